From an optimization exercise on the open Yosys and OpenROAD flow, aimed at small area; shortcuts taken in it are not production practice.
Where RTL was checked, it was by simulation tests only, not by an equivalence proof against the original.
The runs stand in the order in which they began. Some may have run side by side, so a run need not build on the results above it, and the first need not be the original design.
Some runs may be left out. An edit can pass the tests and still lose a function that they never use.
Function not checked in run 9: the RTL went through the layout flow alone.
No activity file was given, so power comes from the tool's default toggle rates.

--- flow/config.mk ---
export PLATFORM = sky130hd
export DESIGN_NAME = Game_trinity
export DESIGN_NICKNAME = Game_trinity
export VERILOG_FILES = /design/flow/design.v
export SDC_FILE = /design/flow/constraint.sdc
export NUM_CORES = 4
export LEC_CHECK = 0
export CAP_MARGIN = 20
export CORE_MARGIN = 2
export CORE_UTILIZATION = 40
export PLACE_DENSITY = 0.6
export SLEW_MARGIN = 20
--- flow/design.v ---
module Game_trinity (SW, B1, B2, CLK, RST, LED, HEX0, HEX1, HEX2, HEX3, HEX4, HEX5);
input [9:0] SW;
input B1, CLK, B2, RST;
output [0:6] HEX0, HEX1, HEX2, HEX3, HEX4, HEX5;
output [9:0] LED;
wire [17:0] V;
wire [3:0] count, set_count, d;
wire W, R_PS, reset;
randomV vector (RST, R_PS, d, CLK, V);
timer t (RST, set_count, CLK, count, LED);													 
GM1 G (RST, reset, SW[5:0], count, CLK, V, W);
controller CC (RST, V, B1, B2, W, CLK, count, SW[9:0], set_count, R_PS, reset, d, HEX0, HEX1, HEX2, HEX3, HEX4, HEX5);
endmodule
module controller(RST, V, B1, B2, W, CLK, count, SW, set_count, R_PS, reset, d, HEX0, HEX1, HEX2, HEX3, HEX4, HEX5);
input RST;
input [17:0] V;
input [9:0] SW;
input [3:0] count;
input B1, B2, W, CLK;
output reg R_PS, reset;
output reg [3:0] set_count, d;
output reg [0:6] HEX0, HEX1, HEX2, HEX3, HEX4, HEX5;
parameter [2:0] S0 = 3'd0, S1 = 3'd1, S2 = 3'd2, S3 = 3'd3;
reg cp, off_c, sp, off_s, sp_q, S, T;
reg [3:0] Hscore_1, Hscore_2, Hscore_3, Hscore_4, read, x, score;
reg [1:0] PS, NS;
integer count_c;
integer count_s;
wire ON_c = ~off_c;
wire ON_s = ~off_s;
always @ (posedge CLK)
if (RST) begin x <= 4'd2; d <= 4'd1; end
else if (score == 4'd0 & PS == S0)
begin
	if(SW[7] == 0 & SW[6] == 0) begin x <= 4'd2; d <= 4'd1; end 		 
	else if(SW[7] == 0 & SW[6] == 1) begin x <= 4'd4; d <= 4'd2; end	 
	else if(SW[7] == 1 & SW[6] == 0) begin x <= 4'd6; d <= 4'd3; end  
	else if(SW[7] == 1 & SW[6] == 1) begin x <= 4'd8; d <= 4'd4; end  
end
always @ (posedge CLK)
if (RST) begin off_c <= 0; count_c <= 0; cp <= 0; end
else if (count != 0)  off_c <= 0;				 
else
begin
	if ((ON_c == 1) &&  (count_c <5))
	begin
	 count_c <= count_c +1;
	 cp <= 1;
	end
	 else if ( (count_c == 5) && (ON_c == 1))
	 begin
	  count_c <= 0;
	  cp <= 0;
	  off_c <= 1;
	 end
end
always @ (posedge CLK)
if (RST) begin off_s <= 0; count_s <= 0; sp <= 0; end
else if (S == 0)  off_s <= 0;				 
else
begin
	if ((ON_s == 1) &&  (count_s <5))
	begin
	 count_s <= count_s +1;
	 sp <= 1;
	end
	 else if ( (count_s == 5) && (ON_s == 1))
	 begin
	  count_s <= 0;
	  sp <= 0;
	  off_s <= 1;
	 end
end
always @ (posedge CLK)		 
if (RST) begin
	sp_q <= 0; score <= 4'd0;
	Hscore_1 <= 4'd0; Hscore_2 <= 4'd0; Hscore_3 <= 4'd0; Hscore_4 <= 4'd0;
end
else
begin
	sp_q <= sp;
	if (sp & !sp_q)		 
	begin
		if(T & d == 1 & Hscore_1 <= score) Hscore_1 <= score;
		else if(T & d == 2 & Hscore_2 <= score) Hscore_2 <= score;
		else if(T & d == 3 & Hscore_3 <= score) Hscore_3 <= score;
		else if(T & d == 4 & Hscore_4 <= score) Hscore_4 <= score;
		else if(!T) score <= score + 4'd1;
		if(T) score <= 4'd0;
	end
end
always @ (SW[9], SW[8], Hscore_1, Hscore_2, Hscore_3, Hscore_4)			 
begin
	if(SW[9] == 0 & SW[8] == 0) read = Hscore_1;
	else if(SW[9] == 0 & SW[8] == 1) read = Hscore_2;
	else if(SW[9] == 1 & SW[8] == 0) read = Hscore_3;
	else read = Hscore_4;
end
always @ (V, PS, cp, SW[9:0], B1, W, score, B2, read, x, count)
begin
	NS = PS;
	case(PS)
	S0: begin																	 
			set_count = 0;
			R_PS = 0;
			reset = 1;
			S = 0;
			T = 0;
			if(B2)
			begin
				HEX0 = 7'h7E; HEX1 = 7'h7E; HEX2 = 7'h7E; HEX3 = 7'h7E; HEX4 = 7'h7E;
				case (score)  
				0: HEX5 = 7'h01;
				1: HEX5 = 7'h4F;
				2: HEX5 = 7'h12;
				3: HEX5 = 7'h06;
				4: HEX5 = 7'h4C;
				5: HEX5 = 7'h24;
				6: HEX5 = 7'h20;
				7: HEX5 = 7'h0F;
				8: HEX5 = 7'h00;
				9: HEX5 = 7'h04;
				default: HEX5 = 7'h7F;
				endcase
			end
			else begin
				HEX5 = 7'h42; HEX4 = 7'h7E; HEX2 = 7'h7E; HEX1 = 7'h7E; HEX0 = 7'h7E;
				case (read)  
				0: HEX3 = 7'h01;
				1: HEX3 = 7'h4F;
				2: HEX3 = 7'h12;
				3: HEX3 = 7'h06;
				4: HEX3 = 7'h4C;
				5: HEX3 = 7'h24;
				6: HEX3 = 7'h20;
				7: HEX3 = 7'h0F;
				8: HEX3 = 7'h00;
				9: HEX3 = 7'h04;
				default: HEX3 = 7'h7F;
				endcase
			end
			if(!B1 & !W) NS = S1; else NS = S0;
		 end
	S1: begin															 
			set_count = x;  
			R_PS = 1;
			reset = 0;
			case (V[2:0])  
			0: HEX0 = 7'h01;
			1: HEX0 = 7'h4F;
			2: HEX0 = 7'h12;
			3: HEX0 = 7'h06;
			4: HEX0 = 7'h4C;
			5: HEX0 = 7'h24;
			6: HEX0 = 7'h20;
			7: HEX0 = 7'h0F;
			default: HEX0 = 7'h7F;
			endcase
			case (V[5:3])	 
			0: HEX1 = 7'h01;
			1: HEX1 = 7'h4F;
			2: HEX1 = 7'h12;
			3: HEX1 = 7'h06;
			4: HEX1 = 7'h4C;
			5: HEX1 = 7'h24;
			6: HEX1 = 7'h20;
			7: HEX1 = 7'h0F;
			default: HEX1 = 7'h7F;
			endcase
			case (V[8:6])	 
			0: HEX2 = 7'h01;
			1: HEX2 = 7'h4F;
			2: HEX2 = 7'h12;
			3: HEX2 = 7'h06;
			4: HEX2 = 7'h4C;
			5: HEX2 = 7'h24;
			6: HEX2 = 7'h20;
			7: HEX2 = 7'h0F;
			default: HEX2 = 7'h7F;
			endcase
			case (V[11:9])	 
			0: HEX3 = 7'h01;
			1: HEX3 = 7'h4F;
			2: HEX3 = 7'h12;
			3: HEX3 = 7'h06;
			4: HEX3 = 7'h4C;
			5: HEX3 = 7'h24;
			6: HEX3 = 7'h20;
			7: HEX3 = 7'h0F;
			default: HEX3 = 7'h7F;
			endcase
			case (V[14:12])	 
			0: HEX4 = 7'h01;
			1: HEX4 = 7'h4F;
			2: HEX4 = 7'h12;
			3: HEX4 = 7'h06;
			4: HEX4 = 7'h4C;
			5: HEX4 = 7'h24;
			6: HEX4 = 7'h20;
			7: HEX4 = 7'h0F;
			default: HEX4 = 7'h7F;
			endcase
			case (V[17:15])	 
			0: HEX5 = 7'h01;
			1: HEX5 = 7'h4F;
			2: HEX5 = 7'h12;
			3: HEX5 = 7'h06;
			4: HEX5 = 7'h4C;
			5: HEX5 = 7'h24;
			6: HEX5 = 7'h20;
			7: HEX5 = 7'h0F;
			default: HEX5 = 7'h7F;
			endcase
			S = 0;
			T = 0;
			if(W) NS = S2;
			if(cp) NS = S3;
		 end
	S2: begin											 
			set_count = 0;
			R_PS = 0;
			reset = 0;
			HEX0 = 7'h3F; HEX1 = 7'h3F; HEX2 = 7'h3F; HEX3 = 7'h3F; HEX4 = 7'h3F; HEX5 = 7'h3F;
			S = 1;
			T = 0;
			if(SW[5:0] == 5'd0 & count == 0) NS = S0;
		 end
	default: begin									 
			set_count = 0;
			R_PS = 0;
			reset = 0;
			HEX0 = 7'h77; HEX1 = 7'h77; HEX2 = 7'h77; HEX3 = 7'h77; HEX4 = 7'h77; HEX5 = 7'h77;
			S = 1;
			T = 1;
			if(SW[5:0] == 5'd0 & count == 0) NS = S0;
		 end
	endcase
end
always @ (posedge CLK)			 
begin
	if (RST) PS <= S0;
	else PS <= NS;
end
endmodule
module randomV (RST, R_PS, d, CLK, V);
input RST, R_PS, CLK;
input [3:0] d;
output reg [17:0] V;
parameter DIV = 2500;			 
reg [3:0] H;
reg [3:0] H0;
reg [3:0] H_n, H0_n;
reg sclk;
reg [4:0] A;
reg [3:0] B;
integer count;
wire S;
wire tick;
assign S = R_PS;
assign tick = (count >= DIV) & ~sclk;			 
always @ (posedge CLK)							 
if (RST) begin count <= 0; sclk <= 0; end
else if (count < DIV) count <= count +1;
else begin
	count <= 0;
	sclk <= ~sclk;
end
always @ (posedge CLK) 						 
if (RST) begin A <= 5'b10000; B <= 4'd0; H0 <= 4'd0; H <= 4'd0; V <= 18'o000123; end
else if (tick)
begin
	H0_n = H0;
	A <= {A[2]^A[0],A[4:1]};
	if (A[4:1] > 4'b1001) B <= A[4:1] - 10;
	else
	begin
		B <= A[4:1];
		case (B)
		0: H0_n = 4'd0;
		1: H0_n = 4'd1;
		2: H0_n = 4'd2;
		3: H0_n = 4'd3;
		4: H0_n = 4'd4;
		5: H0_n = 4'd5;
		6: H0_n = 4'd6;
		7: H0_n = 4'd7;
		8: H0_n = 4'd8;
		9: H0_n = 4'd9;
		default: H0_n = 4'd0;
		endcase
	end
	H0 <= H0_n;
	H_n = H;
	if(!S) H_n = H0_n; 	 
	H <= H_n;
	if (d == 4'd1)  
	begin
		case(H_n)
		0: V <= 18'o000123;
		1: V <= 18'o000132;
		2: V <= 18'o000213;
		3: V <= 18'o000231;
		4: V <= 18'o000321;
		5: V <= 18'o000312;
		6: V <= 18'o000312;
		7: V <= 18'o000132;
		8: V <= 18'o000213;
		9: V <= 18'o000231;
		default: V <= 18'o000123;
		endcase
	end
	else if (d == 4'd2)   
	begin
		case(H_n)
		0: V <= 18'o003421;
		1: V <= 18'o001234;
		2: V <= 18'o001342;
		3: V <= 18'o001432;
		4: V <= 18'o002413;
		5: V <= 18'o002143;
		6: V <= 18'o003124;
		7: V <= 18'o003214;
		8: V <= 18'o004321;
		9: V <= 18'o004213;
		default: V <= 18'o001234;
		endcase
	end
	else if (d == 4'd3)  
	begin
		case(H_n)
		0: V <= 18'o012345;
		1: V <= 18'o014532;
		2: V <= 18'o025143;
		3: V <= 18'o021354;
		4: V <= 18'o032145;
		5: V <= 18'o035241;
		6: V <= 18'o042513;
		7: V <= 18'o043125;
		8: V <= 18'o054312;
		9: V <= 18'o051243;
		default: V <= 18'o012345;
		endcase
	end
	else if (d == 4'd4)  
	begin
		case(H_n)
		0: V <= 18'o124365;
		1: V <= 18'o231546;
		2: V <= 18'o254631;
		3: V <= 18'o342156;
		4: V <= 18'o364521;
		5: V <= 18'o465312;
		6: V <= 18'o412536;
		7: V <= 18'o541236;
		8: V <= 18'o654321;
		9: V <= 18'o621345;
		default: V <= 18'o621345;
		endcase
	end
end
endmodule
module timer(RST, set_count, CLK, count, LED);
input RST;
input [3:0] set_count;
input CLK;
output reg [9:0] LED;
output reg [3:0] count;
parameter DIV = 1250;			 
integer J;
reg SCLK;
wire tick;
assign tick = (J >= DIV) & ~SCLK;			 
always @ (posedge CLK) 				 
if (RST) begin J <= 0; SCLK <= 0; end
else if(J < DIV) J <= J+1;
else
begin
	J <= 0;
	SCLK <= ~SCLK;
end
always @ (posedge CLK)				 
if (RST) count <= 4'd0;
else if (tick)
begin
	count <= set_count;
	if(count != 0) count <= count - 4'd1;
end
always @ (count)				 
begin
	case(count)
	10: LED = 10'h3FF;
	9: LED = 10'h1FF;
	8: LED = 10'h0FF;
	7: LED = 10'h07F;
	6: LED = 10'h03F;
	5: LED = 10'h01F;
	4: LED = 10'h00F;
	3: LED = 10'h007;
	2: LED = 10'h003;
	1: LED = 10'h001;
	0: LED = 10'h000;
	default: LED = 10'h111;
	endcase
end
endmodule
module GM1 (RST, reset, SW, count, CLK, V, W);
input [5:0] SW;
input [17:0] V;
input [3:0] count;
input CLK, reset, RST;
output reg W;
parameter DIV = 140;			 
reg ap, bp, cp, dp, ep, fp, sp;
reg ap_q, bp_q, cp_q, dp_q, ep_q, fp_q, sp_q;
reg [2:0] Y;
reg [2:0] A, B, C, D, E, F;
wire [17:0] SET;
wire S;
reg slow_clk;
integer j;
wire tick;
integer count_a, count_b, count_c, count_d, count_e, count_f, count_s;
reg off_a, off_b, off_c, off_d, off_e, off_f, off_s;
wire ON_a = ~off_a, ON_b = ~off_b, ON_c = ~off_c, ON_d = ~off_d, ON_e = ~off_e, ON_f = ~off_f, ON_s = ~off_s;	 
assign tick = (j >= DIV) & ~slow_clk;		 
always @ (posedge CLK)						 
if (RST) begin j <= 0; slow_clk <= 0; end
else if (j < DIV) j <= j+1;
else begin
j <= 0;
slow_clk <= ~ slow_clk;
end
always @ (posedge CLK)				 
if (RST) begin off_a <= 0; count_a <= 0; ap <= 0; end
else if (tick)
begin
if (SW[0] == 0)  off_a <= 0;
else
begin
	if ((ON_a == 1) &&  (count_a <5))
	begin
	 count_a <= count_a +1;
	 ap <= 1;
	end
	 else if ( (count_a == 5) && (ON_a == 1))
	 begin
	  count_a <= 0;
	  ap <= 0;
	  off_a <= 1;
	 end
end
end
always @ (posedge CLK)				 
if (RST) begin off_b <= 0; count_b <= 0; bp <= 0; end
else if (tick)
begin
if (SW[1] == 0)  off_b <= 0;
else
begin
	if ((ON_b == 1) &&  (count_b <5))
	begin
	 count_b <= count_b +1;
	 bp <= 1;
	end
	 else if ( (count_b == 5) && (ON_b == 1))
	 begin
	  count_b <= 0;
	  bp <= 0;
	  off_b <= 1;
	 end
end
end
always @ (posedge CLK)				 
if (RST) begin off_c <= 0; count_c <= 0; cp <= 0; end
else if (tick)
begin
if (SW[2] == 0)  off_c <= 0;
else
begin
	if ((ON_c == 1) &&  (count_c <5))
	begin
	 count_c <= count_c +1;
	 cp <= 1;
	end
	 else if ( (count_c == 5) && (ON_c == 1))
	 begin
	  count_c <= 0;
	  cp <= 0;
	  off_c <= 1;
	 end
end
end
always @ (posedge CLK)				 
if (RST) begin off_d <= 0; count_d <= 0; dp <= 0; end
else if (tick)
begin
if (SW[3] == 0)  off_d <= 0;
else
begin
	if ((ON_d == 1) &&  (count_d <5))
	begin
	 count_d <= count_d +1;
	 dp <= 1;
	end
	 else if ( (count_d == 5) && (ON_d == 1))
	 begin
	  count_d <= 0;
	  dp <= 0;
	  off_d <= 1;
	 end
end
end
always @ (posedge CLK)				 
if (RST) begin off_e <= 0; count_e <= 0; ep <= 0; end
else if (tick)
begin
if (SW[4] == 0)  off_e <= 0;
else
begin
	if ((ON_e == 1) &&  (count_e <5))
	begin
	 count_e <= count_e +1;
	 ep <= 1;
	end
	 else if ( (count_e == 5) && (ON_e == 1))
	 begin
	  count_e <= 0;
	  ep <= 0;
	  off_e <= 1;
	 end
end
end
always @ (posedge CLK)				 
if (RST) begin off_f <= 0; count_f <= 0; fp <= 0; end
else if (tick)
begin
if (SW[5] == 0)  off_f <= 0;
else
begin
	if ((ON_f == 1) &&  (count_f <5))
	begin
	 count_f <= count_f +1;
	 fp <= 1;
	end
	 else if ( (count_f == 5) && (ON_f == 1))
	 begin
	  count_f <= 0;
	  fp <= 0;
	  off_f <= 1;
	 end
end
end
always @ (A, B, C, D, E, F)
begin
	if(A < F & B < F & C < F & D < F & E < F) Y = F;
	else if(A < E & B < E & C < E & D < E & F < E) Y = E;
	else if(A < D & B < D & C < D & E < D & F < D) Y = D;
	else if(A < C & B < C & E < C & D < C & F < C) Y = C;		 
	else if(A < B & E < B & C < B & D < B & F < B) Y = B;
	else if(E < A & B < A & C < A & D < A & F < A) Y = A;
	else Y = A;
end
always @ (posedge CLK)						 
if (RST) begin ap_q <= 0; bp_q <= 0; cp_q <= 0; dp_q <= 0; ep_q <= 0; fp_q <= 0; sp_q <= 0; end
else begin ap_q <= ap; bp_q <= bp; cp_q <= cp; dp_q <= dp; ep_q <= ep; fp_q <= fp; sp_q <= sp; end
always @ (posedge CLK)
begin
	if(RST | reset) A <= 0; else if (ap & !ap_q) A <= Y + 3'b001;		 
end
always @ (posedge CLK)
begin
	if(RST | reset) B <= 0; else if (bp & !bp_q) B <= Y + 3'b001;		 
end
always @ (posedge CLK)
begin
	if(RST | reset) C <= 0; else if (cp & !cp_q) C <= Y + 3'b001;		 
end
always @ (posedge CLK)
begin
	if(RST | reset) D <= 0; else if (dp & !dp_q) D <= Y + 3'b001;		 
end
always @ (posedge CLK)
begin
	if(RST | reset) E <= 0; else if (ep & !ep_q) E <= Y + 3'b001;		 
end
always @ (posedge CLK)
begin
	if(RST | reset) F <= 0; else if (fp & !fp_q) F <= Y + 3'b001;		 
end
assign SET = {F,E,D,C,B,A};
assign S = (SET[17:0] == V[17:0]);					 
always @ ( posedge CLK)
if (RST) begin off_s <= 0; count_s <= 0; sp <= 0; end
else if (S == 0)  off_s <= 0;								 
else														 
begin
	if ((ON_s == 1) &&  (count_s <5))
	begin
	 count_s <= count_s +1;
	 sp <= 1;
	end
	 else if ( (count_s == 5) && (ON_s == 1))
	 begin
	  count_s <= 0;
	  sp <= 0;
	  off_s <= 1;
	 end
	end
always @ (posedge CLK)
begin
	if(RST | reset) W <= 0;
	else if(sp & !sp_q & count != 0) W <= 1; 			 
end												 
endmodule
--- flow/constraint.sdc ---
create_clock -name core_clock -period 10.0 [get_ports {CLK}]
set_input_delay 2.0000 -clock core_clock [delete_from_list [all_inputs] [get_ports {CLK}]]
set_output_delay 2.0000 -clock core_clock [all_outputs]
set_load 0.01 [all_outputs]
--- flow/run.sh ---
#!/bin/bash
# synth_recipe.tcl (not shown) runs the flow's synth.tcl, then flattens the netlist and writes it again
# the make line also repeats each setting of config.mk as NAME=value (left out here)
make -C /OpenROAD-flow-scripts/flow DESIGN_CONFIG=/design/flow/config.mk WORK_HOME=/design/flow/orfs CLKGATE_MAP_FILE= SYNTH_SCRIPT=/design/flow/synth_recipe.tcl finish
==> results of run 1 <==
sequential cells by signal, indices dropped and copies added, names as in the netlist, 4 cells and up, named ones only:
signal	cells
CC.Hscore_2	4
vector.H0	4
G.count_a	32
G.count_e	32
CC.count_c	32
G.count_c	32
vector.A	4
G.count_f	32
vector.H	4
t.count	4
G.count_d	32
LED	10
t.J	32
vector.V	18
G.count_s	32
CC.Hscore_1	4
CC.score	4
G.j	32
CC.count_s	32
vector.B	4
CC.Hscore_4	4
G.count_b	32
CC.Hscore_3	4
vector.count	32
synth_stat cells (38+ instances only):
| library cell | number | area (um^2) |
|---|---|---|
| nand4_1 | 101 | 632 |
| nor3_1 | 103 | 515 |
| dfxtp_1 | 558 | 11200 |
| clkbuf_1 | 119 | 447 |
| nand3_1 | 181 | 906 |
| a31oi_1 | 38 | 238 |
| nor2b_1 | 44 | 275 |
| ha_1 | 151 | 1890 |
| nor4_1 | 95 | 594 |
| mux2i_1 | 59 | 591 |
| o21ai_0 | 165 | 826 |
| nor2_1 | 527 | 1980 |
| nand2b_1 | 53 | 332 |
| a311oi_1 | 52 | 455 |
| xor2_1 | 142 | 1240 |
| inv_1 | 160 | 601 |
| xnor2_1 | 91 | 797 |
| and3_1 | 87 | 544 |
| nand2_1 | 260 | 976 |
| a21oi_1 | 188 | 941 |
worst register-to-register path: stages (launching register included):
cell       delay (ns)
dfxtp_1          0.50
buf_4            0.36
nand2b_1         0.38
buf_4            0.33
nor2_1           0.07
a31oi_1          0.15
buf_4            0.25
inv_1            0.16
ha_1             0.35
nand2b_1         0.21
nor2_1           0.24
a21oi_1          0.09
o32ai_1          0.36
a2111oi_2        0.08
nor3_1           0.53
inv_1            0.18
ha_1             0.36
mux2_2           0.27
per-layer routing:
metal	vias up	wire, um	global-route usage [%]
li1	12900	-	-
met1	11800	35500	25.5
met2	465	31300	29.0
met3	140	3270	3.38
met4	2	1980	6.09
met5	-	13	0
final timing paths:
kind              cells after the start                 to  slack [ns]             startpoint
setup / recovery                     12            HEX3[4]        3.47                  SW[8]
hold / removal                        2  G.fp_q$_SDFF_PP0_        0.46      G.fp$_SDFFE_PP0P_
setup reg to reg                     17               flop        5.02  CC.PS[1]$_SDFFE_PP0P_
hold reg to reg                       2  G.fp_q$_SDFF_PP0_        0.46      G.fp$_SDFFE_PP0P_
cell families (layout without fill, tap and decap cells):
kind of cell    Yosys count  in the layout
xor+xnor                233            233
mux                      76             76
buf+inv                 312            372
compound gates          670            670
fa+ha+maj               151            151
flops                   558            558
simple gates           1623           1623
cell usage in the layout (no fill, tap or decap), drive strengths merged, types with 103 or more instances in the layout:
| cell type | count |
|---|---|
| nor2 | 536 |
| nand2 | 262 |
| o21ai | 170 |
| xor2 | 142 |
| a21oi | 188 |
| nor3 | 103 |
| ha | 151 |
| dfxtp | 558 |
| inv | 164 |
| nand3 | 181 |
final cells by class:
| cell class | instances | area (um^2) | share of cell area, % |
|---|---|---|---|
| multi-input combinational | 2753 | 17200 | 51.8 |
| sequential | 558 | 11200 | 33.6 |
| clock buffer | 100 | 2030 | 6.11 |
| tap | 959 | 1200 | 3.61 |
| timing repair buffer | 93 | 866 | 2.60 |
| inverter | 162 | 608 | 1.83 |
| clock inverter | 17 | 148 | 0.444 |
metrics by stage:
step	hold WS, ns	worst slack, ns
after floorplan	0.428	4.68
after global routing	0.493	3.27
after global placement	0.445	3.44
after detailed placement	0.455	3.45
final	0.457	3.47
after CTS	0.463	3.45
power breakdown:
group          total, uW  switching [uW]  internal (uW)
logic                368             239            130
clock network       2410             975           1440
registers           2250            16.6           2230
==> flow_metrics.tcl, run 1 <==
set metrics [dict create \
    cp_slowest_cell "mux4_2" \
    final.setup.tns_ns 0 \
    cp-start-kind "primary input" \
    cts_resized 0 \
    synth_compound_area_share_pct 15.0 \
    dpl.cell_count 4525 \
    ys_types 96 \
    syn_area_per_cell_um2 8.17 \
    drv_slew 0 \
    clockBufferDepth 3 \
    critical_path_buf_inv_count 4 \
    min_period_ns 6.53 \
    post-cts-setup-buffers 0 \
    powerDensity_nw_per_um2 151 \
    grt_max_degree 74 \
    synth-edff-count 0 \
    wire_per_inst_um 15.5 \
    start_util_pct 40.5 \
    p_leak_uw 0.0122 \
    root_buffer "clkbuf_16" \
    cts_sinks 558 \
    cts_max_level 3 \
    synthCells 3623 \
    rsz0062_at_grt "false" \
    area_delta_synth_final_pct 12.4 \
    post-route-util_pct 45.5 \
    timing.slew.headroom_pct 28.4 \
    coreArea_um2 73100 \
    grt-ovfl-total 0 \
    finalNonFillerCells 4642 \
    ys_ff_latch 558 \
    setup_violations 0 \
    via_count 25400 \
    arrival_ns 4.53 \
    max_stage_delay_ns 0.63 \
    post_synth_instance_area_um2 29600 \
    antenna_cells 0 \
    die_x_um 276 \
    clk_latency_ns 0.61 \
    ys_async_sr_fraction_pct 0 \
    synthAdderAreaFrac_pct 6.38 \
    path_cells "clkdlybuf4s50_1 > mux4_2 > inv_1 > ha_1 > inv_1 > nand2_1 > o21ai_0 > o22ai_1 > nand2_1 > o21ai_0 > nand2_1 > clkdlybuf4s50_1" \
    ant_nets 0 \
    irDropWorstVdd_mv 0.101 \
    fill_cells 7253 \
    dieArea_um2 76200 \
    viasPerCell 5.47 \
    fin_crit_sh_pct 65.3 \
    drive_above_1_share_pct 5.70 \
    hold_path_class "reg -> reg" \
    antenna_found_initial 1 \
    endpoint_kind "output pin" \
    power_uw 5030 \
    clock_skew_ns 0.0246 \
    path_common_cell "nand2_1" \
    hpwl_um 48700 \
    synth_top_family_by_area "simple AND/OR/NAND/NOR gates" \
    drt_pass1_iterations 16 \
    critPathKind "in -> out" \
    io_buffers 65 \
    hold_viol 0 \
    grt_pass1_vias 23800 \
    hold_buffers 0 \
    yosysWarnings 4 \
    tritoncts "yes" \
    path_max_fanout 7 \
    synth-main-ff-cell "dfxtp_1" \
    die_h_um 276 \
    ys_seq_area_share_pct 37.7 \
    rows 99 \
    max-cap-violations 0 \
    ios 66 \
    final_nets 3800 \
    design_area_um2 33300 \
    cp.required_ns 8.00 \
    cpLargestDelayFamily "buffers and inverters" \
    status "complete, no violations" \
    synthXorXnorAreaFrac_pct 6.89 \
    drc 0 \
    cts_made_buffers 67 \
    tightest_slew_ns 1.06 \
    clk_pin_slew_ns 0.05 \
    synth_mux_area_share_pct 2.83 \
    place_area_um2 31100 \
    fmax_mhz 153 \
    gp_congestion 0.929 \
    drt_wl_total_um 72000 \
    track_usage_pct 18.5 \
    grt_pass1_wl_um 121000 \
    dr.first_iter.drc_count 1552 \
    yosys.area_share.simple_pct 27.1 \
]
==> run 2: changes to the inputs <==
==> flow/design.v (replaced) <==
module Game_trinity (SW, B1, B2, CLK, RST, LED, HEX0, HEX1, HEX2, HEX3, HEX4, HEX5);
input [9:0] SW;
input B1, CLK, B2, RST;
output reg [0:6] HEX0, HEX1, HEX2, HEX3, HEX4, HEX5;
output reg [9:0] LED;
localparam [12:0] R_R = 13'd2365, R_L = 13'd2353, R_T = 13'd3929, R_M = 13'd7037;
localparam [11:0] T_R = 12'd1125, T_L = 12'd1639, T_T = 12'd2921, T_M = 12'd2554;
localparam [8:0]  G_R = 9'd447, G_L = 9'd171, G_T = 9'd197, G_M = 9'd302;
reg [12:0] rdiv;
reg [11:0] tdiv;
reg [8:0]  gdiv;
wire rtick = ((rdiv ^ R_T) & R_M) == 13'd0;
wire ttick = ((tdiv ^ T_T) & T_M) == 12'd0;
wire gtick = ((gdiv ^ G_T) & G_M) == 9'd0;
always @(posedge CLK)
	if (RST) rdiv <= R_R;
	else if (rtick) rdiv <= R_L;
	else rdiv <= {rdiv[11:0], rdiv[12] ^ rdiv[9]};
always @(posedge CLK)
	if (RST) tdiv <= T_R;
	else if (ttick) tdiv <= T_L;
	else tdiv <= {tdiv[10:0], tdiv[11] ^ tdiv[10]};
always @(posedge CLK)
	if (RST) gdiv <= G_R;
	else if (gtick) gdiv <= G_L;
	else gdiv <= {gdiv[7:0], gdiv[8] ^ gdiv[1]};
localparam [1:0] S0 = 2'd0, S1 = 2'd1, S2 = 2'd2, S3 = 2'd3;
reg [1:0] PS, NS;
reg [1:0] diff;			 
reg [3:0] score, Hs1, Hs2, Hs3, Hs4;
reg [3:0] count;		 
reg [4:0] A;			 
reg [3:0] H;			 
reg [1:0] dV;			 
reg [2:0] XA, XB, XC, XD, XE, XF;	 
reg W;
wire idle = (PS == S0);
wire play = (PS == S1);
localparam [2:0] P_I = 3'd0, P_F = 3'd1, P_1 = 3'd2, P_2 = 3'd3, P_3 = 3'd4, P_4 = 3'd5, P_5 = 3'd6, P_O = 3'd7;
function [2:0] pulse_c;
	input [2:0] s;
	input x;
	case (s)
	P_I: pulse_c = x ? P_F : P_I;
	P_F: pulse_c = x ? P_2 : P_1;
	P_1: pulse_c = x ? P_2 : P_1;
	P_2: pulse_c = x ? P_3 : P_2;
	P_3: pulse_c = x ? P_4 : P_3;
	P_4: pulse_c = x ? P_5 : P_4;
	P_5: pulse_c = x ? P_O : P_5;
	default: pulse_c = x ? P_O : P_I;
	endcase
endfunction
function [2:0] pulse_t;
	input [2:0] s;
	input x, t;
	case (s)
	P_I: pulse_t = (t & x) ? P_F : P_I;
	P_F: pulse_t = P_1;
	P_1: pulse_t = (t & x) ? P_2 : P_1;
	P_2: pulse_t = (t & x) ? P_3 : P_2;
	P_3: pulse_t = (t & x) ? P_4 : P_3;
	P_4: pulse_t = (t & x) ? P_5 : P_4;
	P_5: pulse_t = (t & x) ? P_O : P_5;
	default: pulse_t = (t & ~x) ? P_I : P_O;
	endcase
endfunction
reg [2:0] cst;			 
reg [2:0] sst;			 
reg [2:0] mst;			 
reg [2:0] wa, wb, wc, wd, we, wf;	 
wire cp = (cst != P_I) & (cst != P_O);
wire srise = (sst == P_F);
wire mrise = (mst == P_F);
reg [3:0] H0n;
always @(*)
	case (A)
	5'd1: H0n = 4'd1;  5'd2: H0n = 4'd2;  5'd3: H0n = 4'd3;  5'd4: H0n = 4'd4;
	5'd5: H0n = 4'd5;  5'd6: H0n = 4'd6;  5'd7: H0n = 4'd7;  5'd8: H0n = 4'd8;
	5'd9: H0n = 4'd9;  5'd10: H0n = 4'd0; 5'd11: H0n = 4'd1; 5'd12: H0n = 4'd2;
	5'd13: H0n = 4'd3; 5'd14: H0n = 4'd4; 5'd15: H0n = 4'd5; 5'd16: H0n = 4'd0;
	5'd17: H0n = 4'd1; 5'd18: H0n = 4'd2; 5'd19: H0n = 4'd3; 5'd20: H0n = 4'd9;
	5'd21: H0n = 4'd1; 5'd22: H0n = 4'd2; 5'd23: H0n = 4'd4; 5'd24: H0n = 4'd1;
	5'd25: H0n = 4'd3; 5'd26: H0n = 4'd9; 5'd27: H0n = 4'd2; 5'd28: H0n = 4'd3;
	5'd29: H0n = 4'd2; 5'd30: H0n = 4'd3; 5'd31: H0n = 4'd3;
	default: H0n = 4'd0;
	endcase
always @(posedge CLK)
	if (RST) begin A <= 5'b10000; H <= 4'd0; dV <= 2'd0; end
	else if (rtick) begin
		A <= {A[2] ^ A[0], A[4:1]};
		if (!play) H <= H0n;
		dV <= diff;
	end
reg [17:0] V;
always @(*)
	case (dV)
	2'd0:
		case (H)
		0: V = 18'o000123; 1: V = 18'o000132; 2: V = 18'o000213; 3: V = 18'o000231;
		4: V = 18'o000321; 5: V = 18'o000312; 6: V = 18'o000312; 7: V = 18'o000132;
		8: V = 18'o000213; 9: V = 18'o000231; default: V = 18'o000123;
		endcase
	2'd1:
		case (H)
		0: V = 18'o003421; 1: V = 18'o001234; 2: V = 18'o001342; 3: V = 18'o001432;
		4: V = 18'o002413; 5: V = 18'o002143; 6: V = 18'o003124; 7: V = 18'o003214;
		8: V = 18'o004321; 9: V = 18'o004213; default: V = 18'o001234;
		endcase
	2'd2:
		case (H)
		0: V = 18'o012345; 1: V = 18'o014532; 2: V = 18'o025143; 3: V = 18'o021354;
		4: V = 18'o032145; 5: V = 18'o035241; 6: V = 18'o042513; 7: V = 18'o043125;
		8: V = 18'o054312; 9: V = 18'o051243; default: V = 18'o012345;
		endcase
	default:
		case (H)
		0: V = 18'o124365; 1: V = 18'o231546; 2: V = 18'o254631; 3: V = 18'o342156;
		4: V = 18'o364521; 5: V = 18'o465312; 6: V = 18'o412536; 7: V = 18'o541236;
		8: V = 18'o654321; 9: V = 18'o621345; default: V = 18'o621345;
		endcase
	endcase
always @(posedge CLK)
	if (RST) count <= 4'd0;
	else if (ttick) begin
		if (count != 4'd0) count <= count - 4'd1;
		else if (play) count <= {{1'b0, diff} + 3'd1, 1'b0};
		else count <= 4'd0;
	end
integer i;
always @(*)
	for (i = 0; i < 10; i = i + 1) LED[i] = (count > i);
always @(posedge CLK)
	if (RST) begin wa <= P_I; wb <= P_I; wc <= P_I; wd <= P_I; we <= P_I; wf <= P_I; end
	else begin
		wa <= pulse_t(wa, SW[0], gtick);
		wb <= pulse_t(wb, SW[1], gtick);
		wc <= pulse_t(wc, SW[2], gtick);
		wd <= pulse_t(wd, SW[3], gtick);
		we <= pulse_t(we, SW[4], gtick);
		wf <= pulse_t(wf, SW[5], gtick);
	end
reg [2:0] Y;
always @(*)
begin
	if(XA < XF & XB < XF & XC < XF & XD < XF & XE < XF) Y = XF;
	else if(XA < XE & XB < XE & XC < XE & XD < XE & XF < XE) Y = XE;
	else if(XA < XD & XB < XD & XC < XD & XE < XD & XF < XD) Y = XD;
	else if(XA < XC & XB < XC & XE < XC & XD < XC & XF < XC) Y = XC;
	else if(XA < XB & XE < XB & XC < XB & XD < XB & XF < XB) Y = XB;
	else Y = XA;
end
wire [2:0] Y1 = Y + 3'd1;
always @(posedge CLK)
	if (RST | idle) begin XA <= 0; XB <= 0; XC <= 0; XD <= 0; XE <= 0; XF <= 0; end
	else begin
		if (wa == P_F) XA <= Y1;
		if (wb == P_F) XB <= Y1;
		if (wc == P_F) XC <= Y1;
		if (wd == P_F) XD <= Y1;
		if (we == P_F) XE <= Y1;
		if (wf == P_F) XF <= Y1;
	end
wire match = ({XF, XE, XD, XC, XB, XA} == V);
always @(posedge CLK)
	if (RST) begin cst <= P_I; sst <= P_I; mst <= P_I; end
	else begin
		cst <= pulse_c(cst, count == 4'd0);
		sst <= pulse_c(sst, PS[1]);
		mst <= pulse_c(mst, match);
	end
always @(posedge CLK)
	if (RST | idle) W <= 1'b0;
	else if (mrise & (count != 4'd0)) W <= 1'b1;
always @(posedge CLK)
	if (RST) diff <= 2'd0;
	else if (score == 4'd0 & idle) diff <= SW[7:6];
always @(posedge CLK)
	if (RST) begin score <= 4'd0; Hs1 <= 4'd0; Hs2 <= 4'd0; Hs3 <= 4'd0; Hs4 <= 4'd0; end
	else if (srise) begin
		if (PS == S3) begin
			case (diff)
			2'd0: if (Hs1 <= score) Hs1 <= score;
			2'd1: if (Hs2 <= score) Hs2 <= score;
			2'd2: if (Hs3 <= score) Hs3 <= score;
			default: if (Hs4 <= score) Hs4 <= score;
			endcase
			score <= 4'd0;
		end
		else score <= score + 4'd1;
	end
always @(*)
	case (PS)
	S0: NS = (!B1 & !W) ? S1 : S0;
	S1: NS = cp ? S3 : (W ? S2 : S1);
	default: NS = (SW[5:0] == 6'd0 & count == 4'd0) ? S0 : PS;
	endcase
always @(posedge CLK)
	if (RST) PS <= S0;
	else PS <= NS;
function [0:6] seg;
	input [3:0] v;
	case (v)
	0: seg = 7'h01; 1: seg = 7'h4F; 2: seg = 7'h12; 3: seg = 7'h06;
	4: seg = 7'h4C; 5: seg = 7'h24; 6: seg = 7'h20; 7: seg = 7'h0F;
	8: seg = 7'h00; 9: seg = 7'h04; default: seg = 7'h7F;
	endcase
endfunction
reg [3:0] read;
always @(*)
	case (SW[9:8])
	2'd0: read = Hs1;
	2'd1: read = Hs2;
	2'd2: read = Hs3;
	default: read = Hs4;
	endcase
always @(*)
	case (PS)
	S0: begin
		HEX0 = 7'h7E; HEX1 = 7'h7E; HEX2 = 7'h7E; HEX4 = 7'h7E;
		if (B2) begin HEX3 = 7'h7E; HEX5 = seg(score); end
		else begin HEX3 = seg(read); HEX5 = 7'h42; end
	end
	S1: begin
		HEX0 = seg({1'b0, V[2:0]});
		HEX1 = seg({1'b0, V[5:3]});
		HEX2 = seg({1'b0, V[8:6]});
		HEX3 = seg({1'b0, V[11:9]});
		HEX4 = seg({1'b0, V[14:12]});
		HEX5 = seg({1'b0, V[17:15]});
	end
	S2: begin
		HEX0 = 7'h3F; HEX1 = 7'h3F; HEX2 = 7'h3F; HEX3 = 7'h3F; HEX4 = 7'h3F; HEX5 = 7'h3F;
	end
	default: begin
		HEX0 = 7'h77; HEX1 = 7'h77; HEX2 = 7'h77; HEX3 = 7'h77; HEX4 = 7'h77; HEX5 = 7'h77;
	end
	endcase
endmodule
==> run 2 against run 1 <==
- clock skew fell by 0.017 ns
- synthesized cell count is 66% lower
- area after synthesis down 66%
- global-route usage grew 1.1 points
- sequential share of layout area shrank 12 points
- flip-flop and latch count down 432
- design area decreased by 66%
- total power decreased by 74%
- clock-buffer cell count decreased by 80
- critical endpoint is now HEX3[0]
- largest cell class unchanged
==> flow_metrics.tcl, run 2 <==
set metrics [dict create \
    status "complete, no violations" \
    synth-main-ff-cell "dfxtp_1" \
    drt_pass1_iterations 5 \
    dr.first_iter.drc_count 521 \
    hold_buffers 0 \
    grt-ovfl-total 0 \
    drc 0 \
    start_util_pct 40.8 \
    synth_largest_area_cell "dfxtp_1" \
    syn_area_per_cell_um2 8.04 \
    setup_violations 0 \
    synthCells 1237 \
    synth-edff-count 0 \
    synth_top_cell_area_share_pct 25.4 \
    min_period_ns 6.79 \
    io_buffers 65 \
    powerDensity_nw_per_um2 115 \
    post-cts-setup-buffers 0 \
    hold_viol 0 \
    tritoncts "yes" \
    final.setup.tns_ns 0 \
    track_usage_pct 19.6 \
    tightest_slew_ns 1.03 \
    rsz0062_at_grt "false" \
    clockBufferDepth 2 \
    seq_power_share_pct 39.9 \
    grt_pass1_wl_um 42300 \
    dieArea_um2 26100 \
    switching_share_pct 24.1 \
    coreArea_um2 24400 \
    grt_pass1_vias 8210 \
    area_delta_synth_final_pct 15.0 \
    power_switching_uw 318 \
    ys_seq_area_share_pct 25.4 \
    antenna_found_initial 0 \
    die_h_um 162 \
    viasPerCell 5.57 \
    clock_skew_ns 0.00757 \
    ys_top_cells_by_count "dfxtp_1, ha_1, nor2_1" \
    antenna_cells 0 \
    grt_max_degree 83 \
    regMostFlops "rdiv" \
    p_clk_share_pct 48.8 \
    critPathKind "in -> out" \
    p_int_uw 1000 \
    timing.slew.headroom_pct 31.2 \
    cts_made_buffers 17 \
    hold_path_class "reg -> reg" \
    final_nets 1406 \
    pwr-share-comb_pct 11.3 \
    path_max_fanout 5 \
    dpl.cell_count 1571 \
    reg.largest.list "rdiv (13), tdiv (12), gdiv (9)" \
    largest_register_ffs 13 \
    drt_wl_total_um 25700 \
    cp.required_ns 8.00 \
    endpoint_kind "output pin" \
    root_buffer "clkbuf_16" \
    ios 66 \
    cp-start-kind "primary input" \
    fmax_mhz 147 \
    arrival_ns 4.79 \
    via_count 8925 \
    yosysWarnings 1 \
    power_uw 1320 \
    ys_types 85 \
    rows 57 \
    max-cap-violations 0 \
    synth_area_leaders "dfxtp_1, ha_1, mux2i_1, a21oi_1, nor2_1" \
    drive_above_1_share_pct 6.88 \
    irDropWorstVdd_mv 0.114 \
    drv_slew 0 \
    setup_ws_ns 3.21 \
    cts_sinks 126 \
    clk_pin_slew_ns 0.05 \
    wire_per_inst_um 16.0 \
    die_x_um 162 \
    finalNonFillerCells 1603 \
    final_cell_mix "dfxtp_1, ha_1, nor2_1" \
    fin_crit_sh_pct 67.9 \
    ys_async_sr_fraction_pct 0 \
    gp_congestion 0.895 \
    cts_max_level 4 \
    cts_resized 0 \
    ant_nets 0 \
    post_synth_instance_area_um2 9940 \
    dp_slack_ns 3.21 \
    clk_latency_ns 0.42 \
    ys_ff_latch 126 \
    hpwl_um 18700 \
    p_leak_uw 0.00456 \
]
==> run 2: cell families after synthesis <==
kind of cell               after synthesis  share of synthesized area, %
and+or+nand+nor                        447                          22.8
muxes                                   73                          8.19
buffers and inverters                  138                          5.60
DFF                                    126                          25.4
xor gates and xnor gates                18                          1.59
adders and majority gates              131                          16.4
AOI/OAI and AO/OA                      304                          20.1
==> run 2: area by class of cell <==
cell class                 instances  area (um^2)
clock buffer                      20          467
clock inverter                    12          159
fill                            2410        13000
inverter                          72          270
multi-input combinational        973         6890
sequential                       126         2520
tap                              324          405
timing repair buffer              76          728
==> run 2: worst paths after layout <==
check / startpoint / endpoint / slack (ns) / cells past startpoint
setup / recovery: SW[8] / HEX3[0] / 3.21 / 11
hold / removal: rdiv[7]$_SDFF_PP0_ / rdiv[8]$_SDFF_PP1_ / 0.41 / 1
setup reg to reg: XD[2]$_SDFFE_PP0P_ / XF[2]$_SDFFE_PP0P_ / 5.74 / 16
hold reg to reg: rdiv[7]$_SDFF_PP0_ / rdiv[8]$_SDFF_PP1_ / 0.41 / 1
==> run 2: worst max-delay path: stages <==
cell and delay (ns):
clkdlybuf4s50_1 0.61, mux4_2 0.61, inv_1 0.16, ha_1 0.18, nor2_1 0.05, a21oi_1 0.13
o22ai_1 0.13, a21oi_1 0.17, nor2_1 0.06, a31oi_1 0.14, clkdlybuf4s50_1 0.55
==> run 2: power groups by stage <==
stage | registers, uW | clock network (uW) | logic, uW
2_1_floorplan | 534 | 0 | 81.8
3_3_place_gp | 537 | 0 | 151
3_5_place_dp | 537 | 0 | 151
4_1_cts | 527 | 656 | 152
5_1_grt | 529 | 678 | 163
6_report | 527 | 645 | 150
==> run 2: stage by stage <==
stage | hold slack (ns) | cell area [um^2] | utilization [%]
2_1_floorplan | 0.390 | 9940 | -
3_3_place_gp | 0.394 | 10800 | 44.3
3_5_place_dp | 0.400 | 10800 | 44.3
4_1_cts | 0.411 | 11400 | 46.9
5_1_grt | 0.427 | 11400 | 46.9
6_report | 0.406 | 11400 | 46.9
==> run 2: per-layer routing <==
metal	part of all wire (%)	up-vias	GRT usage (%)
li1	-	4491	-
met1	48	4168	27.1
met2	45	216	31.3
met3	4.3	50	2.91
met4	2.4	0	6.88
met5	0	-	0
==> run 3: changes to the inputs <==
--- a/flow/design.v
+++ b/flow/design.v
@@ -74,15 +74,35 @@
 wire mrise = (mst == P_F);
-reg [3:0] H0n;
-always @(*)
-	case (A)
-	5'd1: H0n = 4'd1;  5'd2: H0n = 4'd2;  5'd3: H0n = 4'd3;  5'd4: H0n = 4'd4;
-	5'd5: H0n = 4'd5;  5'd6: H0n = 4'd6;  5'd7: H0n = 4'd7;  5'd8: H0n = 4'd8;
-	5'd9: H0n = 4'd9;  5'd10: H0n = 4'd0; 5'd11: H0n = 4'd1; 5'd12: H0n = 4'd2;
-	5'd13: H0n = 4'd3; 5'd14: H0n = 4'd4; 5'd15: H0n = 4'd5; 5'd16: H0n = 4'd0;
-	5'd17: H0n = 4'd1; 5'd18: H0n = 4'd2; 5'd19: H0n = 4'd3; 5'd20: H0n = 4'd9;
-	5'd21: H0n = 4'd1; 5'd22: H0n = 4'd2; 5'd23: H0n = 4'd4; 5'd24: H0n = 4'd1;
-	5'd25: H0n = 4'd3; 5'd26: H0n = 4'd9; 5'd27: H0n = 4'd2; 5'd28: H0n = 4'd3;
-	5'd29: H0n = 4'd2; 5'd30: H0n = 4'd3; 5'd31: H0n = 4'd3;
-	default: H0n = 4'd0;
-	endcase
+wire [3:0] H0n =
+	(A == 5'd1) ? 4'd1 :
+	(A == 5'd2) ? 4'd2 :
+	(A == 5'd3) ? 4'd3 :
+	(A == 5'd4) ? 4'd4 :
+	(A == 5'd5) ? 4'd5 :
+	(A == 5'd6) ? 4'd6 :
+	(A == 5'd7) ? 4'd7 :
+	(A == 5'd8) ? 4'd8 :
+	(A == 5'd9) ? 4'd9 :
+	(A == 5'd10) ? 4'd0 :
+	(A == 5'd11) ? 4'd1 :
+	(A == 5'd12) ? 4'd2 :
+	(A == 5'd13) ? 4'd3 :
+	(A == 5'd14) ? 4'd4 :
+	(A == 5'd15) ? 4'd5 :
+	(A == 5'd16) ? 4'd0 :
+	(A == 5'd17) ? 4'd1 :
+	(A == 5'd18) ? 4'd2 :
+	(A == 5'd19) ? 4'd3 :
+	(A == 5'd20) ? 4'd9 :
+	(A == 5'd21) ? 4'd1 :
+	(A == 5'd22) ? 4'd2 :
+	(A == 5'd23) ? 4'd4 :
+	(A == 5'd24) ? 4'd1 :
+	(A == 5'd25) ? 4'd3 :
+	(A == 5'd26) ? 4'd9 :
+	(A == 5'd27) ? 4'd2 :
+	(A == 5'd28) ? 4'd3 :
+	(A == 5'd29) ? 4'd2 :
+	(A == 5'd30) ? 4'd3 :
+	(A == 5'd31) ? 4'd3 :
+	4'd0;
 always @(posedge CLK)
@@ -94,30 +114,44 @@
 	end
-reg [17:0] V;
-always @(*)
-	case (dV)
-	2'd0:
-		case (H)
-		0: V = 18'o000123; 1: V = 18'o000132; 2: V = 18'o000213; 3: V = 18'o000231;
-		4: V = 18'o000321; 5: V = 18'o000312; 6: V = 18'o000312; 7: V = 18'o000132;
-		8: V = 18'o000213; 9: V = 18'o000231; default: V = 18'o000123;
-		endcase
-	2'd1:
-		case (H)
-		0: V = 18'o003421; 1: V = 18'o001234; 2: V = 18'o001342; 3: V = 18'o001432;
-		4: V = 18'o002413; 5: V = 18'o002143; 6: V = 18'o003124; 7: V = 18'o003214;
-		8: V = 18'o004321; 9: V = 18'o004213; default: V = 18'o001234;
-		endcase
-	2'd2:
-		case (H)
-		0: V = 18'o012345; 1: V = 18'o014532; 2: V = 18'o025143; 3: V = 18'o021354;
-		4: V = 18'o032145; 5: V = 18'o035241; 6: V = 18'o042513; 7: V = 18'o043125;
-		8: V = 18'o054312; 9: V = 18'o051243; default: V = 18'o012345;
-		endcase
-	default:
-		case (H)
-		0: V = 18'o124365; 1: V = 18'o231546; 2: V = 18'o254631; 3: V = 18'o342156;
-		4: V = 18'o364521; 5: V = 18'o465312; 6: V = 18'o412536; 7: V = 18'o541236;
-		8: V = 18'o654321; 9: V = 18'o621345; default: V = 18'o621345;
-		endcase
-	endcase
+wire [17:0] V =
+	({dV, H} == 6'd0) ? 18'o000123 :
+	({dV, H} == 6'd1) ? 18'o000132 :
+	({dV, H} == 6'd2) ? 18'o000213 :
+	({dV, H} == 6'd3) ? 18'o000231 :
+	({dV, H} == 6'd4) ? 18'o000321 :
+	({dV, H} == 6'd5) ? 18'o000312 :
+	({dV, H} == 6'd6) ? 18'o000312 :
+	({dV, H} == 6'd7) ? 18'o000132 :
+	({dV, H} == 6'd8) ? 18'o000213 :
+	({dV, H} == 6'd9) ? 18'o000231 :
+	({dV, H} == 6'd16) ? 18'o003421 :
+	({dV, H} == 6'd17) ? 18'o001234 :
+	({dV, H} == 6'd18) ? 18'o001342 :
+	({dV, H} == 6'd19) ? 18'o001432 :
+	({dV, H} == 6'd20) ? 18'o002413 :
+	({dV, H} == 6'd21) ? 18'o002143 :
+	({dV, H} == 6'd22) ? 18'o003124 :
+	({dV, H} == 6'd23) ? 18'o003214 :
+	({dV, H} == 6'd24) ? 18'o004321 :
+	({dV, H} == 6'd25) ? 18'o004213 :
+	({dV, H} == 6'd32) ? 18'o012345 :
+	({dV, H} == 6'd33) ? 18'o014532 :
+	({dV, H} == 6'd34) ? 18'o025143 :
+	({dV, H} == 6'd35) ? 18'o021354 :
+	({dV, H} == 6'd36) ? 18'o032145 :
+	({dV, H} == 6'd37) ? 18'o035241 :
+	({dV, H} == 6'd38) ? 18'o042513 :
+	({dV, H} == 6'd39) ? 18'o043125 :
+	({dV, H} == 6'd40) ? 18'o054312 :
+	({dV, H} == 6'd41) ? 18'o051243 :
+	({dV, H} == 6'd48) ? 18'o124365 :
+	({dV, H} == 6'd49) ? 18'o231546 :
+	({dV, H} == 6'd50) ? 18'o254631 :
+	({dV, H} == 6'd51) ? 18'o342156 :
+	({dV, H} == 6'd52) ? 18'o364521 :
+	({dV, H} == 6'd53) ? 18'o465312 :
+	({dV, H} == 6'd54) ? 18'o412536 :
+	({dV, H} == 6'd55) ? 18'o541236 :
+	({dV, H} == 6'd56) ? 18'o654321 :
+	({dV, H} == 6'd57) ? 18'o621345 :
+	18'o000123;
 always @(posedge CLK)
@@ -125,9 +159,26 @@
 	else if (ttick) begin
-		if (count != 4'd0) count <= count - 4'd1;
-		else if (play) count <= {{1'b0, diff} + 3'd1, 1'b0};
-		else count <= 4'd0;
-	end
-integer i;
-always @(*)
-	for (i = 0; i < 10; i = i + 1) LED[i] = (count > i);
+		case (count)
+		4'd0: count <= play ? {diff[1] & diff[0], diff[1] ^ diff[0], ~diff[0], 1'b0} : 4'd0;
+		4'd1: count <= 4'd0;
+		4'd2: count <= 4'd1;
+		4'd3: count <= 4'd2;
+		4'd4: count <= 4'd3;
+		4'd5: count <= 4'd4;
+		4'd6: count <= 4'd5;
+		4'd7: count <= 4'd6;
+		default: count <= 4'd7;
+		endcase
+	end
+always @(*) begin
+	LED[0] = |count;
+	LED[1] = count[3] | count[2] | count[1];
+	LED[2] = count[3] | count[2] | (count[1] & count[0]);
+	LED[3] = count[3] | count[2];
+	LED[4] = count[3] | (count[2] & (count[1] | count[0]));
+	LED[5] = count[3] | (count[2] & count[1]);
+	LED[6] = count[3] | (count[2] & count[1] & count[0]);
+	LED[7] = count[3];
+	LED[8] = 1'b0;
+	LED[9] = 1'b0;
+end
 always @(posedge CLK)
@@ -142,13 +193,16 @@
 	end
-reg [2:0] Y;
-always @(*)
-begin
-	if(XA < XF & XB < XF & XC < XF & XD < XF & XE < XF) Y = XF;
-	else if(XA < XE & XB < XE & XC < XE & XD < XE & XF < XE) Y = XE;
-	else if(XA < XD & XB < XD & XC < XD & XE < XD & XF < XD) Y = XD;
-	else if(XA < XC & XB < XC & XE < XC & XD < XC & XF < XC) Y = XC;
-	else if(XA < XB & XE < XB & XC < XB & XD < XB & XF < XB) Y = XB;
-	else Y = XA;
-end
-wire [2:0] Y1 = Y + 3'd1;
+wire [5:0] b2 = {XF[2], XE[2], XD[2], XC[2], XB[2], XA[2]};
+wire [5:0] b1 = {XF[1], XE[1], XD[1], XC[1], XB[1], XA[1]};
+wire [5:0] b0 = {XF[0], XE[0], XD[0], XC[0], XB[0], XA[0]};
+wire m2 = |b2;
+wire [5:0] c2 = m2 ? b2 : 6'h3F;
+wire [5:0] t1 = c2 & b1;
+wire m1 = |t1;
+wire [5:0] c1 = m1 ? t1 : c2;
+wire [5:0] t0 = c1 & b0;
+wire m0 = |t0;
+wire [5:0] c0 = m0 ? t0 : c1;
+wire multi = (c0[0] & (|c0[5:1])) | (c0[1] & (|c0[5:2])) | (c0[2] & (|c0[5:3])) | (c0[3] & (|c0[5:4])) | (c0[4] & c0[5]);
+wire [2:0] Y = multi ? XA : {m2, m1, m0};
+wire [2:0] Y1 = {Y[2] ^ (Y[1] & Y[0]), Y[1] ^ Y[0], ~Y[0]};
 always @(posedge CLK)
@@ -177,15 +231,25 @@
 	else if (score == 4'd0 & idle) diff <= SW[7:6];
+reg [3:0] best;
+always @(*)
+	case (diff)
+	2'd0: best = Hs1;
+	2'd1: best = Hs2;
+	2'd2: best = Hs3;
+	default: best = Hs4;
+	endcase
+wire best_gt = (best[3] & ~score[3]) |
+	(~(best[3] ^ score[3]) & ((best[2] & ~score[2]) |
+	(~(best[2] ^ score[2]) & ((best[1] & ~score[1]) |
+	(~(best[1] ^ score[1]) & best[0] & ~score[0])))));
+wire lose = PS[1] & PS[0];
+wire hs_we = srise & lose & ~best_gt;
+wire [3:0] score_inc = {score[3] ^ (score[2] & score[1] & score[0]), score[2] ^ (score[1] & score[0]), score[1] ^ score[0], ~score[0]};
 always @(posedge CLK)
 	if (RST) begin score <= 4'd0; Hs1 <= 4'd0; Hs2 <= 4'd0; Hs3 <= 4'd0; Hs4 <= 4'd0; end
-	else if (srise) begin
-		if (PS == S3) begin
-			case (diff)
-			2'd0: if (Hs1 <= score) Hs1 <= score;
-			2'd1: if (Hs2 <= score) Hs2 <= score;
-			2'd2: if (Hs3 <= score) Hs3 <= score;
-			default: if (Hs4 <= score) Hs4 <= score;
-			endcase
-			score <= 4'd0;
-		end
-		else score <= score + 4'd1;
+	else begin
+		if (srise) score <= lose ? 4'd0 : score_inc;
+		if (hs_we & (diff == 2'd0)) Hs1 <= score;
+		if (hs_we & (diff == 2'd1)) Hs2 <= score;
+		if (hs_we & (diff == 2'd2)) Hs3 <= score;
+		if (hs_we & (diff == 2'd3)) Hs4 <= score;
 	end
@@ -202,7 +266,14 @@
 	input [3:0] v;
-	case (v)
-	0: seg = 7'h01; 1: seg = 7'h4F; 2: seg = 7'h12; 3: seg = 7'h06;
-	4: seg = 7'h4C; 5: seg = 7'h24; 6: seg = 7'h20; 7: seg = 7'h0F;
-	8: seg = 7'h00; 9: seg = 7'h04; default: seg = 7'h7F;
-	endcase
+	seg =
+		(v == 4'd0) ? 7'h01 :
+		(v == 4'd1) ? 7'h4F :
+		(v == 4'd2) ? 7'h12 :
+		(v == 4'd3) ? 7'h06 :
+		(v == 4'd4) ? 7'h4C :
+		(v == 4'd5) ? 7'h24 :
+		(v == 4'd6) ? 7'h20 :
+		(v == 4'd7) ? 7'h0F :
+		(v == 4'd8) ? 7'h00 :
+		(v == 4'd9) ? 7'h04 :
+		7'h7F;
 endfunction
--- a/flow/config.mk
+++ b/flow/config.mk
@@ -7,2 +7,3 @@
 export LEC_CHECK = 0
+export ABC_AREA = 1
 export CAP_MARGIN = 20
==> run 3 against run 2 <==
- worst hold slack improved by 0.0042 ns
- synthesized cell count is 4.5% higher
- sequential power decreased by 5.3%
- non-clock buffer count is 9 lower
- area after synthesis decreased by 19%
- utilization up 1.3 points
- worst setup slack worse by 0.031 ns
- die area fell by 19%
- register-to-register slack improved by 1.1 ns
- sequential share of layout area up 3.2 points
- combinational power up 23%
- clock skew about the same
==> flow_metrics.tcl, run 3 <==
set metrics [dict create \
    syn_area_per_cell_um2 6.20 \
    grt-ovfl-total 0 \
    fin_crit_sh_pct 68.2 \
    final_cell_mix "nand2_1, inv_1, nor2_1" \
    pwr-share-comb_pct 14.9 \
    p_clk_share_pct 44.6 \
    hold_buffers 0 \
    cp.required_ns 8.00 \
    regMostFlops "rdiv" \
    synth_top_cell_area_share_pct 29.7 \
    place_area_um2 8910 \
    design_area_um2 9450 \
    reg2reg_slack_ns 6.82 \
    largest_register_ffs 13 \
    critPathKind "in -> out" \
    setup_violations 0 \
    p_leak_uw 0.00432 \
    rsz0062_at_grt "false" \
    multi_input_area_um2 4710 \
    critPathLaunch "SW[8]" \
    synthCells 1293 \
    drc 0 \
    synth-edff-count 0 \
    cts_made_buffers 17 \
    final.setup.tns_ns 0 \
    drt_wl_total_um 23200 \
    crit_path_end "HEX3[6]" \
    start_util_pct 40.9 \
    endpoint_kind "output pin" \
    drive_above_1_share_pct 8.79 \
    clk_pin_slew_ns 0.05 \
    arrival_ns 4.82 \
    ys_seq_area_share_pct 29.7 \
    max-cap-violations 0 \
    seq_power_share_pct 40.5 \
    grt_pass1_wl_um 37400 \
    clk_latency_ns 0.42 \
    cts_max_level 4 \
    ios 66 \
    synth_area_leaders "dfxtp_1, nand2_1, inv_1, nor2_1, a21oi_1" \
    viasPerCell 5.18 \
    final_nets 1381 \
    antenna_cells 0 \
    tritoncts "yes" \
    clockBufferDepth 2 \
    status "complete, no violations" \
    drt_pass1_iterations 5 \
    drv_slew 0 \
    ant_nets 0 \
    path_max_fanout 8 \
    switching_share_pct 26.2 \
    root_buffer "clkbuf_16" \
    yosysWarnings 1 \
    cts_resized 0 \
    dieArea_um2 21200 \
    post-cts-setup-buffers 0 \
    regArea_um2 2380 \
    gp_congestion 0.983 \
    wire_per_inst_um 14.2 \
    area_delta_synth_final_pct 17.8 \
    reg.largest.list "rdiv (13), tdiv (12), gdiv (9)" \
    coreArea_um2 19600 \
    clock_skew_ns 0.00778 \
    track_usage_pct 21.5 \
    synth_most_common_cell "nand2_1" \
    io_buffers 63 \
    hold_ws_ns 0.410 \
    hold_viol 0 \
    post-route-util_pct 48.2 \
    ys_ff_latch 119 \
    power_switching_uw 324 \
    synth_largest_area_cell "dfxtp_1" \
    cp-start-kind "primary input" \
    die_x_um 146 \
    grt_pass1_vias 7567 \
    ys_top_cells_by_count "nand2_1, inv_1, nor2_1" \
    ys_types 52 \
    fill_cells 2105 \
    antenna_found_initial 0 \
    irDropWorstVdd_mv 0.114 \
    mostFrequentLayoutCell "nand2_1" \
    min_period_ns 6.82 \
    tightest_slew_ns 0.725 \
    hold_path_class "reg -> reg" \
    powerDensity_nw_per_um2 131 \
    cts_sinks 119 \
    rr_endpoint "XB[1]$_SDFFE_PP0P_" \
    post_synth_instance_area_um2 8020 \
    via_count 8439 \
    p_int_uw 909 \
    synth-main-ff-cell "dfxtp_1" \
    rr_worst_depth 21 \
    grt_max_degree 40 \
    fmax_mhz 147 \
    timing.slew.headroom_pct 51.3 \
    dr.first_iter.drc_count 616 \
    rr_startpoint "XE[2]$_SDFFE_PP0P_" \
    die_h_um 146 \
    hpwl_um 18100 \
    ys_async_sr_fraction_pct 0 \
    rows 51 \
]
[run 3: cell types whose count changed after synthesis, moves of 33 or more]
| cell | previous run | this run |
|---|---|---|
| mux2i_1 | 63 | 0 |
| o21ai_0 | 51 | 84 |
| ha_1 | 126 | 12 |
| nand2_1 | 84 | 270 |
| nand3_1 | 41 | 91 |
| nand2b_1 | 33 | 0 |
| inv_1 | 68 | 204 |
[run 3: final cells by class]
cell class	count	area share [%]
Multi-Input combinational cell	927	49.8
Sequential cell	119	25.2
Inverter	223	8.86
Timing Repair Buffer	67	6.99
Clock buffer	19	4.69
Tap cell	265	3.51
Clock inverter	10	0.887
[run 3: how the worst min path moves through the flow]
| stage | start | end | cells after the start |
|---|---|---|---|
| after floorplan | gdiv[0]$_SDFF_PP1_ | gdiv[1]$_SDFF_PP1_ | 1 |
| final | gdiv[0]$_SDFF_PP1_ | gdiv[1]$_SDFF_PP1_ | 1 |
| after global placement | tdiv[9]$_SDFF_PP0_ | tdiv[10]$_SDFF_PP1_ | 1 |
| after CTS | gdiv[0]$_SDFF_PP1_ | gdiv[1]$_SDFF_PP1_ | 1 |
| after global routing | gdiv[0]$_SDFF_PP1_ | gdiv[1]$_SDFF_PP1_ | 1 |
| after detailed placement | gdiv[0]$_SDFF_PP1_ | gdiv[1]$_SDFF_PP1_ | 1 |
[run 3: metal layers]
metal	wire length (um)	global-route usage, %	up-vias
li1	-	-	4368
met1	10800	28.4	3807
met2	10600	34.8	224
met3	1170	3.61	40
met4	624	8.63	0
met5	0	0	-
[run 3: power by group through the flow]
stage	Clock, uW	Combinational (uW)	Sequential, uW
global placement	0	184	509
CTS	561	185	499
global route	582	202	500
finish	551	184	499
detailed placement	0	184	508
floorplan	0	101	505
[run 3: metrics by stage]
stage / instances / power (uW) / setup WS (ns)
detailed placement: 1601 / 693 / 3.21
floorplan: 1294 / 606 / 4.57
global placement: 1601 / 692 / 3.29
finish: 1630 / 1230 / 3.18
global route: 1630 / 1280 / 2.90
CTS: 1630 / 1240 / 3.19
[run 3: kinds of logic (layout without fill, tap and decap cells)]
logic type	Yosys count	count (layout)	share of synthesized area [%]
XOR/XNOR	7	7	0.764
multiplexers	1	1	0.140
other	1	2	0.0467
buffers and inverters	248	319	11.7
flip-flops	119	119	29.7
AND/OR/NAND/NOR	659	659	37.9
AO/OA/AOI/OAI	246	246	17.8
adder cells (fa/ha/maj)	12	12	1.87
[run 3: worst max-delay path, stage by stage]
cell and delay, ns:
clkdlybuf4s50_1 0.58, nand2_1 0.14, o21ai_0 0.46, nand2_1 0.13
inv_1 0.10, nand2_1 0.08, o221ai_1 0.11, a21oi_1 0.07
inv_1 0.07, o31ai_1 0.08, a31oi_1 0.16, nand3_1 0.09
o311ai_0 0.14, clkdlybuf4s50_1 0.61
==> run 4: changes to the inputs <==
==> flow/flow/run.sh (new file) <==
#!/bin/bash
# The standard layout, with the port buffers made of the smallest buffer cell.
set -euo pipefail
bash standard.sh finish BUFFER_PORTS_ARGS="-buffer_cell sky130_fd_sc_hd__buf_1" > standard_flow.log 2>&1
==> flow/standard.sh (new file) <==
#!/bin/bash
# synth_recipe.tcl (not shown) runs the flow's synth.tcl, then flattens the netlist and writes it again
# the make line also repeats each setting of config.mk as NAME=value (left out here)
make -C /OpenROAD-flow-scripts/flow DESIGN_CONFIG=/design/flow/config.mk WORK_HOME=/design/flow/orfs CLKGATE_MAP_FILE= SYNTH_SCRIPT=/design/flow/synth_recipe.tcl "${@:-finish}"
--- a/flow/config.mk
+++ b/flow/config.mk
@@ -11,2 +11,5 @@
 export CORE_UTILIZATION = 40
+export CTS_BUF_LIST = sky130_fd_sc_hd__clkbuf_4 sky130_fd_sc_hd__clkbuf_8
+export CTS_CLUSTER_DIAMETER = 100
+export CTS_CLUSTER_SIZE = 30
 export PLACE_DENSITY = 0.6
removed: flow/run.sh
==> run 4 against run 3 <==
- still clean
- via count increased by 1.2%
- worst setup slack improved by 0.73 ns
- total power decreased by 14%
- maximum frequency increased by 12%
- flip-flop and latch count unchanged
- design area decreased by 5.8%
- global-route usage decreased by 0.29 points
- combinational power decreased by 19%
- register-to-register slack about the same
- sequential share of layout area increased by 1.6 points
- highest routed layer unchanged
==> flow_metrics.tcl, run 4 <==
set metrics [dict create \
    status "complete, no violations" \
    synth_most_common_cell "nand2_1" \
    timing.slew.headroom_pct 39.0 \
    arrival_ns 4.09 \
    multi_input_area_um2 4710 \
    endpoint_kind "output pin" \
    cts_max_level 4 \
    rr_startpoint "XE[2]$_SDFFE_PP0P_" \
    dieArea_um2 21200 \
    cp.required_ns 8.00 \
    fin_crit_sh_pct 60.9 \
    critPathKind "in -> out" \
    ys_ff_latch 119 \
    path_max_fanout 6 \
    rr_worst_depth 24 \
    hold_ws_ns 0.411 \
    ys_async_sr_fraction_pct 0 \
    synth-main-ff-cell "dfxtp_1" \
    antenna_found_initial 0 \
    viasPerCell 5.24 \
    mostFrequentLayoutCell "nand2_1" \
    cts_made_buffers 17 \
    ys_top_cells_by_count "nand2_1, inv_1, nor2_1" \
    min_period_ns 6.09 \
    synthCells 1293 \
    irDropWorstVdd_mv 0.0718 \
    grt_pass1_vias 7640 \
    final.setup.tns_ns 0 \
    wire_per_inst_um 14.0 \
    drv_slew 0 \
    dpl.cell_count 1600 \
    ys_types 52 \
    min_path_cells 2 \
    grt_pass1_wl_um 37100 \
    post_synth_instance_area_um2 8020 \
    tightest_slew_ns 0.916 \
    io_buffers 63 \
    rr_endpoint "XE[2]$_SDFFE_PP0P_" \
    clockBufferDepth 2 \
    largest_register_ffs 13 \
    cts_resized 0 \
    root_buffer "clkbuf_8" \
    setup_ws_ns 3.91 \
    p_leak_uw 0.00408 \
    fmax_mhz 164 \
    die_h_um 146 \
    start_util_pct 40.9 \
    regArea_um2 2380 \
    reg.largest.list "rdiv (13), tdiv (12), gdiv (9)" \
    hold_path_class "reg -> reg" \
    final_nets 1380 \
    tritoncts "yes" \
    reg2reg_slack_ns 6.83 \
    ant_nets 0 \
    cp-start-kind "primary input" \
    powerDensity_nw_per_um2 119 \
    syn_area_per_cell_um2 6.20 \
    track_usage_pct 21.2 \
    fill_cells 2139 \
    rows 51 \
    gp_congestion 0.951 \
    drc 0 \
    yosysWarnings 1 \
    hold_start "tdiv[2]$_SDFF_PP1_" \
    grt_max_degree 40 \
    dp_slack_ns 3.98 \
    drt_wl_total_um 22900 \
    rsz0062_at_grt "false" \
    via_count 8539 \
    drive_above_1_share_pct 9.00 \
    post-route-util_pct 45.4 \
    dr.first_iter.drc_count 734 \
    synth_largest_area_cell "dfxtp_1" \
    die_x_um 146 \
    clk_pin_slew_ns 0.06 \
    finalNonFillerCells 1631 \
    hpwl_um 17600 \
    setup_violations 0 \
    cts_sinks 119 \
    ios 66 \
    ys_seq_area_share_pct 29.7 \
    final_cell_mix "nand2_1, inv_1, nor2_1" \
    clock_skew_ns 0.0125 \
    max-cap-violations 0 \
    regMostFlops "rdiv" \
    hold_viol 0 \
    synth_top_cell_area_share_pct 29.7 \
    synth-edff-count 0 \
    clk_latency_ns 0.44 \
    antenna_cells 0 \
    synth_area_leaders "dfxtp_1, nand2_1, inv_1, nor2_1, a21oi_1" \
    worstHoldEndpoint "tdiv[3]$_SDFF_PP0_" \
    hold_buffers 0 \
    coreArea_um2 19600 \
    post-cts-setup-buffers 0 \
    drt_pass1_iterations 6 \
    area_delta_synth_final_pct 10.9 \
    grt-ovfl-total 0 \
]
[run 4: power breakdown]
| part | switching, uW | internal (uW) |
|---|---|---|
| Sequential | 11.1 | 487 |
| Clock | 188 | 225 |
| Combinational | 102 | 47.1 |
[run 4: kinds of logic after synthesis]
logic type | Yosys count | synth area share (%)
buf+inv | 248 | 11.7
xor+xnor | 7 | 0.764
fa+ha+maj | 12 | 1.87
compound gates | 246 | 17.8
flops | 119 | 29.7
other cells | 1 | 0.0467
mux | 1 | 0.140
simple gates | 659 | 37.9
[run 4: final cells by class]
class | count | area share (%)
Tap cell | 265 | 3.73
Multi-Input combinational cell | 927 | 52.9
Clock inverter | 8 | 0.816
Inverter | 223 | 9.41
Sequential cell | 119 | 26.8
Clock buffer | 23 | 3.42
Timing Repair Buffer | 66 | 2.93
[run 4: stage by stage]
| step | instance area, um^2 | power [uW] |
|---|---|---|
| detailed placement | 8510 | 657 |
| CTS | 8890 | 1070 |
| finish | 8900 | 1060 |
| global placement | 8510 | 657 |
| floorplan | 8030 | 606 |
| global route | 8900 | 1110 |
[run 4: per-layer routing]
metal  global-route usage (%)  vias to the layer above  routed length (um)
met5                        0                        -                   0
met4                     7.84                        0                 514
met3                     3.10                       41                1160
met2                     34.6                      280               10300
met1                     28.4                     3860               10800
li1                         -                     4358                   -
[run 4: how the worst max path moves through the flow]
stage,endpoint,depth (start not counted),slack [ns],from
finish,HEX3[6],17,3.91,SW[9]
global route,HEX3[6],17,3.58,SW[9]
detailed placement,HEX3[6],17,3.98,SW[9]
global placement,HEX3[6],17,4.06,SW[9]
CTS,HEX3[6],17,3.96,SW[9]
floorplan,HEX3[6],15,4.57,SW[9]
[run 4: worst max-delay path: stages]
cell and delay (ns):
buf_1 0.18, inv_1 0.10, nor2_1 0.09, inv_1 0.08
o211ai_1 0.20, o21ai_0 0.23, nand2_1 0.14, inv_1 0.06
nand2_1 0.10, o221ai_1 0.14, a21oi_1 0.15, inv_1 0.07
o31ai_1 0.09, a31oi_1 0.08, nand3_1 0.09, o311ai_0 0.13
buf_1 0.17
==> run 5: changes to the inputs <==
==> flow/flow/run.sh (replaced) <==
#!/bin/bash
# The standard layout, with the port buffers made of the smallest buffer cell and a clock
# tree of a few small buffers (each cluster of registers gets one buffer; no dummy loads).
set -euo pipefail
bash standard.sh finish \
  BUFFER_PORTS_ARGS="-buffer_cell sky130_fd_sc_hd__buf_1" \
  CTS_ARGS="-sink_clustering_enable -repair_clock_nets -sink_clustering_size 32 -sink_clustering_max_diameter 200 -buf_list sky130_fd_sc_hd__clkbuf_4 -root_buf sky130_fd_sc_hd__clkbuf_4 -dont_use_dummy_load" \
  > standard_flow.log 2>&1
--- a/flow/config.mk
+++ b/flow/config.mk
@@ -11,5 +11,2 @@
 export CORE_UTILIZATION = 40
-export CTS_BUF_LIST = sky130_fd_sc_hd__clkbuf_4 sky130_fd_sc_hd__clkbuf_8
-export CTS_CLUSTER_DIAMETER = 100
-export CTS_CLUSTER_SIZE = 30
 export PLACE_DENSITY = 0.6
==> run 5 against run 4 <==
- still clean on timing, DRC and antenna
- maximum frequency hardly changed
- global-route usage is essentially flat
- largest power group unchanged
- cell count decreased by 0.80%
- critical path depth unchanged
- synthesized cell count is the same
- area after synthesis unchanged
- via count down 0.20%
==> flow_metrics.tcl, run 5 <==
set metrics [dict create \
    status "complete, no violations" \
    path_common_cell "inv_1" \
    post_synth_instance_area_um2 8020 \
    reg2reg_slack_ns 6.82 \
    arrival_ns 4.09 \
    synth_most_common_cell "nand2_1" \
    p_leak_uw 0.00397 \
    dp_slack_ns 3.98 \
    clk_latency_ns 0.53 \
    tightest_slew_ns 0.910 \
    met1_length_um 10900 \
    max_stage_delay_ns 0.24 \
    wire_per_inst_um 14.1 \
    cpLargestDelayFamily "compound AO/OA/AOI/OAI gates" \
    timing.slew.headroom_pct 39.3 \
    ys_ff_latch 119 \
    hold_path_class "reg -> reg" \
    endpoint_kind "output pin" \
    final_cell_mix "nand2_1, inv_1, nor2_1" \
    drv_slew 0 \
    synthCells 1293 \
    rr_worst_depth 25 \
    grt-ovfl-total 0 \
    drive_above_1_share_pct 8.06 \
    design_area_um2 8650 \
    ys_seq_area_share_pct 29.7 \
    largest_register_ffs 13 \
    ys_types 52 \
    grt_pass1_vias 7608 \
    die_x_um 146 \
    gp_congestion 0.951 \
    path_max_fanout 6 \
    yosysWarnings 1 \
    min_period_ns 6.09 \
    rsz0062_at_grt "false" \
    dieArea_um2 21200 \
    clock_skew_ns 0.0352 \
    clockBufferDepth 2 \
    ant_nets 0 \
    dr.first_iter.drc_count 766 \
    cts_resized 0 \
    dpl.cell_count 1600 \
    hpwl_um 17600 \
    cts_max_level 4 \
    final_nets 1380 \
    rr_startpoint "XA[2]$_SDFFE_PP0P_" \
    grt_pass1_wl_um 37100 \
    min_path_cells 2 \
    irDropWorstVdd_mv 0.0844 \
    viasPerCell 5.27 \
    ys_async_sr_fraction_pct 0 \
    wl_met3_um 1110 \
    top_layer "met4" \
    cp.required_ns 8.00 \
    die_h_um 146 \
    place_area_um2 8510 \
    io_buffers 63 \
    fill_cells 2160 \
    cp-start-kind "primary input" \
    cp_slowest_cell "o21ai_0" \
    cts_sinks 119 \
    fmax_mhz 164 \
    cts_made_buffers 17 \
    critical_path_buf_inv_count 6 \
    rows 51 \
    synth-edff-count 0 \
    reg.largest.list "rdiv (13), tdiv (12), gdiv (9)" \
    synth_top_cell_area_share_pct 29.7 \
    syn_area_per_cell_um2 6.20 \
    post-cts-setup-buffers 0 \
    path_cells "buf_1 > inv_1 > nor2_1 > inv_1 > o211ai_1 > o21ai_0 > nand2_1 > inv_1 > nand2_1 > o221ai_1 > a21oi_1 > inv_1 > o31ai_1 > a31oi_1 > nand3_1 > o311ai_0 > buf_1" \
    grt_max_degree 40 \
    fin_crit_sh_pct 60.9 \
    setup_ws_ns 3.91 \
    regMostFlops "rdiv" \
    hold_buffers 0 \
    max-cap-violations 0 \
    final.setup.tns_ns 0 \
    root_buffer "clkbuf_4" \
    worstHoldEndpoint "tdiv[3]$_SDFF_PP0_" \
    antenna_found_initial 1 \
    drt_wl_total_um 22800 \
    mostFrequentLayoutCell "nand2_1" \
    ios 66 \
    hold_ws_ns 0.412 \
    track_usage_pct 21.1 \
    via_count 8522 \
    tritoncts "yes" \
    start_util_pct 40.9 \
    rr_endpoint "XE[2]$_SDFFE_PP0P_" \
    coreArea_um2 19600 \
    drt_pass1_iterations 5 \
    area_delta_synth_final_pct 7.85 \
    synth_area_leaders "dfxtp_1, nand2_1, inv_1, nor2_1, a21oi_1" \
    setup_violations 0 \
    synth-main-ff-cell "dfxtp_1" \
    hold_viol 0 \
    synth_largest_area_cell "dfxtp_1" \
    finalNonFillerCells 1618 \
    drc 0 \
    hold_start "tdiv[2]$_SDFF_PP1_" \
    clk_pin_slew_ns 0.08 \
    critPathKind "in -> out" \
    powerDensity_nw_per_um2 101 \
    ys_top_cells_by_count "nand2_1, inv_1, nor2_1" \
    met2_length_um 10300 \
]
[run 5: worst max path at each step]
| stage | startpoint | to | slack (ns) | cells past startpoint |
|---|---|---|---|---|
| 5_1_grt | SW[9] | HEX3[6] | 3.58 | 17 |
| 3_3_place_gp | SW[9] | HEX3[6] | 4.06 | 17 |
| 6_report | SW[9] | HEX3[6] | 3.91 | 17 |
| 4_1_cts | SW[9] | HEX3[6] | 3.96 | 17 |
| 3_5_place_dp | SW[9] | HEX3[6] | 3.98 | 17 |
| 2_1_floorplan | SW[9] | HEX3[6] | 4.57 | 15 |
[run 5: metal layers]
| metal | global-route usage, % | up-vias |
|---|---|---|
| met3 | 3.67 | 41 |
| met4 | 6.96 | 0 |
| met2 | 34.5 | 275 |
| met5 | 0 | - |
| li1 | - | 4350 |
| met1 | 28.3 | 3856 |
[run 5: kinds of logic after synthesis]
kind of cell | Yosys count | share of synthesized area (%)
multiplexers | 1 | 0.140
XOR/XNOR | 7 | 0.764
AO/OA/AOI/OAI | 246 | 17.8
other | 1 | 0.0467
adder cells (fa/ha/maj) | 12 | 1.87
buffers and inverters | 248 | 11.7
flip-flops | 119 | 29.7
AND/OR/NAND/NOR | 659 | 37.9
[run 5: worst reg2reg max path: cells and delay by family, from the launching register on]
kind | cells | cell delay (ns)
buffers and inverters | 3 | 0.23
AND/OR/NAND/NOR | 20 | 2.17
adder cells (fa/ha/maj) | 1 | 0.23
AO/OA/AOI/OAI | 1 | 0.15
flip-flops | 1 | 0.35
[run 5: per-stage QoR]
step	power, uW	util [%]
finish	873	44.2
global route	924	44.2
CTS	885	44.1
detailed placement	657	43.5
global placement	657	43.5
floorplan	606	-
[run 5: cell type report]
| cell class | instances | area [um^2] | share of cell area [%] |
|---|---|---|---|
| clock buffer | 17 | 128 | 1.48 |
| multi-input combinational | 927 | 4710 | 54.4 |
| antenna | 1 | 2.50 | 0.0289 |
| sequential | 119 | 2380 | 27.5 |
| tap | 265 | 332 | 3.83 |
| timing repair buffer | 66 | 260 | 3.01 |
| inverter | 223 | 837 | 9.68 |
[run 5: where the power goes]
part	switching (uW)	leakage (uW)	internal (uW)	total (uW)
Sequential	10.9	0.000969	487	498
Combinational	102	0.00292	47.1	149
Clock	149	0.0000782	77.5	226
==> run 6: changes to the inputs <==
--- a/flow/design.v
+++ b/flow/design.v
@@ -38,3 +38,5 @@
 wire play = (PS == S1);
-localparam [2:0] P_I = 3'd0, P_F = 3'd1, P_1 = 3'd2, P_2 = 3'd3, P_3 = 3'd4, P_4 = 3'd5, P_5 = 3'd6, P_O = 3'd7;
+localparam [2:0] T_I = 3'd0, T_F = 3'd1, T_1 = 3'd2, T_2 = 3'd3, T_3 = 3'd4, T_4 = 3'd5, T_5 = 3'd6, T_O = 3'd7;
+localparam [2:0] C_I = 3'd0, C_F = 3'd1, C_1 = 3'd2, C_2 = 3'd3, C_3 = 3'd4, C_4 = 3'd5, C_5 = 3'd6, C_O = 3'd7;
+localparam [2:0] K_I = 3'd0, K_1 = 3'd1, K_2 = 3'd2, K_3 = 3'd3, K_4 = 3'd4, K_5 = 3'd5, K_O = 3'd6;
 function [2:0] pulse_c;
@@ -43,10 +45,10 @@
 	case (s)
-	P_I: pulse_c = x ? P_F : P_I;
-	P_F: pulse_c = x ? P_2 : P_1;
-	P_1: pulse_c = x ? P_2 : P_1;
-	P_2: pulse_c = x ? P_3 : P_2;
-	P_3: pulse_c = x ? P_4 : P_3;
-	P_4: pulse_c = x ? P_5 : P_4;
-	P_5: pulse_c = x ? P_O : P_5;
-	default: pulse_c = x ? P_O : P_I;
+	C_I: pulse_c = x ? C_F : C_I;
+	C_F: pulse_c = x ? C_2 : C_1;
+	C_1: pulse_c = x ? C_2 : C_1;
+	C_2: pulse_c = x ? C_3 : C_2;
+	C_3: pulse_c = x ? C_4 : C_3;
+	C_4: pulse_c = x ? C_5 : C_4;
+	C_5: pulse_c = x ? C_O : C_5;
+	default: pulse_c = x ? C_O : C_I;
 	endcase
@@ -57,10 +59,23 @@
 	case (s)
-	P_I: pulse_t = (t & x) ? P_F : P_I;
-	P_F: pulse_t = P_1;
-	P_1: pulse_t = (t & x) ? P_2 : P_1;
-	P_2: pulse_t = (t & x) ? P_3 : P_2;
-	P_3: pulse_t = (t & x) ? P_4 : P_3;
-	P_4: pulse_t = (t & x) ? P_5 : P_4;
-	P_5: pulse_t = (t & x) ? P_O : P_5;
-	default: pulse_t = (t & ~x) ? P_I : P_O;
+	T_I: pulse_t = (t & x) ? T_F : T_I;
+	T_F: pulse_t = T_1;
+	T_1: pulse_t = (t & x) ? T_2 : T_1;
+	T_2: pulse_t = (t & x) ? T_3 : T_2;
+	T_3: pulse_t = (t & x) ? T_4 : T_3;
+	T_4: pulse_t = (t & x) ? T_5 : T_4;
+	T_5: pulse_t = (t & x) ? T_O : T_5;
+	default: pulse_t = (t & ~x) ? T_I : T_O;
+	endcase
+endfunction
+function [2:0] pulse_k;
+	input [2:0] s;
+	input x;
+	if (!x) pulse_k = K_I;
+	else case (s)
+	K_I: pulse_k = K_1;
+	K_1: pulse_k = K_2;
+	K_2: pulse_k = K_3;
+	K_3: pulse_k = K_4;
+	K_4: pulse_k = K_5;
+	default: pulse_k = K_O;
 	endcase
@@ -71,5 +86,5 @@
 reg [2:0] wa, wb, wc, wd, we, wf;	 
-wire cp = (cst != P_I) & (cst != P_O);
-wire srise = (sst == P_F);
-wire mrise = (mst == P_F);
+wire cp = (cst != K_I) & (cst != K_O);
+wire srise = (sst == C_F);
+wire mrise = (mst == C_F);
 wire [3:0] H0n =
@@ -112,3 +127,3 @@
 		if (!play) H <= H0n;
-		dV <= diff;
+		dV <= (diff == 2'd0) ? 2'd0 : (diff == 2'd1) ? 2'd1 : (diff == 2'd2) ? 2'd2 : 2'd3;
 	end
@@ -155,3 +170,3 @@
 	({dV, H} == 6'd57) ? 18'o621345 :
-	18'o000123;
+	18'o000000;
 always @(posedge CLK)
@@ -184,3 +199,3 @@
 always @(posedge CLK)
-	if (RST) begin wa <= P_I; wb <= P_I; wc <= P_I; wd <= P_I; we <= P_I; wf <= P_I; end
+	if (RST) begin wa <= T_I; wb <= T_I; wc <= T_I; wd <= T_I; we <= T_I; wf <= T_I; end
 	else begin
@@ -210,8 +225,8 @@
 	else begin
-		if (wa == P_F) XA <= Y1;
-		if (wb == P_F) XB <= Y1;
-		if (wc == P_F) XC <= Y1;
-		if (wd == P_F) XD <= Y1;
-		if (we == P_F) XE <= Y1;
-		if (wf == P_F) XF <= Y1;
+		if (wa == T_F) XA <= Y1;
+		if (wb == T_F) XB <= Y1;
+		if (wc == T_F) XC <= Y1;
+		if (wd == T_F) XD <= Y1;
+		if (we == T_F) XE <= Y1;
+		if (wf == T_F) XF <= Y1;
 	end
@@ -219,6 +234,6 @@
 always @(posedge CLK)
-	if (RST) begin cst <= P_I; sst <= P_I; mst <= P_I; end
+	if (RST) begin cst <= K_I; sst <= C_I; mst <= C_I; end
 	else begin
-		cst <= pulse_c(cst, count == 4'd0);
-		sst <= pulse_c(sst, PS[1]);
+		cst <= pulse_k(cst, count == 4'd0);
+		sst <= pulse_c(sst, (PS == S2) | (PS == S3));
 		mst <= pulse_c(mst, match);
@@ -243,3 +258,3 @@
 	(~(best[1] ^ score[1]) & best[0] & ~score[0])))));
-wire lose = PS[1] & PS[0];
+wire lose = (PS == S3);
 wire hs_we = srise & lose & ~best_gt;
@@ -279,2 +294,14 @@
 endfunction
+function [0:6] seg3;
+	input [2:0] v;
+	seg3 =
+		(v == 3'd0) ? 7'h01 :
+		(v == 3'd1) ? 7'h4F :
+		(v == 3'd2) ? 7'h12 :
+		(v == 3'd3) ? 7'h06 :
+		(v == 3'd4) ? 7'h4C :
+		(v == 3'd5) ? 7'h24 :
+		(v == 3'd6) ? 7'h20 :
+		7'h0F;
+endfunction
 reg [3:0] read;
@@ -295,8 +322,8 @@
 	S1: begin
-		HEX0 = seg({1'b0, V[2:0]});
-		HEX1 = seg({1'b0, V[5:3]});
-		HEX2 = seg({1'b0, V[8:6]});
-		HEX3 = seg({1'b0, V[11:9]});
-		HEX4 = seg({1'b0, V[14:12]});
-		HEX5 = seg({1'b0, V[17:15]});
+		HEX0 = seg3(V[2:0]);
+		HEX1 = seg3(V[5:3]);
+		HEX2 = seg3(V[8:6]);
+		HEX3 = seg3(V[11:9]);
+		HEX4 = seg3(V[14:12]);
+		HEX5 = seg3(V[17:15]);
 	end
==> flow/flow/run.sh (replaced) <==
#!/bin/bash
# Standard synthesis, then the combinational logic re-mapped for area (registers untouched,
# proven equivalent), then the standard layout with the smallest buffer cell on the ports and
# a clock tree of small buffers without dummy loads.
set -euo pipefail
YOSYS=$FLOW_HOME/../tools/install/yosys/bin/yosys
R=orfs/results/$FLOW_PLATFORM/Game_trinity/base
export RESYN_LIB=$FLOW_HOME/platforms/$FLOW_PLATFORM/lib/sky130_fd_sc_hd__tt_025C_1v80.lib
export RESYN_TOP=$FLOW_TOP RESYN_IN=$PWD/resyn_in.v RESYN_OUT=$PWD/resyn_out.v RESYN_SCRIPT=$PWD/flow/resyn.abc

bash standard.sh synth > 1_standard_synth.log 2>&1
cp $R/1_2_yosys.v resyn_in.v
$YOSYS -c flow/resyn.tcl > 2_resyn.log 2>&1
$YOSYS -c flow/eqchk.tcl > 3_resyn_equiv.log 2>&1
cp resyn_out.v $R/1_2_yosys.v
rm -f $R/1_synth.odb $R/1_synth.sdc
bash standard.sh finish \
  BUFFER_PORTS_ARGS="-buffer_cell sky130_fd_sc_hd__buf_1" \
  CTS_ARGS="-sink_clustering_enable -repair_clock_nets -sink_clustering_size 32 -sink_clustering_max_diameter 200 -buf_list sky130_fd_sc_hd__clkbuf_4 -root_buf sky130_fd_sc_hd__clkbuf_8 -dont_use_dummy_load" \
  > 4_standard_finish.log 2>&1
==> flow/flow/eqchk.tcl (new file) <==
# Prove the re-mapped netlist equivalent to the standard synthesis netlist (same registers).
yosys -import
read_liberty -ignore_miss_func $::env(RESYN_LIB)
read_verilog $::env(RESYN_IN)
yosys rename $::env(RESYN_TOP) gold
read_verilog $::env(RESYN_OUT)
yosys rename $::env(RESYN_TOP) gate
hierarchy -check
flatten
yosys rename -hide gold/w:_* gate/w:_*
opt_clean
equiv_make gold gate equiv
hierarchy -top equiv
equiv_simple -seq 1
equiv_induct
equiv_status -assert
==> flow/flow/resyn.abc (new file) <==
strash
&get -n
&deepsyn -T 60
&put
dch -f
amap
topo
==> flow/flow/resyn.tcl (new file) <==
# Re-map the combinational logic of the standard synthesis netlist with a stronger
# area-oriented ABC script. The flip-flop instances (names, cells, Q nets) are kept as they are.
yosys -import
set lib $::env(RESYN_LIB)
read_liberty -ignore_miss_func $lib
read_verilog $::env(RESYN_IN)
hierarchy -top $::env(RESYN_TOP)
foreach ff [list sky130_fd_sc_hd__dfxtp_1 sky130_fd_sc_hd__dfxtp_2 sky130_fd_sc_hd__dfxtp_4] {
  setattr -mod -set keep_hierarchy 1 $ff
}
flatten
opt_clean -purge
stat
abc -liberty $lib -script $::env(RESYN_SCRIPT) -dont_use *lpflow* -dont_use *probe*
opt_clean -purge
hilomap -singleton -hicell sky130_fd_sc_hd__conb_1 HI -locell sky130_fd_sc_hd__conb_1 LO
splitnets
insbuf -buf sky130_fd_sc_hd__buf_4 A X
opt_clean -purge
stat -liberty $lib
select -module $::env(RESYN_TOP)
write_verilog -noexpr -noattr -nohex -nodec -selected $::env(RESYN_OUT)
==> run 6 against run 5 <==
- combinational power barely moved
- cell count fell by 25%
- design area fell by 19%
- flip-flop and latch count did not move
- clock-buffer cell count did not move
- die area fell by 20%
- routed wire length fell by 9.4%
- worst hold slack barely moved
- critical endpoint is now HEX2[0]
- largest power group unchanged
==> flow_metrics.tcl, run 6 <==
set metrics [dict create \
    status "complete, no violations" \
    dpl.cell_count 1200 \
    drc 0 \
    yosysWarnings 1 \
    hold_start "gdiv[0]$_SDFF_PP1_" \
    antenna_cells 0 \
    hold_viol 0 \
    clk_pin_slew_ns 0.09 \
    tritoncts "yes" \
    synthCells 915 \
    endpoint_kind "output pin" \
    fmax_mhz 142 \
    final_nets 1017 \
    syn_area_per_cell_um2 6.94 \
    fin_crit_sh_pct 70.5 \
    ios 66 \
    root_buffer "clkbuf_8" \
    finalNonFillerCells 1217 \
    ant_nets 0 \
    drt_pass1_iterations 6 \
    fill_cells 1676 \
    mostFrequentLayoutCell "nor2_1" \
    powerDensity_nw_per_um2 124 \
    rr_endpoint "mst[1]$_SDFF_PP0_" \
    path_max_fanout 11 \
    final_cell_mix "nor2_1, clkinv_1, dfxtp_1" \
    clock_skew_ns 0.0320 \
    irDropWorstVdd_mv 0.0955 \
    setup_violations 0 \
    rsz0062_at_grt "false" \
    rows 46 \
    arrival_ns 5.05 \
    drt_wl_total_um 20600 \
    dr.first_iter.drc_count 793 \
    dieArea_um2 16900 \
    max-cap-violations 0 \
    coreArea_um2 15700 \
    start_util_pct 40.4 \
    reg2reg_slack_ns 4.77 \
    track_usage_pct 24.6 \
    clockBufferDepth 2 \
    final.setup.tns_ns 0 \
    via_count 6919 \
    regMostFlops "rdiv" \
    p_leak_uw 0.00232 \
    post-route-util_pct 44.8 \
    reg.largest.list "rdiv (13), tdiv (12), gdiv (9)" \
    worstHoldEndpoint "gdiv[1]$_SDFF_PP1_" \
    io_buffers 63 \
    cts_sinks 119 \
    hpwl_um 15700 \
    timing.slew.headroom_pct 40.5 \
    clk_latency_ns 0.41 \
    grt_pass1_vias 6119 \
    cts_resized 0 \
    min_period_ns 7.05 \
    post-cts-setup-buffers 0 \
    die_h_um 130 \
    hold_buffers 0 \
    drv_slew 0 \
    min_path_cells 1 \
    area_delta_synth_final_pct 10.9 \
    tightest_slew_ns 0.886 \
    drive_above_1_share_pct 2.70 \
    rr_startpoint "dV[1]$_SDFFE_PP0P_" \
    grt_pass1_wl_um 32300 \
    critPathKind "reg -> out" \
    cp-start-kind "flop" \
    cts_max_level 4 \
    antenna_found_initial 1 \
    die_x_um 130 \
    largest_register_ffs 13 \
    viasPerCell 5.69 \
    wire_per_inst_um 16.9 \
    grt_max_degree 43 \
    gp_congestion 1.03 \
    hold_path_class "reg -> reg" \
    grt-ovfl-total 0 \
    post_synth_instance_area_um2 6350 \
    cp.required_ns 8.00 \
    rr_worst_depth 16 \
    cts_made_buffers 17 \
]
run 6: cell types whose count changed in the layout (fill, tap and decap cells not counted), moves of 21 or more:
| cell | previous run | this run |
|---|---|---|
| o22ai_1 | 5 | 69 |
| a21oi_1 | 91 | 46 |
| inv_1 | 204 | 0 |
| nand2_1 | 270 | 83 |
| nand4_1 | 30 | 3 |
| nand3_1 | 91 | 24 |
| nor2_1 | 154 | 175 |
| or3_1 | 0 | 23 |
| clkinv_1 | 2 | 141 |
run 6: worst max-delay path by stage:
stage,start,to,cells after the start
finish,dV[1]$_SDFFE_PP0P_,HEX2[0],16
global route,dV[1]$_SDFFE_PP0P_,HEX2[0],16
CTS,dV[1]$_SDFFE_PP0P_,HEX2[0],16
detailed placement,dV[1]$_SDFFE_PP0P_,HEX2[0],16
global placement,SW[8],HEX3[2],11
floorplan,SW[9],HEX3[2],8
run 6: critical path, stage by stage, from the launching register on:
cell,delay [ns]
dfxtp_1,0.58
clkinv_1,0.29
nor2_1,0.49
clkinv_1,0.20
nor2_1,0.34
clkinv_1,0.21
nand2_1,0.13
nor2_1,0.07
nor4b_1,0.33
a211oi_1,0.15
clkinv_1,0.18
nor2_1,0.05
a2111oi_0,0.72
clkinv_1,0.21
o211a_1,0.28
or3_1,0.30
buf_1,0.13
run 6: metrics by stage:
step | setup WS, ns | power [uW] | hold slack, ns | area [um^2]
6_report | 2.95 | 870 | 0.412 | 7040
5_1_grt | 2.54 | 918 | 0.429 | 7040
4_1_cts | 3.07 | 883 | 0.417 | 7040
3_5_place_dp | 3.52 | 650 | 0.392 | 6900
3_3_place_gp | 3.67 | 649 | 0.385 | 6900
2_1_floorplan | 4.16 | 590 | 0.384 | 6350
run 6: layer usage:
metal	share of wire [%]	GRT usage, %	up-vias	wire length [um]
li1	-	-	3437	-
met1	45	34.6	3109	9320
met2	43	37.1	316	8950
met3	8.1	4.72	55	1660
met4	3.3	9.99	2	679
met5	0.063	0	-	13
run 6: where the power goes:
part	leakage (uW)	internal [uW]	switching (uW)
logic	0.00127	45.6	100
clock network	0.0000808	83.3	148
registers	0.000969	486	8.13
run 6: cell type report:
cell class              count  area (um^2)  share of cell area [%]
multi-input cells         653         3430                    48.7
flip-flops and latches    119         2380                    33.8
inverters                 141          529                    7.52
repair buffers             71          298                    4.23
well taps                 216          270                    3.84
clock buffers              17          134                    1.90
==> run 7: changes to the inputs <==
--- a/flow/flow/resyn.tcl
+++ b/flow/flow/resyn.tcl
@@ -10,2 +10,3 @@
 }
+yosys rename -hide c:_*
 flatten
==> run 7 against run 6 <==
- design area shrank 1.0%
- first-iteration DRC count fell by 6.7%
- worst hold slack improved by 0.0059 ns
- still clean on timing, DRC and antenna
- largest cell class unchanged
- total power fell by 2.1%
- clock power rose by 3%
- die area decreased by 0.32%
- highest routed layer is now met4
- sequential share of layout area up 0.34 points
- critical path depth down 7
- clock skew is 0.0037 ns higher
- combinational power shrank 18%
==> flow_metrics.tcl, run 7 <==
set metrics [dict create \
    dr.first_iter.drc_count 740 \
    cp_slowest_cell "nor2_1" \
    post-route-util_pct 45.5 \
    arrival_ns 4.27 \
    wire_per_inst_um 16.9 \
    synthCells 913 \
    root_buffer "clkbuf_8" \
    max-cap-violations 0 \
    yosysWarnings 1 \
    rows 45 \
    irDropWorstVdd_mv 0.0676 \
    tightest_slew_ns 1.01 \
    ant_nets 0 \
    die_x_um 130 \
    rsz0062_at_grt "false" \
    largest_register_ffs 13 \
    cp.required_ns 8.00 \
    critPathKind "reg -> out" \
    antenna_found_initial 0 \
    coreArea_um2 15300 \
    path_cells "clkinv_1 > nor2_1 > clkinv_1 > nor2_1 > o21ai_0 > o21ai_0 > o21a_1 > nor3_1 > buf_1" \
    drv_slew 0 \
    final_cell_mix "nor2_1, clkinv_1, dfxtp_1" \
    regMostFlops "rdiv" \
    ios 66 \
    fin_crit_sh_pct 62.7 \
    grt_max_degree 44 \
    via_count 6902 \
    cts_sinks 119 \
    clock_skew_ns 0.0356 \
    start_util_pct 41.3 \
    area_delta_synth_final_pct 10.1 \
    clk_latency_ns 0.41 \
    cts_resized 0 \
    design_area_um2 6970 \
    grt_pass1_wl_um 32300 \
    cts_max_level 4 \
    max_stage_delay_ns 0.84 \
    reg.largest.list "rdiv (13), tdiv (12), gdiv (9)" \
    viasPerCell 5.73 \
    grt_pass1_vias 6125 \
    hold_viol 0 \
    post_synth_instance_area_um2 6330 \
    grt-ovfl-total 0 \
    cp-start-kind "flop" \
    min_period_ns 6.27 \
    io_buffers 63 \
    clockBufferDepth 2 \
    p_leak_uw 0.00232 \
    drt_wl_total_um 20300 \
    fmax_mhz 159 \
    post-cts-setup-buffers 0 \
    hold_ws_ns 0.418 \
    powerDensity_nw_per_um2 122 \
    dieArea_um2 16800 \
    syn_area_per_cell_um2 6.93 \
    endpoint_kind "output pin" \
    setup_violations 0 \
    final_nets 1010 \
    timing.slew.headroom_pct 31.7 \
    hpwl_um 15200 \
    antenna_cells 0 \
    gp_congestion 0.970 \
    clk_pin_slew_ns 0.09 \
    drive_above_1_share_pct 2.11 \
    path_max_fanout 15 \
    drc 0 \
    power_uw 852 \
    hold_buffers 0 \
    cts_made_buffers 17 \
    hold_path_class "reg -> reg" \
    drt_pass1_iterations 5 \
    die_h_um 130 \
    reg2reg_slack_ns 4.96 \
    final.setup.tns_ns 0 \
    place_area_um2 6840 \
    tritoncts "yes" \
    track_usage_pct 24.7 \
    mostFrequentLayoutCell "nor2_1" \
    fill_cells 1682 \
    status "complete, no violations" \
]
-- run 7: cell count changes in the layout (fill, tap and decap cells not counted), moves of 7 or more --
cell,change
or2_0,-11
o21ai_0,-14
nor3_1,+13
nand3_1,-11
a311oi_1,+7
nor2_1,+10
-- run 7: power breakdown --
part | switching [uW] | leakage [uW] | total, uW | internal, uW
logic | 84.3 | 0.00127 | 120 | 35.7
clock network | 155 | 0.0000808 | 238 | 83.4
registers | 8.48 | 0.000969 | 494 | 485
-- run 7: worst max-delay path, delay by kind of cell, from the launching register on --
kind	cells	cell delay, ns
buffers and inverters	3	1.41
DFF	1	0.68
and+or+nand+nor	3	1.35
AOI/OAI and AO/OA	3	0.45
-- run 7: area by class of cell --
class                   instances  area [um^2]  area share, %
well taps                     211          264           3.79
repair buffers                 66          260           3.73
clock buffers                  17          134           1.92
inverters                     147          552           7.92
flip-flops and latches        119         2380           34.2
multi-input cells             645         3380           48.5
-- run 7: layer usage --
metal	up-vias	share of wire, %	GRT usage (%)
met3	38	7.3	5.82
met5	-	0	0
met1	3176	48	35.4
met4	0	2.2	7.78
li1	3409	-	-
met2	279	42	36.6
-- run 7: worst paths after layout --
check,from,endpoint,cells after the start
worst min-delay path,rdiv[7]$_SDFF_PP0_,rdiv[8]$_SDFF_PP1_,1
worst max register to register,dV[1]$_SDFFE_PP0P_,mst[1]$_SDFF_PP0_,14
worst min register to register,rdiv[7]$_SDFF_PP0_,rdiv[8]$_SDFF_PP1_,1
worst max-delay path,PS[0]$_SDFFE_PP0P_,HEX5[3],9
-- run 7: metrics by stage --
step | instances | setup WS [ns]
after detailed placement | 1188 | 3.87
after floorplan | 914 | 4.32
after global routing | 1205 | 3.43
final | 1205 | 3.73
after global placement | 1188 | 3.96
after CTS | 1205 | 3.82
==> run 8: changes to the inputs <==
--- a/flow/flow/resyn.tcl
+++ b/flow/flow/resyn.tcl
@@ -18,3 +18,3 @@
 splitnets
-insbuf -buf sky130_fd_sc_hd__buf_4 A X
+insbuf -buf sky130_fd_sc_hd__buf_1 A X
 opt_clean -purge
--- a/flow/config.mk
+++ b/flow/config.mk
@@ -10,4 +10,5 @@
 export CORE_MARGIN = 2
-export CORE_UTILIZATION = 40
-export PLACE_DENSITY = 0.6
+export CORE_UTILIZATION = 55
+export GPL_TIMING_DRIVEN = 0
+export PLACE_DENSITY = 0.65
 export SLEW_MARGIN = 20
==> run 8 against run 7 <==
- still clean on timing, DRC and antenna
- utilization is 15 points higher
- flip-flop and latch count stayed put
- area after synthesis is 0.18% lower
- combinational power is 4% lower
- first-iteration DRC count is 6.5% lower
- critical path depth is 6 higher
- routed wire length is 2.2% lower
- worst setup slack worse by 0.13 ns
- critical endpoint is now HEX3[0]
- highest routed layer unchanged
==> flow_metrics.tcl, run 8 <==
set metrics [dict create \
    status "complete, no violations" \
    cts_max_level 4 \
    fill_cells 1069 \
    gp_congestion 1.02 \
    setup_ws_ns 3.60 \
    max_stage_delay_ns 0.54 \
    viasPerCell 6.23 \
    design_area_um2 6870 \
    mostFrequentLayoutCell "nor2_1" \
    hold_buffers 0 \
    cts_sinks 119 \
    grt_max_degree 44 \
    drt_wl_total_um 19900 \
    grt_pass1_vias 6653 \
    drc 0 \
    io_buffers 63 \
    yosysWarnings 1 \
    final_cell_mix "nor2_1, clkinv_1, dfxtp_1" \
    cts_resized 0 \
    cp.required_ns 8.00 \
    antenna_cells 0 \
    antenna_found_initial 0 \
    powerDensity_nw_per_um2 123 \
    root_buffer "clkbuf_8" \
    cp_slowest_cell "nor2_1" \
    multi_input_area_um2 3380 \
    cp-start-kind "flop" \
    irDropWorstVdd_mv 0.133 \
    cts_made_buffers 17 \
    grt_pass1_wl_um 32300 \
    grt-ovfl-total 0 \
    largest_register_ffs 13 \
    reg.largest.list "rdiv (13), tdiv (12), gdiv (9)" \
    regMostFlops "rdiv" \
    drt_pass1_iterations 9 \
    hpwl_um 15000 \
    tritoncts "yes" \
    drive_above_1_share_pct 1.81 \
    clock_skew_ns 0.0381 \
    ant_nets 0 \
    place_area_um2 6740 \
    die_x_um 111 \
    rows 39 \
    clk_pin_slew_ns 0.09 \
    fmax_mhz 156 \
    ios 66 \
    endpoint_kind "output pin" \
    post-cts-setup-buffers 0 \
    coreArea_um2 11300 \
    drv_slew 0 \
    path_cells "clkinv_1 > nor2_1 > clkinv_1 > nor2_1 > nor2_1 > a31oi_1 > nor2_1 > a21oi_1 > a31oi_1 > o21ai_0 > clkinv_1 > nor2_1 > nor2_1 > nor2_1 > buf_1" \
    hold_path_class "reg -> reg" \
    path_common_cell "nor2_1" \
    critPathKind "reg -> out" \
    syn_area_per_cell_um2 6.92 \
    regArea_um2 2380 \
    fin_crit_sh_pct 64.0 \
    p_leak_uw 0.00231 \
    post-route-util_pct 60.7 \
    timing.slew.headroom_pct 28.2 \
    synthCells 913 \
    max-cap-violations 0 \
    tightest_slew_ns 1.07 \
    path_max_fanout 10 \
    post_synth_instance_area_um2 6320 \
    power_uw 846 \
    hold_viol 0 \
    dr.first_iter.drc_count 692 \
    min_period_ns 6.40 \
    wire_per_inst_um 17.5 \
    start_util_pct 55.8 \
    setup_violations 0 \
    via_count 7089 \
    clk_latency_ns 0.43 \
    clockBufferDepth 2 \
    final_nets 1010 \
    arrival_ns 4.40 \
    die_h_um 111 \
    final.setup.tns_ns 0 \
    dieArea_um2 12400 \
    dp_slack_ns 3.73 \
    area_delta_synth_final_pct 8.79 \
    track_usage_pct 31.9 \
    rsz0062_at_grt "false" \
]
==> run 8: metal layers <==
metal / GRT usage, % / vias up / share of wire (%)
met5: 0 / - / 0
met1: 40.5 / 3242 / 42
met4: 15.3 / 0 / 3.9
li1: - / 3407 / -
met3: 5.96 / 69 / 8.1
met2: 52.4 / 371 / 46
==> run 8: where the power goes <==
group | internal (uW) | switching, uW | leakage (uW)
logic | 34.9 | 79.7 | 0.00126
registers | 485 | 9.94 | 0.000969
clock network | 83.2 | 153 | 0.0000808
==> run 8: critical path, delay by kind of cell, from the launching register on <==
family,cells,cell delay [ns]
flip-flops,1,0.41
AND/OR/NAND/NOR,7,1.46
buffers and inverters,4,1.05
AO/OA/AOI/OAI,4,1.08
==> run 8: layout make-up <==
cell class | instances | area share (%)
Tap cell | 143 | 2.60
Buffer | 3 | 0.164
Multi-Input combinational cell | 645 | 49.1
Sequential cell | 119 | 34.7
Inverter | 147 | 8.03
Timing Repair Buffer | 63 | 3.46
Clock buffer | 17 | 1.95
==> run 8: final timing paths <==
path	depth (start not counted)	slack [ns]	from	endpoint
min	1	0.41	rdiv[7]$_SDFF_PP0_	rdiv[8]$_SDFF_PP1_
max	15	3.60	dV[1]$_SDFFE_PP0P_	HEX3[0]
max reg2reg	16	4.82	dV[1]$_SDFFE_PP0P_	mst[1]$_SDFF_PP0_
min reg2reg	1	0.41	rdiv[7]$_SDFF_PP0_	rdiv[8]$_SDFF_PP1_
==> run 8: per-stage QoR <==
step	hold WS [ns]	cells
floorplan	0.384	914
global placement	0.391	1120
detailed placement	0.399	1120
CTS	0.416	1137
global route	0.429	1137
finish	0.415	1137
==> run 9: changes to the inputs <==
--- a/flow/design.v
+++ b/flow/design.v
@@ -314,2 +314,24 @@
 	endcase
+function [0:6] sym;
+	input [3:0] v;
+	sym =
+		(v == 4'd0) ? 7'h01 :
+		(v == 4'd1) ? 7'h4F :
+		(v == 4'd2) ? 7'h12 :
+		(v == 4'd3) ? 7'h06 :
+		(v == 4'd4) ? 7'h4C :
+		(v == 4'd5) ? 7'h24 :
+		(v == 4'd6) ? 7'h20 :
+		(v == 4'd7) ? 7'h0F :
+		(v == 4'd8) ? 7'h00 :
+		(v == 4'd9) ? 7'h04 :
+		(v == 4'd11) ? 7'h7E :
+		(v == 4'd12) ? 7'h3F :
+		(v == 4'd13) ? 7'h77 :
+		(v == 4'd14) ? 7'h42 :
+		7'h7F;
+endfunction
+wire [3:0] ssym = (score[3] & (score[2] | score[1])) ? 4'd10 : score;
+wire [3:0] rsym = (read[3] & (read[2] | read[1])) ? 4'd10 : read;
+reg [3:0] y0, y1, y2, y3, y4, y5;
 always @(*)
@@ -317,21 +339,17 @@
 	S0: begin
-		HEX0 = 7'h7E; HEX1 = 7'h7E; HEX2 = 7'h7E; HEX4 = 7'h7E;
-		if (B2) begin HEX3 = 7'h7E; HEX5 = seg(score); end
-		else begin HEX3 = seg(read); HEX5 = 7'h42; end
+		y0 = 4'd11; y1 = 4'd11; y2 = 4'd11; y4 = 4'd11;
+		y3 = B2 ? 4'd11 : rsym;
+		y5 = B2 ? ssym : 4'd14;
 	end
 	S1: begin
-		HEX0 = seg3(V[2:0]);
-		HEX1 = seg3(V[5:3]);
-		HEX2 = seg3(V[8:6]);
-		HEX3 = seg3(V[11:9]);
-		HEX4 = seg3(V[14:12]);
-		HEX5 = seg3(V[17:15]);
-	end
-	S2: begin
-		HEX0 = 7'h3F; HEX1 = 7'h3F; HEX2 = 7'h3F; HEX3 = 7'h3F; HEX4 = 7'h3F; HEX5 = 7'h3F;
-	end
-	default: begin
-		HEX0 = 7'h77; HEX1 = 7'h77; HEX2 = 7'h77; HEX3 = 7'h77; HEX4 = 7'h77; HEX5 = 7'h77;
+		y0 = {1'b0, V[2:0]}; y1 = {1'b0, V[5:3]}; y2 = {1'b0, V[8:6]};
+		y3 = {1'b0, V[11:9]}; y4 = {1'b0, V[14:12]}; y5 = {1'b0, V[17:15]};
 	end
+	S2: begin y0 = 4'd12; y1 = 4'd12; y2 = 4'd12; y3 = 4'd12; y4 = 4'd12; y5 = 4'd12; end
+	default: begin y0 = 4'd13; y1 = 4'd13; y2 = 4'd13; y3 = 4'd13; y4 = 4'd13; y5 = 4'd13; end
 	endcase
+always @(*) begin
+	HEX0 = sym(y0); HEX1 = sym(y1); HEX2 = sym(y2);
+	HEX3 = sym(y3); HEX4 = sym(y4); HEX5 = sym(y5);
+end
 endmodule
==> flow/flow/run.sh (replaced) <==
#!/bin/bash
# Standard synthesis; then the combinational logic re-mapped for area by ABC (three seeds of
# the same script run side by side; the smallest netlist is kept), registers untouched and the
# result proven equivalent to the standard netlist; then the standard layout, with the smallest
# buffer cell on the ports and a clock tree of small buffers without dummy loads.
set -euo pipefail
YOSYS=$FLOW_HOME/../tools/install/yosys/bin/yosys
R=orfs/results/$FLOW_PLATFORM/Game_trinity/base
export RESYN_LIB=$FLOW_HOME/platforms/$FLOW_PLATFORM/lib/sky130_fd_sc_hd__tt_025C_1v80.lib
export RESYN_TOP=$FLOW_TOP RESYN_IN=$PWD/resyn_in.v

bash standard.sh synth > 1_standard_synth.log 2>&1
cp $R/1_2_yosys.v resyn_in.v
for s in 1 2 3; do
  RESYN_SCRIPT=$PWD/flow/resyn$s.abc RESYN_OUT=$PWD/resyn_out$s.v $YOSYS -c flow/resyn.tcl > 2_resyn$s.log 2>&1 &
done
wait
best=""; bestarea=""
for s in 1 2 3; do
  a=$(grep "Chip area for top module" 2_resyn$s.log | awk '{print $NF}' || true)
  if [[ -n "$a" && -s resyn_out$s.v ]]; then
    if [[ -z "$best" ]] || awk -v a="$a" -v b="$bestarea" 'BEGIN{exit !(a<b)}'; then best=$s; bestarea=$a; fi
  fi
done
echo "kept seed $best, area $bestarea" > 2_resyn_choice.log
cp resyn_out$best.v resyn_out.v
RESYN_OUT=$PWD/resyn_out.v $YOSYS -c flow/eqchk.tcl > 3_resyn_equiv.log 2>&1
cp resyn_out.v $R/1_2_yosys.v
rm -f $R/1_synth.odb $R/1_synth.sdc
bash standard.sh finish \
  BUFFER_PORTS_ARGS="-buffer_cell sky130_fd_sc_hd__buf_1" \
  CTS_ARGS="-sink_clustering_enable -repair_clock_nets -sink_clustering_size 32 -sink_clustering_max_diameter 200 -buf_list sky130_fd_sc_hd__clkbuf_4 -root_buf sky130_fd_sc_hd__clkbuf_8 -dont_use_dummy_load" \
  > 4_standard_finish.log 2>&1
==> flow/flow/resyn1.abc (new file) <==
strash
&get -n
&deepsyn -T 40 -S 1
&put
dch -f
amap
strash
&get -n
&deepsyn -T 40 -S 1
&put
dch -f
amap
topo
==> flow/flow/resyn2.abc (new file) <==
strash
&get -n
&deepsyn -T 40 -S 2
&put
dch -f
amap
strash
&get -n
&deepsyn -T 40 -S 2
&put
dch -f
amap
topo
==> flow/flow/resyn3.abc (new file) <==
strash
&get -n
&deepsyn -T 40 -S 3
&put
dch -f
amap
strash
&get -n
&deepsyn -T 40 -S 3
&put
dch -f
amap
topo
--- a/flow/config.mk
+++ b/flow/config.mk
@@ -10,5 +10,5 @@
 export CORE_MARGIN = 2
-export CORE_UTILIZATION = 55
+export CORE_UTILIZATION = 45
 export GPL_TIMING_DRIVEN = 0
-export PLACE_DENSITY = 0.65
+export PLACE_DENSITY = 0.6
 export SLEW_MARGIN = 20
removed: flow/flow/resyn.abc
==> run 9 against run 8 <==
- area after synthesis shrank 3.0%
- largest power group unchanged
- largest cell class unchanged
- register-to-register slack lost 0.08 ns
- sequential power is essentially flat
- maximum frequency shrank 8.7%
- die area grew 18%
- non-clock buffer count grew 1
- design area shrank 1.6%
- worst setup slack lost 0.61 ns
- routed wire length shrank 6.8%
==> flow_metrics.tcl, run 9 <==
set metrics [dict create \
    status "complete, no violations" \
    drive_above_1_share_pct 2.23 \
    design_area_um2 6770 \
    max_stage_delay_ns 0.50 \
    post_synth_instance_area_um2 6130 \
    rows 42 \
    critPathLaunch "dV[1]$_SDFFE_PP0P_" \
    arrival_ns 5.01 \
    place_area_um2 6600 \
    drt_pass1_iterations 5 \
    antenna_found_initial 0 \
    coreArea_um2 13300 \
    critPathKind "reg -> out" \
    post-cts-setup-buffers 0 \
    die_x_um 121 \
    drt_wl_total_um 18500 \
    tritoncts "yes" \
    path_cells "clkinv_1 > nor2_1 > clkinv_1 > nor2_1 > clkinv_1 > nor2_1 > nor2_1 > o32ai_1 > o2111ai_1 > o21ai_0 > clkinv_1 > o21ai_0 > nand2_1 > o21bai_1 > o21ai_0 > o21ai_0 > buf_1" \
    cts_max_level 4 \
    dr.first_iter.drc_count 607 \
    cts_resized 0 \
    largest_register_ffs 13 \
    final_nets 956 \
    drc 0 \
    irDropWorstVdd_mv 0.103 \
    ant_nets 0 \
    hold_path_class "reg -> reg" \
    gp_congestion 0.999 \
    max-cap-violations 0 \
    hold_start "gdiv[4]$_SDFF_PP1_" \
    grt-ovfl-total 0 \
    dieArea_um2 14600 \
    cp-start-kind "flop" \
    drv_slew 0 \
    clock_skew_ns 0.0488 \
    final_cell_mix "nor2_1, clkinv_1, dfxtp_1" \
    cts_made_buffers 17 \
    viasPerCell 5.99 \
    cpLargestDelayFamily "compound AO/OA/AOI/OAI gates" \
    io_buffers 63 \
    critical_path_buf_inv_count 5 \
    clk_latency_ns 0.42 \
    die_h_um 121 \
    yosysWarnings 1 \
    clockBufferDepth 2 \
    min_period_ns 7.01 \
    post-route-util_pct 50.9 \
    area_delta_synth_final_pct 10.3 \
    rsz0062_at_grt "false" \
    tightest_slew_ns 1.15 \
    endpoint_kind "output pin" \
    timing.slew.headroom_pct 22.6 \
    hold_buffers 0 \
    via_count 6682 \
    fill_cells 1351 \
    track_usage_pct 25.6 \
    fin_crit_sh_pct 70.1 \
    hold_ws_ns 0.414 \
    clk_pin_slew_ns 0.11 \
    root_buffer "clkbuf_8" \
    cp_slowest_cell "dfxtp_1" \
    fmax_mhz 143 \
    mostFrequentLayoutCell "nor2_1" \
    reg.largest.list "rdiv (13), tdiv (12), gdiv (9)" \
    grt_pass1_wl_um 30000 \
    p_leak_uw 0.00224 \
    syn_area_per_cell_um2 7.15 \
    powerDensity_nw_per_um2 128 \
    synthCells 858 \
    grt_pass1_vias 6151 \
    cp.required_ns 8.00 \
    grt_max_degree 39 \
    start_util_pct 46.1 \
    antenna_cells 0 \
    rr_startpoint "dV[1]$_SDFFE_PP0P_" \
    path_max_fanout 8 \
    final.setup.tns_ns 0 \
    hold_viol 0 \
    hpwl_um 14000 \
    regMostFlops "rdiv" \
    setup_violations 0 \
    cts_sinks 119 \
    ios 66 \
    wire_per_inst_um 16.6 \
]
[run 9: changes by cell type in the layout (fill, tap and decap cells not counted), moves of 6 or more]
cell and delta:
a311oi_1 -6, a31oi_1 +9, clkinv_1 -18, nor2_1 -49
nor3_1 -8, o21ai_0 +15, or2_0 +10
[run 9: layer usage]
metal,global-route usage [%],routed length [um],vias to the layer above
li1,-,-,3263
met4,10.9,573,0
met1,33.6,8350,3062
met5,0,0,-
met3,4.62,1260,50
met2,41.4,8350,307
[run 9: final timing paths]
| kind | cells after the start | slack, ns | end |
|---|---|---|---|
| max | 17 | 2.99 | HEX3[0] |
| min | 1 | 0.41 | gdiv[5]$_SDFF_PP1_ |
| max reg2reg | 18 | 4.74 | mst[1]$_SDFF_PP0_ |
| min reg2reg | 1 | 0.41 | gdiv[5]$_SDFF_PP1_ |
[run 9: power by group]
group / switching (uW) / leakage (uW) / total (uW) / internal [uW]
clock: 144 / 0.0000808 / 228 / 83.0
sequential: 9.91 / 0.000969 / 495 / 485
combinational: 96.6 / 0.00119 / 141 / 44.8
[run 9: stage by stage]
step / instances / total power [uW] / setup WS (ns)
2_1_floorplan: 859 / 592 / 4.07
4_1_cts: 1115 / 871 / 3.21
3_3_place_gp: 1098 / 641 / 3.38
3_5_place_dp: 1098 / 645 / 3.29
6_report: 1116 / 864 / 2.99
5_1_grt: 1116 / 911 / 2.55
[run 9: layout make-up]
cell class	instances	area, um^2	share of cell area, %
clock buffer	17	134	1.98
timing repair buffer	64	265	3.92
multi-input combinational	608	3270	48.3
sequential	119	2380	35.2
buffer	3	11.3	0.166
tap	176	220	3.26
inverter	129	484	7.16
==> run 10: changes to the inputs <==
--- a/flow/design.v
+++ b/flow/design.v
@@ -279,29 +279,2 @@
 	else PS <= NS;
-function [0:6] seg;
-	input [3:0] v;
-	seg =
-		(v == 4'd0) ? 7'h01 :
-		(v == 4'd1) ? 7'h4F :
-		(v == 4'd2) ? 7'h12 :
-		(v == 4'd3) ? 7'h06 :
-		(v == 4'd4) ? 7'h4C :
-		(v == 4'd5) ? 7'h24 :
-		(v == 4'd6) ? 7'h20 :
-		(v == 4'd7) ? 7'h0F :
-		(v == 4'd8) ? 7'h00 :
-		(v == 4'd9) ? 7'h04 :
-		7'h7F;
-endfunction
-function [0:6] seg3;
-	input [2:0] v;
-	seg3 =
-		(v == 3'd0) ? 7'h01 :
-		(v == 3'd1) ? 7'h4F :
-		(v == 3'd2) ? 7'h12 :
-		(v == 3'd3) ? 7'h06 :
-		(v == 3'd4) ? 7'h4C :
-		(v == 3'd5) ? 7'h24 :
-		(v == 3'd6) ? 7'h20 :
-		7'h0F;
-endfunction
 reg [3:0] read;
==> run 10 against run 9 <==
- first-iteration DRC count did not move
- critical path depth did not move
- total power did not move
- clock power barely moved
- combinational power barely moved
- utilization did not move
- maximum frequency did not move
- global-route usage did not move
- sequential share of layout area did not move
- flip-flop and latch count did not move
- cell count did not move
- sequential power barely moved
- critical path type unchanged
==> flow_metrics.tcl, run 10 <==
set metrics [dict create \
    reg2reg_slack_ns 4.74 \
    antenna_found_initial 0 \
    path_max_fanout 8 \
    rr_startpoint "dV[1]$_SDFFE_PP0P_" \
    coreArea_um2 13300 \
    dr.first_iter.drc_count 607 \
    final_nets 956 \
    synthCells 858 \
    design_area_um2 6770 \
    start_util_pct 46.1 \
    powerDensity_nw_per_um2 128 \
    clock_skew_ns 0.0488 \
    post-cts-setup-buffers 0 \
    drt_wl_total_um 18500 \
    worstHoldEndpoint "gdiv[5]$_SDFF_PP1_" \
    clk_latency_ns 0.42 \
    hold_path_class "reg -> reg" \
    die_x_um 121 \
    status "complete, no violations" \
    p_leak_uw 0.00224 \
    rsz0062_at_grt "false" \
    via_count 6682 \
    ant_nets 0 \
    cts_max_level 4 \
    rows 42 \
    place_area_um2 6600 \
    grt_max_degree 39 \
    clockBufferDepth 2 \
    yosysWarnings 1 \
    area_delta_synth_final_pct 10.3 \
    grt-ovfl-total 0 \
    dieArea_um2 14600 \
    final.setup.tns_ns 0 \
    min_path_cells 1 \
    regMostFlops "rdiv" \
    min_period_ns 7.01 \
    grt_pass1_wl_um 30000 \
    final_cell_mix "nor2_1, clkinv_1, dfxtp_1" \
    drive_above_1_share_pct 2.23 \
    irDropWorstVdd_mv 0.103 \
    grt_pass1_vias 6151 \
    io_buffers 63 \
    cts_sinks 119 \
    rr_worst_depth 18 \
    drv_slew 0 \
    gp_congestion 0.999 \
    ios 66 \
    post_synth_instance_area_um2 6130 \
    reg.largest.list "rdiv (13), tdiv (12), gdiv (9)" \
    largest_register_ffs 13 \
    critPathKind "reg -> out" \
    tightest_slew_ns 1.15 \
    hold_buffers 0 \
    syn_area_per_cell_um2 7.15 \
    dpl.cell_count 1098 \
    viasPerCell 5.99 \
    hold_viol 0 \
    clk_pin_slew_ns 0.11 \
    tritoncts "yes" \
    cts_made_buffers 17 \
    root_buffer "clkbuf_8" \
    drc 0 \
    endpoint_kind "output pin" \
    fin_crit_sh_pct 70.1 \
    max-cap-violations 0 \
    drt_pass1_iterations 5 \
    cts_resized 0 \
    antenna_cells 0 \
    cp.required_ns 8.00 \
    wire_per_inst_um 16.6 \
    mostFrequentLayoutCell "nor2_1" \
    rr_endpoint "mst[1]$_SDFF_PP0_" \
    cp-start-kind "flop" \
    finalNonFillerCells 1116 \
    hpwl_um 14000 \
    fmax_mhz 143 \
    die_h_um 121 \
    hold_start "gdiv[4]$_SDFF_PP1_" \
    track_usage_pct 25.6 \
    timing.slew.headroom_pct 22.6 \
    arrival_ns 5.01 \
    setup_violations 0 \
]
run 10: routing by layer:
metal / share of wire (%) / routed length (um) / GRT usage [%]
met1: 45 / 8350 / 33.6
met2: 45 / 8350 / 41.4
met3: 6.8 / 1260 / 4.62
met4: 3.1 / 573 / 10.9
met5: 0 / 0 / 0
run 10: stage by stage:
step / util (%) / power [uW] / hold WS, ns / setup WS, ns
floorplan: - / 592 / 0.384 / 4.07
global placement: 49.6 / 641 / 0.386 / 3.38
detailed placement: 49.7 / 645 / 0.390 / 3.29
CTS: 50.7 / 871 / 0.422 / 3.21
global route: 50.9 / 911 / 0.446 / 2.55
finish: 50.9 / 864 / 0.414 / 2.99
run 10: cell type report:
type / instances / area [um^2]
flip-flops and latches: 119 / 2380
plain buffers: 3 / 11.3
multi-input cells: 608 / 3270
fillers: 1351 / 6530
inverters: 129 / 484
clock buffers: 17 / 134
repair buffers: 64 / 265
well taps: 176 / 220
run 10: worst max-delay path: stages (launching register included):
cell       delay, ns
dfxtp_1         0.50
clkinv_1        0.34
nor2_1          0.30
clkinv_1        0.32
nor2_1          0.35
clkinv_1        0.26
nor2_1          0.27
nor2_1          0.11
o32ai_1         0.22
o2111ai_1       0.36
o21ai_0         0.42
clkinv_1        0.17
o21ai_0         0.24
nand2_1         0.10
o21bai_1        0.20
o21ai_0         0.14
o21ai_0         0.16
buf_1           0.17
run 10: power by group:
group	leakage (uW)	internal, uW	total (uW)	switching [uW]
clock	0.0000808	83.0	228	144
sequential	0.000969	485	495	9.91
combinational	0.00119	44.8	141	96.6
run 10: how the worst max path moves through the flow:
stage                  startpoint  endpoint  slack (ns)
6_report       dV[1]$_SDFFE_PP0P_   HEX3[0]        2.99
5_1_grt        dV[1]$_SDFFE_PP0P_   HEX3[0]        2.55
4_1_cts        dV[1]$_SDFFE_PP0P_   HEX3[0]        3.21
3_5_place_dp                SW[9]   HEX3[0]        3.29
3_3_place_gp                SW[9]   HEX3[0]        3.38
2_1_floorplan               SW[9]   HEX3[0]        4.07
==> run 11: changes to the inputs <==
--- a/flow/design.v
+++ b/flow/design.v
@@ -38,3 +38,3 @@
 wire play = (PS == S1);
-localparam [2:0] T_I = 3'd0, T_F = 3'd1, T_1 = 3'd2, T_2 = 3'd3, T_3 = 3'd4, T_4 = 3'd5, T_5 = 3'd6, T_O = 3'd7;
+localparam [2:0] T_I = 3'd0, T_F = 3'd1, T_1 = 3'd3, T_2 = 3'd2, T_3 = 3'd6, T_4 = 3'd7, T_5 = 3'd5, T_O = 3'd4;
 localparam [2:0] C_I = 3'd0, C_F = 3'd1, C_1 = 3'd2, C_2 = 3'd3, C_3 = 3'd4, C_4 = 3'd5, C_5 = 3'd6, C_O = 3'd7;
--- a/flow/flow/resyn.tcl
+++ b/flow/flow/resyn.tcl
@@ -7,5 +7,4 @@
 hierarchy -top $::env(RESYN_TOP)
-foreach ff [list sky130_fd_sc_hd__dfxtp_1 sky130_fd_sc_hd__dfxtp_2 sky130_fd_sc_hd__dfxtp_4] {
-  setattr -mod -set keep_hierarchy 1 $ff
-}
+# every sequential cell stays an instance of its own (flip-flops: *df*, latches: *dl*)
+setattr -mod -set keep_hierarchy 1 sky130_fd_sc_hd__*df* sky130_fd_sc_hd__*dl*
 yosys rename -hide c:_*
==> run 11 against run 10 <==
- non-clock buffer count unchanged
- highest routed layer unchanged
- sequential power hardly changed
- utilization decreased by 0.31 points
==> flow_metrics.tcl, run 11 <==
set metrics [dict create \
    status "complete, no violations" \
    antenna_found_initial 0 \
    grt_pass1_wl_um 29700 \
    hpwl_um 14200 \
    multi_input_area_um2 3200 \
    dr.first_iter.drc_count 526 \
    drv_slew 0 \
    ant_nets 0 \
    fin_crit_sh_pct 71.5 \
    drc 0 \
    final.setup.tns_ns 0 \
    tritoncts "yes" \
    fmax_mhz 140 \
    die_h_um 120 \
    grt-ovfl-total 0 \
    rr_worst_depth 13 \
    rows 42 \
    worstHoldEndpoint "tdiv[10]$_SDFF_PP1_" \
    setup_violations 0 \
    cp-start-kind "flop" \
    hold_ws_ns 0.419 \
    regMostFlops "rdiv" \
    root_buffer "clkbuf_8" \
    grt_max_degree 39 \
    reg.largest.list "rdiv (13), tdiv (12), gdiv (9)" \
    cts_max_level 4 \
    die_x_um 120 \
    dp_slack_ns 3.34 \
    io_buffers 63 \
    clockBufferDepth 2 \
    syn_area_per_cell_um2 7.06 \
    hold_path_class "reg -> reg" \
    min_path_cells 1 \
    hold_viol 0 \
    powerDensity_nw_per_um2 133 \
    setup_ws_ns 2.85 \
    max-cap-violations 0 \
    mostFrequentLayoutCell "nor2_1" \
    antenna_cells 0 \
    wire_per_inst_um 16.4 \
    coreArea_um2 13200 \
    min_period_ns 7.15 \
    grt_pass1_vias 6158 \
    post-cts-setup-buffers 0 \
    regArea_um2 2380 \
    cp.required_ns 8.00 \
    endpoint_kind "output pin" \
    synthCells 859 \
    post_synth_instance_area_um2 6060 \
    track_usage_pct 25.8 \
    hold_start "tdiv[9]$_SDFF_PP0_" \
    critPathKind "reg -> out" \
    timing.slew.headroom_pct 23.7 \
    hold_buffers 0 \
    cts_made_buffers 17 \
    rr_startpoint "H[1]$_SDFFE_PP0P_" \
    via_count 6598 \
    clock_skew_ns 0.0488 \
    largest_register_ffs 13 \
    irDropWorstVdd_mv 0.117 \
    p_leak_uw 0.00233 \
    area_delta_synth_final_pct 10.0 \
    final_nets 957 \
    rsz0062_at_grt "false" \
    final_cell_mix "nor2_1, clkinv_1, dfxtp_1" \
    drt_wl_total_um 18400 \
    drive_above_1_share_pct 2.02 \
    dieArea_um2 14400 \
    yosysWarnings 1 \
    arrival_ns 5.15 \
    reg2reg_slack_ns 4.80 \
    viasPerCell 5.91 \
    ios 66 \
    clk_pin_slew_ns 0.09 \
    fill_cells 1344 \
    tightest_slew_ns 1.13 \
    cts_sinks 119 \
    start_util_pct 46.0 \
    cts_resized 0 \
    path_max_fanout 13 \
    drt_pass1_iterations 8 \
    clk_latency_ns 0.42 \
    rr_endpoint "mst[1]$_SDFF_PP0_" \
    gp_congestion 0.939 \
]
-- run 11: area by class of cell --
cell class	count	share of cell area, %
Multi-Input combinational cell	609	47.9
Inverter	129	7.26
Buffer	3	0.169
Clock buffer	17	2.01
Timing Repair Buffer	64	3.62
Tap cell	176	3.30
Sequential cell	119	35.7
-- run 11: power by group --
part	total [uW]	internal (uW)	switching, uW
Sequential	495	485	9.08
Combinational	161	49.8	112
Clock	228	83.0	145
-- run 11: how the worst max path moves through the flow --
stage | to | from | cells after the start | slack [ns]
2_1_floorplan | HEX3[0] | SW[8] | 14 | 4.08
3_3_place_gp | HEX4[0] | H[1]$_SDFFE_PP0P_ | 13 | 2.97
3_5_place_dp | HEX4[0] | H[1]$_SDFFE_PP0P_ | 13 | 3.34
4_1_cts | HEX4[0] | H[1]$_SDFFE_PP0P_ | 13 | 2.91
5_1_grt | HEX4[0] | H[1]$_SDFFE_PP0P_ | 13 | 2.45
6_report | HEX4[0] | H[1]$_SDFFE_PP0P_ | 13 | 2.85
-- run 11: through the flow --
step	power, uW	util (%)	area (um^2)	instances
finish	884	50.6	6670	1117
global route	931	50.6	6670	1117
CTS	890	50.5	6670	1117
detailed placement	665	49.5	6530	1100
global placement	662	49.5	6520	1099
floorplan	607	-	6070	860
-- run 11: layer usage --
| layer | share of wire (%) | GRT usage (%) | vias to the layer above |
|---|---|---|---|
| met5 | 0 | 0 | - |
| met4 | 2.9 | 10.4 | 0 |
| met3 | 7.1 | 5.89 | 46 |
| met2 | 47 | 43.4 | 278 |
| met1 | 43 | 32.0 | 3051 |
| li1 | - | - | 3223 |
-- run 11: worst max-delay path, stage by stage (launching register included) --
cell and delay, ns:
dfxtp_1 0.51, clkinv_1 0.43, nand3_1 0.40, nor2_1 0.17
clkinv_1 0.12, o32ai_1 0.10, or3_1 0.49, a2111oi_1 0.85
nor3_1 0.16, nor4_1 0.64, clkinv_1 0.30, a211oi_1 0.38
nor2_1 0.09, buf_1 0.14

afterwards: timing with drivers on the ports:
In the flow no input, the clock included, has a driving cell. The finished layouts below were timed again as built, in two steps. Step 1 assumes that a clkbuf_16 drives the clock port and a buf_2 every other input. Step 2 also shifts input and output timing later by t, the mid clock arrival at the registers, as if the neighbouring blocks saw the same clock. Three values: no drivers, after step 1, after step 2; two values: the first two.
| run | t, ns | slack for setup (ns) | hold slack, ns |
|---|---|---|---|
| run 1 | 0.653 | 3.465 / 3.432 / 3.432 | 0.457 / 0.457 / 0.457 |
| run 2 | 0.455 | 3.210 / 3.180 / 3.180 | 0.406 / 0.406 / 0.406 |
| run 3 | 0.453 | 3.179 / 3.154 / 3.154 | 0.410 / 0.410 / 0.410 |
| run 4 | 0.475 | 3.908 / 3.884 / 3.884 | 0.411 / 0.411 / 0.411 |
| run 5 | 0.547 | 3.908 / 3.884 / 3.884 | 0.412 / 0.412 / 0.412 |
| run 6 | 0.427 | 2.945 / 2.907 / 3.335 | 0.412 / 0.412 / 0.412 |
| run 7 | 0.429 | 3.726 / 3.687 / 3.798 | 0.418 / 0.418 / 0.418 |
| run 8 | 0.444 | 3.600 / 3.563 / 3.590 | 0.415 / 0.415 / 0.415 |
| run 9 | 0.428 | 2.990 / 2.953 / 3.180 | 0.414 / 0.414 / 0.414 |
| run 10 | 0.428 | 2.990 / 2.953 / 3.180 | 0.414 / 0.414 / 0.414 |
| run 11 | 0.435 | 2.846 / 2.809 / 3.244 | 0.419 / 0.419 / 0.419 |
After both steps setup and hold are still met in every run listed. For run 1, which loses most, drivers alone change the setup slack by -0.033 ns; drivers and shift together by -0.033 ns.
